Background: an optimization exercise with open tools, aiming at small area. Do not read the settings as production practice.
At most, simulation tests tie the RTL to the original design; equivalence was not proved.
Order is by start time. A run may have started before the one above it ended, and the first run may already hold edits.
Some runs may be left out. An edit can pass the tests and still lose a function that they never use.
The RTL of runs 1 to 6 and 9 to 11 was laid out without a check of its function.
In runs 5 to 12, 14 and 15 the design's own scripts or RTL, not TritonCTS, make the clock network.
The clock input has no modelled driver; a real chip could not lean on it and would need a root buffer or a full tree.
No activity file was given, so power comes from the tool's default toggle rates.

## flow/config.mk

```make
export PLATFORM = sky130hd
export DESIGN_NAME = vg75
export DESIGN_NICKNAME = vg75
export VERILOG_FILES = /design/flow/design.v
export SDC_FILE = /design/flow/constraint.sdc
export NUM_CORES = 4
export LEC_CHECK = 0
export CAP_MARGIN = 20
export CORE_MARGIN = 2
export CORE_UTILIZATION = 40
export SLEW_MARGIN = 20
```

## flow/constraint.sdc

```tcl
create_clock -name core_clock -period 10.0 [get_ports {clock}]
set_input_delay 2.0000 -clock core_clock [delete_from_list [all_inputs] [get_ports {clock}]]
set_output_delay 2.0000 -clock core_clock [all_outputs]
set_load 0.01 [all_outputs]
```

## flow/design.v

```verilog
/*verilator lint_off WIDTH*/
/*verilator lint_off CASEINCOMPLETE*/
/*verilator lint_off CASEX*/
module vg75
(
    input               clock,           
    input               reset_n,         
    output reg          r,
    output reg          g,
    output reg          b,
    output              hs,
    output              vs,
    input      [15:0]   cpu_address,
    input      [ 7:0]   cpu_out,
    input               cpu_we,
    input               cpu_rd,
    output reg [15:0]   address,         
    output reg [10:0]   font_address,    
    input       [7:0]   in,              
    input       [7:0]   font_in          
);
localparam
    hz_visible = 640, vt_visible = 400,
    hz_front   = 16,  vt_front   = 12,
    hz_sync    = 96,  vt_sync    = 2,
    hz_back    = 48,  vt_back    = 35,
    hz_whole   = 800, vt_whole   = 449;
localparam
    LOAD_CURSOR = 1,
    DISPLAY_OFF = 2;
assign hs = x  < (hz_back + hz_visible + hz_front);  
assign vs = y >= (vt_back + vt_visible + vt_front);  
wire        xmax = (x == hz_whole - 1);
wire        ymax = (y == vt_whole - 1);
wire        vis  = (x >= hz_back && x < hz_visible + hz_back && y >= vt_back && y < vt_visible + vt_back);
reg  [10:0] x;
reg  [10:0] y;
reg  [ 2:0] cnt_xfine;   
reg  [ 3:0] cnt_yfine;   
reg  [ 6:0] cnt_x;       
reg  [ 5:0] cnt_y;       
reg         flash;       
reg  [ 5:0] frame;       
reg  [ 7:0] mask;        
reg         display;
reg  [ 2:0] cmd;
reg  [ 2:0] cmd_cnt;
reg  [ 6:0] cursor_x;
reg  [ 5:0] cursor_y;
reg  [15:0] base_address;
reg  [ 2:0] sym_height;
reg  [ 1:0] sym_gap;
wire [ 7:0] cursor_area =
    (cursor_x == cnt_x && cursor_y == cnt_y) &&
    (flash && cnt_yfine > sym_height) ?
        8'hFF : 8'h00;
always @(posedge clock)
if (reset_n == 0) begin
    base_address <= 16'hE6A0;
    sym_height   <= 7;  
    sym_gap      <= 2;  
    cursor_x     <= 0;
    cursor_y     <= 0;
    display      <= 1;
    x            <= 0;
    y            <= 0;
    cnt_xfine    <= 0;
    cnt_yfine    <= 0;
    cnt_x        <= 0;
    cnt_y        <= 0;
    flash        <= 0;
    frame        <= 0;
    mask         <= 0;
    cmd          <= 0;
    cmd_cnt      <= 0;
    {r, g, b}    <= 3'b000;
    address      <= 0;
    font_address <= 0;
end
else begin
    x <= xmax ?         0 : x + 1;
    y <= xmax ? (ymax ? 0 : y + 1) : y;
    if (xmax && ymax) begin
        frame <= (frame == 29) ? 0 : frame + 1;
        if (frame == 29) flash <= ~flash;
    end
    {r, g, b} <= display & vis & mask[5 - cnt_xfine] ? 3'b111 : 3'b000;
    if (x >= hz_back + 74 && x < hz_back + 79 + (80*6) && y >= vt_back + 50 && cnt_y < 30) begin
        cnt_xfine <= cnt_xfine + 1;
        case (cnt_xfine)
        0: begin address      <= cnt_x + (80*cnt_y) + base_address; end
        1: begin font_address <= {in, cnt_yfine[2:0]}; end
        5: begin
            mask      <= (cnt_yfine > sym_height ? cursor_area : font_in);
            cnt_xfine <= 0;
            cnt_x     <= cnt_x + 1;
        end
        endcase
    end
    else begin
        cnt_xfine <= 0;
        cnt_x     <= 0;
        mask      <= 0;
        if (xmax) begin
            if (y >= vt_back + 50 && cnt_y < 30) begin
                cnt_yfine <= (cnt_yfine == (sym_height + sym_gap) ? 0 : cnt_yfine + 1);
                if (cnt_yfine == (sym_height + sym_gap)) cnt_y <= cnt_y + 1;
            end
            if (ymax) begin cnt_y <= 0; cnt_yfine <= 0; end
        end
    end
    if (cpu_we) begin
        if (cpu_address == 16'hC001) begin
            casex (cpu_out)
            8'b001x_xxxx: begin cmd <= DISPLAY_OFF; cmd_cnt <= 0; display <= |cpu_out[4:0]; end
            8'b1000_0000: begin cmd <= LOAD_CURSOR; cmd_cnt <= 0; end
            endcase
        end
        else if (cpu_address == 16'hC000) begin
            case (cmd)
                LOAD_CURSOR: case (cmd_cnt)
                0: begin cmd_cnt <= 1; cursor_x <= cpu_out; end
                1: begin cmd_cnt <= 0; cursor_y <= cpu_out; end
                endcase
            endcase
        end
    end
end
endmodule
```

## flow/run.sh

```bash
#!/bin/bash
# synth_recipe.tcl (not shown) runs the flow's synth.tcl, then flattens the netlist and writes it again
# the make line also repeats each setting of config.mk as NAME=value (left out here)
make -C /OpenROAD-flow-scripts/flow DESIGN_CONFIG=/design/flow/config.mk WORK_HOME=/design/flow/orfs CLKGATE_MAP_FILE= SYNTH_SCRIPT=/design/flow/synth_recipe.tcl finish
```

==> results of run 1 <==
-- worst paths after layout --
| check | startpoint | endpoint | slack (ns) | depth (start not counted) |
|---|---|---|---|---|
| worst max register to register | cnt_y[1] | address[12] | 7.22 | 9 |
| worst min-delay path | address[14] | address[14] | 0.47 | 1 |
| worst min register to register | address[14] | address[14] | 0.47 | 1 |
| worst max-delay path | y[0] | vs | 5.91 | 6 |
-- power breakdown --
group          internal [mW]  total (mW)  switching (mW)
Clock                  0.247       0.404           0.157
Sequential             0.407       0.409         0.00195
Combinational         0.0179      0.0304          0.0124
Total                  0.672       0.844           0.171
-- metrics by stage --
| step | worst slack, ns | instances | util [%] | hold slack [ns] |
|---|---|---|---|---|
| floorplan | 6.516 | 616 | - | 0.4298 |
| global placement | 5.705 | 834 | 46.97 | 0.4484 |
| detailed placement | 5.617 | 834 | 46.97 | 0.4621 |
| CTS | 5.886 | 850 | 49.61 | 0.4793 |
| global route | 5.752 | 850 | 49.61 | 0.4993 |
| finish | 5.911 | 850 | 49.61 | 0.4718 |
-- layout by cell type (no fill, tap or decap), types with 17 or more instances in the layout --
cell and n:
xor2_1 17, nand3_1 42, o21ai_0 31, inv_1 18, nand2_1 27, nor2_1 72
clkdlybuf4s50_1 74, a21oi_1 44, dfxtp_1 102, xnor2_1 32, ha_1 29
-- routing by layer --
| layer | track usage [%] | routed length (um) | up-vias |
|---|---|---|---|
| met2 | 31.82 | 6189 | 74 |
| li1 | - | - | 2297 |
| met4 | 4.018 | 96 | 0 |
| met3 | 3.448 | 394 | 8 |
| met1 | 24.07 | 5964 | 2181 |
| met5 | 0 | 0 | - |
-- layout make-up --
class | instances | area (sq um)
Clock buffer | 10 | 229.0
Clock inverter | 6 | 116.4
Fill cell | 1237 | 6594
Inverter | 19 | 71.32
Multi-Input combinational cell | 458 | 3034
Sequential cell | 102 | 2042
Tap cell | 176 | 220.2
Timing Repair Buffer | 79 | 778.2
-- logic make-up (layout without fill, tap and decap cells) --
family,Yosys count,count (layout)
AOI/OAI and AO/OA,121,121
and+or+nand+nor,239,239
buffers and inverters,56,114
adders and majority gates,31,31
xor gates and xnor gates,49,49
muxes,18,18
DFF,102,102
-- synthesized netlist by cell type (3+ instances only) --
library cell	count	area (sq um)
nor4_1	10	62.56
o21a_1	4	30.03
nand3_1	42	210.2
and3_1	12	75.07
inv_1	18	67.56
a21oi_1	44	220.2
a211oi_1	14	105.1
nand2b_1	13	81.33
nor3_1	10	50.05
nand2_1	27	101.4
or3_1	8	50.05
nor2b_1	3	18.77
nor4b_1	3	26.28
xnor2_1	32	280.3
ha_1	29	362.9
a21o_1	5	37.54
buf_4	3	22.52
nand4_1	13	81.33
mux2i_1	16	160.2
xor2_1	17	148.9
o21ai_0	31	155.2
nor2_1	72	270.3
dfxtp_1	102	2042
clkbuf_1	25	93.84
nor3b_1	4	30.03
buf_2	5	25.02
or2_2	4	25.02
and4_1	3	26.28
or4_1	3	22.52
-- registers in the layout, indices dropped and copies added (netlist names), 7 cells and up --
name / flops
address: 16
font_address: 11
x: 11
y: 11
mask: 8
cnt_x: 7
cursor_x: 7
-- critical path: cells and delay by family (launching register included) --
kind | cells | cell delay (ns)
buf+inv | 1 | 0.56
flops | 1 | 0.47
fa+ha+maj | 1 | 0.32
compound gates | 2 | 0.25
simple gates | 2 | 0.16
==> impl_metrics.py, run 1 <==
metrics = {
    "status": {
        "run_status": "complete, no violations",
    },
    "clock_network": {
        "cts_made_buffers": 9,
        "cts_sinks": 102,
        "cts_setup_buffers": 0,
        "clockRootBuffer": "clkbuf_16",
        "hold_buffers": 0,
        "clkTransAtPathRegs_ns": 0.07,
        "cts_tree": "built",
        "ctsResizeCount": 0,
        "clkLatencyLatePin_ns": 0.35,
        "htreeDepth": 3,
        "clk_path_buf_depth": 2,
    },
    "placement": {
        "dpl-instance-area_sq_mm": 0.006146,
        "portBuffers": 74,
        "place.gp.congestion": 0.8527,
        "dp_hpwl_mm": 9.254,
    },
    "synthesis": {
        "synthMuxAreaShare_pct": 3.870,
        "async_flop_share_pct": 0,
        "synth_compound_gate_area_share_pct": 14.04,
        "avgSynthCellArea_sq_um": 8.608,
        "synth_edf_count": 0,
        "synth_top_family_by_area": "simple AND/OR/NAND/NOR gates",
        "synth_cells": 616,
        "synth-seq-cells": 102,
        "synth_seq_area_share_pct": 38.51,
        "synth_xor_area_share_pct": 8.093,
        "ys.flop_type": "dfxtp_1",
        "ys_warn_count": 1,
        "synth.net_count": 691,
        "synth_fa_ha_area_share_pct": 7.598,
        "ys_types": 64,
        "netlist_area_sq_mm": 0.005303,
        "synth-simple-area-share_pct": 23.43,
    },
    "detailed_routing": {
        "drt_iter0_drc": 303,
        "via_count": 4560,
        "routed_wl_mm": 12.64,
        "route.detailed.drc": 0,
        "drtPass1Iterations": 5,
        "viasPerCell": 5.365,
        "ant_nets": 0,
        "wire_per_inst_um": 14.88,
    },
    "sta": {
        "rsz0062_at_grt": "no",
        "fmax_mhz": 244.6,
        "tightest_slew_ns": 0.8487,
        "slew_viol_final": 0,
        "hold_viol_final": 0,
        "setup_viol": 0,
        "relSlewSlack_pct": 43.24,
        "setup_tns_ns": 0,
        "fin_crit_sh_pct": 40.89,
        "period_minus_slack_ns": 4.089,
        "clock_skew_ns": 0.01159,
    },
    "hold_path": {
        "hp-class": "reg -> reg",
    },
    "pwr": {
        "ir_worst_vdd_v": 0.00008831,
        "p_leak_nw": 2.381,
        "finalPower_uw": 843.5,
        "power_density_mw_per_mm2": 129.9,
    },
    "floorplan": {
        "core_sq_mm": 0.01309,
        "dieHeight_um": 119.1,
        "io_pins": 76,
        "start_util_pct": 40.52,
        "die_area_sq_mm": 0.01419,
        "num_rows": 42,
        "dieWidth_um": 119.1,
    },
    "global_route": {
        "overflow": 0,
        "antenna_found_initial": 0,
        "grt_max_degree": 44,
        "grt_pass1_vias": 4417,
        "track_usage_pct": 18.48,
        "grt_pass1_wl_mm": 21.44,
    },
    "critical_path": {
        "slowest_delay_ns": 0.56,
        "cp-start-kind": "flop",
        "required_ns": 8.00,
        "path_cells": "ha_1, a21oi_1, nor2_1, nor2_1, o21bai_1, clkdlybuf4s50_1",
        "cp-end-kind": "primary output",
        "arrival_ns": 2.09,
        "critPathKind": "reg -> out",
        "slowest_stage": "clkdlybuf4s50_1",
        "cp_max_fo": 7,
        "crit_top_cell": "nor2_1",
    },
    "cells_and_area": {
        "drive_gt1_share_pct": 5.193,
        "fin_nets": 744,
        "area_delta_synth_final_pct": 22.42,
        "post-route-cell-area_sq_mm": 0.006491,
        "diodes": 0,
    },
    "run": {
        "max-cap-violations": 0,
    },
}
==> run 2, diff against run 1 <==
==> flow/design.v (replaced) <==
module vg75
(
    input               clock,
    input               reset_n,
    output reg          r,
    output              g,
    output              b,
    output              hs,
    output              vs,
    input      [15:0]   cpu_address,
    input      [ 7:0]   cpu_out,
    input               cpu_we,
    input               cpu_rd,
    output     [15:0]   address,
    output reg [10:0]   font_address,
    input       [7:0]   in,
    input       [7:0]   font_in
);
assign g = r;
assign b = r;
reg  [ 2:0] ph;          
reg  [ 7:0] hc;          
reg  [ 3:0] ln;          
reg  [ 5:0] vr;          
reg  [ 4:0] frame;       
reg         flash;
reg  [ 5:0] mask;        
reg  [12:0] addr;        
reg         loaded;      
reg         display;
reg         ld;          
reg         ld_row;      
reg  [ 6:0] cursor_x;
reg  [ 5:0] cursor_y;
wire p0 = ~ph[2] & ~ph[0];
wire p1 = ~ph[1] &  ph[0];
wire p5 =  ph[2] & ~ph[1];
wire xmax  = ~hc[7] & hc[6] & hc[5] & hc[4] & p5;        
wire vlast =  vr[5] & ~vr[4] & vr[2];                    
wire ymax  = vlast & ln[1] & ln[0];                      
wire lnmax = ln[3] & ln[0];                              
assign hs = hc[7] | ~(hc[6] & hc[5]) | (hc[4:0] == 5'd0);   
assign vs = vlast & ln[1];                                 
wire text  = ~vr[5] & ~(vr[4] & vr[3] & vr[2] & vr[1]);   
wire hpos  = ~hc[7] & (~hc[6] | ~hc[5] & ~hc[4]);          
wire h80   = hc == 8'd80;
wire fetch = text & (hpos | h80);                          
wire match = (cursor_x == hc[6:0]) & (cursor_y == vr);
assign address = {{3{loaded}}, addr};
always @(posedge clock) begin
    ph <= reset_n == 0 || xmax ? 3'b110 : {ph[1:0], ~ph[2]};
    if (reset_n == 0 || xmax)
        hc <= 8'd235;
    else if (p5)
        hc <= hc + 1;
    if (reset_n == 0) begin
        ln <= 5;
        vr <= 6'd55;
    end else if (xmax) begin
        if (ymax) begin
            ln <= 5;
            vr <= 6'd55;
        end else if (lnmax) begin
            ln <= 0;
            vr <= vr + 1;
        end else
            ln <= ln + 1;
    end
    if (reset_n == 0) begin
        frame <= 0;
        flash <= 0;
    end else if (xmax && ymax) begin
        frame <= (frame == 29) ? 0 : frame + 1;
        if (frame == 29) flash <= ~flash;
    end
    if (reset_n == 0) begin
        addr   <= 0;
        loaded <= 0;
    end else if (fetch && p0) begin
        loaded <= 1;
        if (hc == 0) begin
            if (ln == 0) begin
                if (vr == 0) addr <= 13'h06A0;
            end else
                addr[12:4] <= addr[12:4] - 5;
        end else
            addr <= addr + 1;
    end
    if (reset_n == 0)
        font_address <= 0;
    else if (fetch && p1)
        font_address <= {in, ln[2:0]};
    if (text && hpos && p5)
        mask <= ln[3] ? {6{match & flash}} : font_in[5:0];
    else
        mask <= {mask[4:0], 1'b0};
    r <= reset_n & display & mask[5] & ~hc[7];
    if (reset_n == 0) begin
        display  <= 1;
        ld       <= 0;
        cursor_x <= 0;
        cursor_y <= 0;
    end else if (cpu_we) begin
        if (cpu_address == 16'hC001) begin
            if (cpu_out[7:5] == 3'b001) begin
                ld      <= 0;
                display <= |cpu_out[4:0];
            end
            if (cpu_out == 8'h80) begin
                ld     <= 1;
                ld_row <= 0;
            end
        end else if (cpu_address == 16'hC000 && ld) begin
            ld_row <= ~ld_row;
            if (ld_row) cursor_y <= cpu_out[5:0];
            else        cursor_x <= cpu_out[6:0];
        end
    end
end
endmodule
==> run 2 against run 1 <==
Effect of this change:
- still clean on timing, DRC and antenna
- flip-flop and latch count is 27 lower
- final area is 25% lower
- fmax is 1.2% higher
- global-route usage is 0.51 points higher
- synthesized area is 27% lower
- largest cell class unchanged
==> impl_metrics.py, run 2 <==
metrics = {
    "detailed_routing": {
        "drt_iter0_drc": 133,
        "via_count": 3442,
        "ant_nets": 0,
        "wire_per_inst_um": 14.89,
        "route.detailed.drc": 0,
        "viasPerCell": 5.403,
        "drtPass1Iterations": 5,
        "routed_wl_mm": 9.485,
    },
    "sta": {
        "fin_crit_sh_pct": 40.40,
        "hold_viol_final": 0,
        "fin_ws_ns": 5.960,
        "slew_viol_final": 0,
        "setup_viol": 0,
        "hold_ws_ns": 0.4720,
        "period_minus_slack_ns": 4.040,
        "setup_tns_ns": 0,
        "rsz0062_at_grt": "no",
        "fmax_mhz": 247.5,
        "relSlewSlack_pct": 39.05,
        "tightest_slew_ns": 0.9125,
        "clock_skew_ns": 0.01897,
    },
    "critical_path": {
        "cp-end-kind": "primary output",
        "required_ns": 8.00,
        "arrival_ns": 2.04,
        "cp-start-kind": "flop",
        "critPathKind": "reg -> out",
        "cp_max_fo": 6,
    },
    "clock_network": {
        "hold_buffers": 0,
        "cts_tree": "built",
        "clkLatencyLatePin_ns": 0.36,
        "clockRootBuffer": "clkbuf_8",
        "cts_made_buffers": 9,
        "cts_sinks": 75,
        "ctsResizeCount": 0,
        "clkTransAtPathRegs_ns": 0.10,
        "clk_path_buf_depth": 2,
        "cts_setup_buffers": 0,
        "htreeDepth": 3,
    },
    "floorplan": {
        "io_pins": 76,
        "num_rows": 35,
        "core_sq_mm": 0.009328,
        "start_util_pct": 41.50,
        "die_area_sq_mm": 0.01048,
        "dieWidth_um": 102.4,
        "dieHeight_um": 102.4,
    },
    "cells_and_area": {
        "diodes": 0,
        "area_delta_synth_final_pct": 25.11,
        "mostFrequentLayoutCell": "dfxtp_1",
        "drive_gt1_share_pct": 6.693,
        "post-route-cell-area_sq_mm": 0.004843,
        "fin_nets": 558,
        "top_register": "addr",
        "final-instance-count-excl-fill": 637,
        "layout_common_cells": "dfxtp_1 (74), clkdlybuf4s50_1 (72), nor2_1 (54), nand2_1 (38), mux2i_1 (26)",
        "largest_register_ffs": 13,
        "utilization_pct": 51.92,
        "largestRegisters": "addr: 13 flops, font_address: 11 flops, hc: 8 flops",
    },
    "pwr": {
        "ir_worst_vdd_v": 0.00009102,
        "power_density_mw_per_mm2": 120.4,
        "p_leak_nw": 1.765,
        "finalPower_uw": 583.0,
    },
    "synthesis": {
        "ys_warn_count": 1,
        "synth_edf_count": 1,
        "synth.net_count": 499,
        "async_flop_share_pct": 0,
        "synth-seq-cells": 75,
        "yosysTopAreaCell": "dfxtp_1",
        "avgSynthCellArea_sq_um": 8.719,
        "ys.flop_type": "dfxtp_1",
        "ys_types": 60,
        "synthTopCellsByArea": "dfxtp_1 (38%), mux2i_1 (6.7%), nor2_1 (5.2%)",
        "yosys-top-cells-count": "dfxtp_1 (74), nor2_1 (54), nand2_1 (38)",
        "synth_most_common_cell": "dfxtp_1",
        "synth_cells": 444,
        "synth_top_area_share_pct": 38.27,
        "synth_seq_area_share_pct": 39.04,
        "netlist_area_sq_mm": 0.003871,
    },
    "hold_path": {
        "hp-class": "reg -> reg",
    },
    "placement": {
        "portBuffers": 72,
        "dp_slack_ns": 6.011,
        "place.gp.congestion": 0.7909,
        "dp_cells": 621,
        "dp_hpwl_mm": 6.920,
        "dpl-instance-area_sq_mm": 0.004643,
    },
    "global_route": {
        "grt_max_degree": 34,
        "overflow": 0,
        "grt_pass1_wl_mm": 15.85,
        "track_usage_pct": 18.99,
        "antenna_found_initial": 0,
        "grt_pass1_vias": 3363,
    },
    "run": {
        "max-cap-violations": 0,
    },
    "status": {
        "run_status": "complete, no violations",
    },
}
==> run 2: final timing paths <==
path / start / to / slack (ns) / cells past startpoint
worst max-delay path: hc[0] / hs / 5.96 / 5
worst min-delay path: mask[3] / mask[4] / 0.47 / 2
worst max register to register: hc[0] / addr[12] / 7.60 / 7
worst min register to register: mask[3] / mask[4] / 0.47 / 2
==> run 2: report_power, final <==
| part | internal (mW) | switching, mW |
|---|---|---|
| clock | 0.117 | 0.125 |
| combinational | 0.0209 | 0.0144 |
| sequential | 0.302 | 0.00458 |
==> run 2: layout make-up <==
type	instances	area [sq um]
Fill cell	902	4484
Multi-Input combinational cell	326	2167
Sequential cell	75	1511
Timing Repair Buffer	75	743.2
Tap cell	129	161.4
Clock buffer	9	123.9
Clock inverter	7	76.32
Inverter	16	60.06
==> run 2: cells by family after synthesis <==
group,count (synthesis),synth area share (%)
xor gates and xnor gates,29,6.561
AOI/OAI and AO/OA,72,12.86
DFF,75,39.04
and+or+nand+nor,188,26.12
muxes,26,6.723
buffers and inverters,43,5.139
adders and majority gates,11,3.555
==> run 2: worst max-delay path, stage by stage, from the launching register on <==
cell and delay [ns]:
dfxtp_1 0.37, inv_1 0.08, ha_1 0.18, nor4b_4 0.35, nand2b_1 0.18, clkdlybuf4s50_1 0.54
==> run 2: per-layer routing <==
layer	vias to the layer above	wire, um	global-route usage [%]
met5	-	0	0
met4	0	116	6.051
met3	11	524	5.062
met2	122	4508	31.22
met1	1597	4337	24.34
li1	1712	-	-
==> run 3, diff against run 2 <==
--- a/flow/config.mk
+++ b/flow/config.mk
@@ -5,6 +5,7 @@
 export SDC_FILE = /design/flow/constraint.sdc
 export NUM_CORES = 4
 export LEC_CHECK = 0
+export ABC_AREA = 1
 export CAP_MARGIN = 20
 export CORE_MARGIN = 2
 export CORE_UTILIZATION = 40
==> run 3 against run 2 <==
Effect of this change:
- still clean
- global-route usage rose by 0.19 points
- clock power increased by 9.5%
- via count rose by 22%
- flip-flop and latch count stayed put
- critical path depth stayed put
- first-iteration DRC count rose by 32%
- hold slack lost 0.021 ns
- core utilization decreased by 0.91 points
- synthesized cell count increased by 48%
- critical endpoint unchanged
==> impl_metrics.py, run 3 <==
metrics = {
    "critical_path": {
        "cp-end-kind": "primary output",
        "cp-start-kind": "flop",
        "r2r_cells": 11,
        "arrival_ns": 2.06,
        "critPathKind": "reg -> out",
        "required_ns": 8.00,
        "reg2reg_to": "addr[5]",
        "reg2reg_setup_slack_ns": 7.66,
        "worstReg2RegStart": "hc[0]",
        "cp_max_fo": 4,
    },
    "synthesis": {
        "ys.flop_type": "dfxtp_1",
        "synth_cells": 657,
        "synth_edf_count": 1,
        "avgSynthCellArea_sq_um": 6.526,
        "synth_seq_area_share_pct": 35.25,
        "synth.net_count": 712,
        "yosysTopAreaCell": "dfxtp_1",
        "netlist_area_sq_mm": 0.004288,
        "synth_most_common_cell": "nand2_1",
        "synth_top_area_share_pct": 34.55,
        "yosys-top-cells-count": "nand2_1 (159), nor2_1 (95), nand3_1 (75)",
        "synthTopCellsByArea": "dfxtp_1 (35%), nand2_1 (14%), nand3_1 (8.8%)",
        "ys_warn_count": 1,
        "ys_types": 38,
        "async_flop_share_pct": 0,
        "synth-seq-cells": 75,
    },
    "clock_network": {
        "clk_path_buf_depth": 2,
        "cts_made_buffers": 9,
        "cts_setup_buffers": 0,
        "hold_buffers": 0,
        "cts_tree": "built",
        "clkTransAtPathRegs_ns": 0.08,
        "htreeDepth": 3,
        "ctsResizeCount": 0,
        "cts_sinks": 75,
        "clockRootBuffer": "clkbuf_8",
        "clkLatencyLatePin_ns": 0.34,
    },
    "pwr": {
        "power_density_mw_per_mm2": 114.8,
        "ir_worst_vdd_v": 0.00007651,
        "p_leak_nw": 2.281,
    },
    "sta": {
        "period_minus_slack_ns": 4.059,
        "slew_viol_final": 0,
        "relSlewSlack_pct": 53.75,
        "rsz0062_at_grt": "no",
        "fmax_mhz": 246.4,
        "setup_tns_ns": 0,
        "fin_crit_sh_pct": 40.59,
        "setup_viol": 0,
        "hold_viol_final": 0,
        "tightest_slew_ns": 0.6912,
        "clock_skew_ns": 0.01174,
        "fin_ws_ns": 5.941,
    },
    "floorplan": {
        "start_util_pct": 41.35,
        "io_pins": 76,
        "dieHeight_um": 107.5,
        "dieWidth_um": 107.5,
        "die_area_sq_mm": 0.01156,
        "core_sq_mm": 0.01037,
        "num_rows": 37,
    },
    "cells_and_area": {
        "fin_nets": 774,
        "largestRegisters": "addr: 13 flops, font_address: 11 flops, hc: 8 flops",
        "mostFrequentLayoutCell": "nand2_1",
        "multiInputGateArea_sq_mm": 0.002347,
        "diodes": 0,
        "layout_common_cells": "nand2_1 (159), nor2_1 (95), nand3_1 (75), dfxtp_1 (74), inv_1 (73)",
        "top_register": "addr",
        "seqCellArea_sq_mm": 0.001511,
        "largest_register_ffs": 13,
        "drive_gt1_share_pct": 4.841,
        "fill_cells": 1073,
        "area_delta_synth_final_pct": 23.37,
    },
    "global_route": {
        "grt_pass1_vias": 4082,
        "grt_max_degree": 27,
        "track_usage_pct": 19.18,
        "antenna_found_initial": 0,
        "grt_pass1_wl_mm": 18.20,
        "overflow": 0,
    },
    "detailed_routing": {
        "viasPerCell": 4.908,
        "routed_wl_mm": 10.29,
        "drt_iter0_drc": 176,
        "ant_nets": 0,
        "via_count": 4216,
        "route.detailed.drc": 0,
        "drtPass1Iterations": 4,
        "wire_per_inst_um": 11.97,
    },
    "run": {
        "max-cap-violations": 0,
    },
    "hold_path": {
        "hold_path_depth": 2,
        "whs_endpoint": "r",
        "hp-class": "reg -> reg",
        "hp-start": "display",
    },
    "placement": {
        "dp_hpwl_mm": 7.713,
        "dp_slack_ns": 6.008,
        "portBuffers": 72,
        "place.gp.congestion": 0.8665,
    },
    "status": {
        "run_status": "complete, no violations",
    },
}
run 3: cell types whose count changed after synthesis, sizes merged, moves of 6 or more:
cell	previous run	this run
or3	6	0
a21oi	20	32
a31oi	6	0
o21ai	16	25
nand2	39	160
inv	16	78
nand4	10	24
nor2	54	103
mux2i	26	0
or4	6	0
nand3	12	77
xnor2	19	7
nor4b	6	0
nor4	9	1
run 3: layer usage:
layer / track usage [%] / wire length, um / up-vias
met5: 0 / 0 / -
met4: 5.769 / 63 / 0
met3: 3.148 / 312 / 5
met2: 32.93 / 4857 / 65
met1: 24.61 / 5052 / 1912
li1: - / - / 2234
run 3: worst max path at each step:
| stage | start | endpoint | depth (start not counted) |
|---|---|---|---|
| floorplan | reset_n | ld_row | 4 |
| global placement | reset_n | ld_row | 5 |
| detailed placement | reset_n | ld_row | 5 |
| CTS | hc[1] | hs | 5 |
| global route | hc[0] | hs | 5 |
| finish | hc[0] | hs | 5 |
run 3: logic make-up after synthesis:
family	count (synthesis)	share of synthesized area, %
simple gates	386	40.12
buf+inv	103	10.01
flops	75	35.25
compound gates	69	8.754
xor+xnor	13	2.655
fa+ha+maj	11	3.210
run 3: critical path, cell delays in order, from the launching register on:
cell             delay [ns]
dfxtp_1                0.33
inv_1                  0.13
ha_1                   0.20
nand3_1                0.20
o211ai_1               0.28
clkdlybuf4s50_1        0.58
run 3: power breakdown:
part | total [mW] | internal (mW) | switching [mW]
sequential | 0.305 | 0.301 | 0.00354
clock | 0.265 | 0.154 | 0.111
combinational | 0.0380 | 0.0197 | 0.0183
total | 0.607 | 0.475 | 0.132
run 3: cell type report:
cell class	count	area share (%)
multi-input cells	479	44.37
flip-flops and latches	75	28.57
repair buffers	74	13.91
inverters	80	5.676
well taps	136	3.217
clock buffers	11	2.886
clock inverters	4	1.372
run 3: through the flow:
stage                     hold WS [ns]  instances  power [mW]  util [%]  area [sq um]
after global placement          0.4344        844      0.3490     48.84          5065
after floorplan                 0.4205        657      0.3281         -          4288
after detailed placement        0.4310        844      0.3500     48.84          5065
final                           0.4510        859      0.6074     51.01          5290
after CTS                       0.4513        859      0.6176     51.01          5290
after global routing            0.4838        859      0.6331     51.01          5290
==> run 4, diff against run 3 <==
==> flow/flow/run.sh (new file) <==
#!/bin/bash
# Standard synthesis, then the standard layout with small port buffers.
set -euo pipefail
bash standard.sh synth > synth.log 2>&1
bash standard.sh "BUFFER_PORTS_ARGS=-buffer_cell sky130_fd_sc_hd__buf_1" finish > layout.log 2>&1
==> flow/standard.sh (new file) <==
#!/bin/bash
# synth_recipe.tcl (not shown) runs the flow's synth.tcl, then flattens the netlist and writes it again
# the make line also repeats each setting of config.mk as NAME=value (left out here)
make -C /OpenROAD-flow-scripts/flow DESIGN_CONFIG=/design/flow/config.mk WORK_HOME=/design/flow/orfs CLKGATE_MAP_FILE= SYNTH_SCRIPT=/design/flow/synth_recipe.tcl "${@:-finish}"
--- a/flow/config.mk
+++ b/flow/config.mk
@@ -5,7 +5,6 @@
 export SDC_FILE = /design/flow/constraint.sdc
 export NUM_CORES = 4
 export LEC_CHECK = 0
-export ABC_AREA = 1
 export CAP_MARGIN = 20
 export CORE_MARGIN = 2
 export CORE_UTILIZATION = 40
removed: flow/run.sh
==> run 4 against run 3 <==
Effect of this change:
- hold slack gained 0.028 ns
- register-to-register slack is essentially flat
- clock skew shrank 0.0012 ns
- largest power group unchanged
- combinational power shrank 35%
- die area shrank 9.4%
- power shrank 7.9%
- count of clock-buffer cells in the layout shrank 1
- still clean
- final area shrank 17%
- synthesized cell count shrank 32%
==> impl_metrics.py, run 4 <==
metrics = {
    "status": {
        "run_status": "complete, no violations",
    },
    "detailed_routing": {
        "routed_wl_mm": 9.039,
        "drtPass1Iterations": 4,
        "drt_iter0_drc": 139,
        "wire_per_inst_um": 14.19,
        "via_count": 3380,
        "ant_nets": 0,
        "route.detailed.drc": 0,
        "viasPerCell": 5.306,
    },
    "synthesis": {
        "synth.net_count": 499,
        "synth_most_common_cell": "dfxtp_1",
        "async_flop_share_pct": 0,
        "ys_types": 60,
        "synth-seq-cells": 75,
        "synth_seq_area_share_pct": 39.04,
        "synth_cells": 444,
        "netlist_area_sq_mm": 0.003871,
        "avgSynthCellArea_sq_um": 8.719,
        "synthTopCellsByArea": "dfxtp_1 (38%), mux2i_1 (6.7%), nor2_1 (5.2%)",
        "synth_top_area_share_pct": 38.27,
        "synth_edf_count": 1,
        "ys.flop_type": "dfxtp_1",
        "ys_warn_count": 1,
        "yosys-top-cells-count": "dfxtp_1 (74), nor2_1 (54), nand2_1 (38)",
        "yosysTopAreaCell": "dfxtp_1",
    },
    "clock_network": {
        "hold_buffers": 0,
        "cts_made_buffers": 9,
        "clkTransAtPathRegs_ns": 0.09,
        "clk_path_buf_depth": 2,
        "cts_tree": "built",
        "clkLatencyLatePin_ns": 0.35,
        "ctsResizeCount": 0,
        "clockRootBuffer": "clkbuf_8",
        "htreeDepth": 3,
        "cts_setup_buffers": 0,
        "cts_sinks": 75,
    },
    "critical_path": {
        "required_ns": 8.00,
        "critPathKind": "reg -> out",
        "cp-start-kind": "flop",
        "cp-end-kind": "primary output",
        "slowest_stage": "nor4b_4",
        "arrival_ns": 1.69,
        "cp_max_fo": 6,
        "path_cells": "inv_1, ha_1, nor4b_4, nand2b_1, buf_1",
        "slowest_delay_ns": 0.38,
    },
    "floorplan": {
        "num_rows": 35,
        "dieWidth_um": 102.4,
        "core_sq_mm": 0.009328,
        "dieHeight_um": 102.4,
        "io_pins": 76,
        "start_util_pct": 41.50,
        "die_area_sq_mm": 0.01048,
    },
    "cells_and_area": {
        "post-route-cell-area_sq_mm": 0.004388,
        "drive_gt1_share_pct": 6.693,
        "top_register": "addr",
        "largest_register_ffs": 13,
        "multiInputGateArea_sq_mm": 0.002167,
        "diodes": 0,
        "fill_cells": 932,
        "seqCellArea_sq_mm": 0.001511,
        "fin_nets": 558,
        "largestRegisters": "addr: 13 flops, font_address: 11 flops, hc: 8 flops",
        "layout_common_cells": "dfxtp_1 (74), buf_1 (72), nor2_1 (54), nand2_1 (38), mux2i_1 (26)",
        "final-instance-count-excl-fill": 637,
        "mostFrequentLayoutCell": "dfxtp_1",
        "area_delta_synth_final_pct": 13.35,
    },
    "pwr": {
        "power_density_mw_per_mm2": 127.4,
        "p_leak_nw": 1.585,
        "ir_worst_vdd_v": 0.00009096,
    },
    "global_route": {
        "grt_max_degree": 33,
        "antenna_found_initial": 0,
        "track_usage_pct": 18.45,
        "grt_pass1_vias": 3208,
        "grt_pass1_wl_mm": 15.25,
        "overflow": 0,
    },
    "placement": {
        "dp_cells": 621,
        "portBuffers": 72,
        "dpl-instance-area_sq_mm": 0.004193,
        "dp_hpwl_mm": 6.543,
        "place.gp.congestion": 0.8076,
    },
    "sta": {
        "hold_viol_final": 0,
        "slew_viol_final": 0,
        "clock_skew_ns": 0.01053,
        "fmax_mhz": 271.1,
        "rsz0062_at_grt": "no",
        "tightest_slew_ns": 0.9255,
        "relSlewSlack_pct": 38.18,
        "setup_tns_ns": 0,
        "setup_viol": 0,
        "period_minus_slack_ns": 3.689,
        "fin_crit_sh_pct": 36.89,
    },
    "run": {
        "max-cap-violations": 0,
    },
    "hold_path": {
        "hp-class": "reg -> reg",
    },
}
run 4: final timing paths:
check                           startpoint       to  slack [ns]  cells after the start
worst max-delay path                 hc[0]       hs        6.31                      5
worst min register to register     mask[1]  mask[2]        0.48                      2
worst min-delay path               mask[1]  mask[2]        0.48                      2
worst max register to register       ln[0]  addr[9]        7.65                      6
run 4: power breakdown:
part / total [mW] / internal, mW / switching, mW
combinational: 0.0247 / 0.0107 / 0.0141
clock: 0.228 / 0.106 / 0.122
sequential: 0.306 / 0.301 / 0.00455
run 4: critical path: cells and delay by family, from the launching register on:
| family | cells | cell delay, ns |
|---|---|---|
| buffers and inverters | 2 | 0.23 |
| adder cells (fa/ha/maj) | 1 | 0.16 |
| AND/OR/NAND/NOR | 2 | 0.58 |
| flip-flops | 1 | 0.37 |
run 4: logic make-up (layout without fill, tap and decap cells):
group                      Yosys count  count (layout)  share of synthesized area (%)
AOI/OAI and AO/OA                   72              72                          12.86
xor gates and xnor gates            29              29                          6.561
adders and majority gates           11              11                          3.555
buffers and inverters               43             107                          5.139
DFF                                 75              75                          39.04
muxes                               26              26                          6.723
and+or+nand+nor                    188             188                          26.12
run 4: area by class of cell:
| type | count | area share [%] |
|---|---|---|
| Inverter | 16 | 1.369 |
| Sequential cell | 75 | 34.45 |
| Tap cell | 129 | 3.678 |
| Clock inverter | 6 | 1.055 |
| Timing Repair Buffer | 75 | 6.672 |
| Multi-Input combinational cell | 326 | 49.39 |
| Clock buffer | 10 | 3.393 |
run 4: through the flow:
stage	worst slack [ns]	power, mW	util [%]	hold WS (ns)
2_1_floorplan	6.621	0.3264	-	0.4386
3_3_place_gp	6.400	0.3377	44.95	0.4481
3_5_place_dp	6.354	0.3380	44.95	0.4595
4_1_cts	6.295	0.5674	47.04	0.4769
5_1_grt	6.168	0.5823	47.04	0.5164
6_report	6.311	0.5592	47.04	0.4786
run 4: layer usage:
layer	wire length [um]	vias to the layer above	global-route usage, %
met5	0	-	0
met4	88	0	5.333
met3	384	8	4.583
met2	4290	85	31.02
met1	4276	1579	23.54
li1	-	1708	-
==> run 5, diff against run 4 <==
==> flow/flow/run.sh (replaced) <==
#!/bin/bash
# Standard synthesis, then the standard layout with two changes:
#  - port buffers are buf_1 cells;
#  - the clock tree is a few clock buffers, each driving one k-means group
#    of flip-flops (flow/cts_hook.tcl), instead of TritonCTS's tree.
set -euo pipefail
export FLOW_CTS_K=${FLOW_CTS_K:-4}
export FLOW_CTS_BUF=${FLOW_CTS_BUF:-sky130_fd_sc_hd__clkbuf_8}
bash standard.sh synth > synth.log 2>&1
bash standard.sh \
  "BUFFER_PORTS_ARGS=-buffer_cell sky130_fd_sc_hd__buf_1" \
  "PRE_CTS_TCL=$PWD/flow/cts_hook.tcl" \
  finish > layout.log 2>&1
==> flow/flow/cts_hook.tcl (new file) <==
# Clock tree: the clock port drives a few clock buffers, each placed at the
# centre of a group of flip-flops (k-means on their placed positions), and
# each buffer drives its group's clock pins. This replaces TritonCTS.
proc my_kmeans_cts { k bufcell } {
  set block [ord::get_db_block]
  set dbu [$block getDefUnits]
  set pins {}
  set xs {}
  set ys {}
  foreach pin [get_pins -of_objects [get_nets clock]] {
    if { [get_property $pin direction] != "input" } { continue }
    set it [sta::sta_to_db_pin $pin]
    set loc [[$it getInst] getLocation]
    lappend pins $pin
    lappend xs [expr [lindex $loc 0] / double($dbu)]
    lappend ys [expr [lindex $loc 1] / double($dbu)]
  }
  set n [llength $pins]
  # initial centres: spread along x
  set order [lsort -real -indices $xs]
  set cx {}
  set cy {}
  for { set j 0 } { $j < $k } { incr j } {
    set i [lindex $order [expr int(($j + 0.5) * $n / $k)]]
    lappend cx [lindex $xs $i]
    lappend cy [lindex $ys $i]
  }
  for { set iter 0 } { $iter < 50 } { incr iter } {
    set asg {}
    for { set i 0 } { $i < $n } { incr i } {
      set best 0
      set bd 1e30
      for { set j 0 } { $j < $k } { incr j } {
        set d [expr abs([lindex $xs $i] - [lindex $cx $j]) + abs([lindex $ys $i] - [lindex $cy $j])]
        if { $d < $bd } { set bd $d; set best $j }
      }
      lappend asg $best
    }
    set ncx {}
    set ncy {}
    for { set j 0 } { $j < $k } { incr j } {
      set sx 0.0; set sy 0.0; set c 0
      for { set i 0 } { $i < $n } { incr i } {
        if { [lindex $asg $i] == $j } {
          set sx [expr $sx + [lindex $xs $i]]
          set sy [expr $sy + [lindex $ys $i]]
          incr c
        }
      }
      if { $c > 0 } {
        lappend ncx [expr $sx / $c]
        lappend ncy [expr $sy / $c]
      } else {
        lappend ncx [lindex $cx $j]
        lappend ncy [lindex $cy $j]
      }
    }
    set cx $ncx
    set cy $ncy
  }
  for { set j 0 } { $j < $k } { incr j } {
    set group {}
    for { set i 0 } { $i < $n } { incr i } {
      if { [lindex $asg $i] == $j } { lappend group [lindex $pins $i] }
    }
    if { [llength $group] == 0 } { continue }
    puts "clock group $j: [llength $group] sinks at [lindex $cx $j] [lindex $cy $j]"
    insert_buffer -buffer_cell $bufcell -net clock -load_pins $group \
      -location [list [lindex $cx $j] [lindex $cy $j]] \
      -buffer_name clkbuf_leaf_$j -net_name clknet_leaf_$j
  }
}

my_kmeans_cts $::env(FLOW_CTS_K) $::env(FLOW_CTS_BUF)
rename clock_tree_synthesis my_unused_cts
proc clock_tree_synthesis { args } {
  set_propagated_clock [all_clocks]
}
--- a/flow/config.mk
+++ b/flow/config.mk
@@ -7,5 +7,6 @@
 export LEC_CHECK = 0
 export CAP_MARGIN = 20
 export CORE_MARGIN = 2
-export CORE_UTILIZATION = 40
+export CORE_UTILIZATION = 70
+export PLACE_DENSITY = 0.8
 export SLEW_MARGIN = 20
==> run 5 against run 4 <==
Effect of this change:
- still clean on timing, DRC and antenna
- synthesized cell count did not move
- synthesized area unchanged
- setup slack better by 0.20 ns
- sequential share of layout area grew 1.7 points
- power down 20%
- largest cell class unchanged
==> impl_metrics.py, run 5 <==
metrics = {
    "status": {
        "run_status": "complete, no violations",
    },
    "global_route": {
        "overflow": 0,
        "grt_max_degree": 39,
        "antenna_found_initial": 0,
        "grt_pass1_wl_mm": 14.88,
        "grt_pass1_vias": 3273,
        "track_usage_pct": 28.92,
    },
    "detailed_routing": {
        "wire_per_inst_um": 15.34,
        "routed_wl_mm": 8.714,
        "via_count": 3436,
        "drtPass1Iterations": 4,
        "drt_iter0_drc": 160,
        "route.detailed.drc": 0,
        "viasPerCell": 6.049,
        "ant_nets": 0,
    },
    "cells_and_area": {
        "post-route-cell-area_sq_mm": 0.004177,
        "diodes": 0,
        "top_register": "addr",
        "drive_gt1_share_pct": 4.435,
        "largest_register_ffs": 13,
        "layout_common_cells": "dfxtp_1 (74), buf_1 (72), nor2_1 (54), nand2_1 (38), mux2i_1 (26)",
        "mostFrequentLayoutCell": "dfxtp_1",
        "fin_nets": 553,
        "largestRegisters": "addr: 13 flops, font_address: 11 flops, hc: 8 flops",
        "area_delta_synth_final_pct": 7.886,
    },
    "synthesis": {
        "synth_top_area_share_pct": 38.27,
        "synth_most_common_cell": "dfxtp_1",
        "avgSynthCellArea_sq_um": 8.719,
        "ys.flop_type": "dfxtp_1",
        "ys_types": 60,
        "yosys-top-cells-count": "dfxtp_1 (74), nor2_1 (54), nand2_1 (38)",
        "ys_warn_count": 1,
        "synth_cells": 444,
        "synth_seq_area_share_pct": 39.04,
        "synth.net_count": 499,
        "synthTopCellsByArea": "dfxtp_1 (38%), mux2i_1 (6.7%), nor2_1 (5.2%)",
        "async_flop_share_pct": 0,
        "synth_edf_count": 1,
        "netlist_area_sq_mm": 0.003871,
        "synth-seq-cells": 75,
        "yosysTopAreaCell": "dfxtp_1",
    },
    "sta": {
        "setup_viol": 0,
        "slew_viol_final": 0,
        "clock_skew_ns": 0.01993,
        "period_minus_slack_ns": 3.494,
        "hold_viol_final": 0,
        "fin_crit_sh_pct": 34.94,
        "rsz0062_at_grt": "no",
        "setup_tns_ns": 0,
        "fmax_mhz": 286.2,
        "tightest_slew_ns": 0.9347,
        "relSlewSlack_pct": 37.52,
    },
    "hold_path": {
        "hold_path_depth": 2,
        "hp-class": "reg -> reg",
    },
    "critical_path": {
        "arrival_ns": 3.53,
        "cp-end-kind": "flop",
        "r2r_cells": 8,
        "required_ns": 10.04,
        "cp-start-kind": "input port",
        "critPathKind": "in -> reg",
        "cp_max_fo": 7,
    },
    "pwr": {
        "power_density_mw_per_mm2": 106.8,
        "ir_worst_vdd_v": 0.0001324,
        "p_leak_nw": 1.520,
    },
    "placement": {
        "portBuffers": 72,
        "dpl-instance-area_sq_mm": 0.004121,
        "dp_hpwl_mm": 6.291,
        "place.gp.congestion": 0.8453,
    },
    "floorplan": {
        "core_sq_mm": 0.005439,
        "dieWidth_um": 78.37,
        "io_pins": 76,
        "dieHeight_um": 78.37,
        "die_area_sq_mm": 0.006141,
        "num_rows": 27,
        "start_util_pct": 71.18,
    },
    "run": {
        "max-cap-violations": 0,
    },
    "clock_network": {
        "hold_buffers": 0,
        "clkTransAtPathRegs_ns": 0.12,
        "cts_setup_buffers": 0,
        "ctsResizeCount": 0,
        "clkLatencyLatePin_ns": 0.17,
    },
}
run 5: cell counts after synthesis:
Identical to the previous run, type by type.
run 5: cell families after synthesis:
logic type	Yosys count	share of synthesized area [%]
mux	26	6.723
xor+xnor	29	6.561
simple gates	188	26.12
buf+inv	43	5.139
fa+ha+maj	11	3.555
compound gates	72	12.86
flops	75	39.04
run 5: final timing paths:
| check | slack [ns] | end | start |
|---|---|---|---|
| max | 6.51 | cursor_x[1] | cpu_address[12] |
| min | 0.48 | mask[3] | mask[2] |
| max reg2reg | 7.52 | font_address[6] | hc[0] |
| min reg2reg | 0.48 | mask[3] | mask[2] |
run 5: through the flow:
stage	utilization [%]	cells	setup slack [ns]	total power, mW	hold slack [ns]
3_3_place_gp	75.78	564	6.410	0.3367	0.4464
2_1_floorplan	-	444	6.621	0.3264	0.4386
3_5_place_dp	75.78	564	6.333	0.3382	0.4683
5_1_grt	76.79	568	6.322	0.4612	0.5040
6_report	76.79	568	6.506	0.4460	0.4798
4_1_cts	76.79	568	6.495	0.4447	0.4853
run 5: final cells by class, without the clock buffers:
type	count	area, sq um
flip-flops and latches	75	1511
inverters	16	60.06
fillers	433	1262
well taps	72	90.09
repair buffers	75	292.8
multi-input cells	326	2167
run 5: worst max-delay path, cell delays in order:
cell       delay, ns
buf_1           0.08
nand4bb_1       0.25
nor3b_1         0.37
nand3b_1        0.43
mux2i_1         0.33
nor2_1          0.07
run 5: where the power goes:
group	total (mW)	internal (mW)	switching (mW)
clock network	0.114	0.0375	0.0767
registers	0.306	0.302	0.00462
logic	0.0255	0.0107	0.0147
total	0.446	0.350	0.0960
run 5: layer usage:
metal  global-route usage (%)  vias up  wire (um)
met1                    36.36     1623       3669
li1                         -     1695          -
met2                    54.14      106       4501
met3                    2.184       12        412
met4                    6.140        0        131
met5                        0        -          0
==> run 6, diff against run 5 <==
--- a/flow/flow/run.sh
+++ b/flow/flow/run.sh
@@ -5,7 +5,7 @@
 #    of flip-flops (flow/cts_hook.tcl), instead of TritonCTS's tree.
 set -euo pipefail
 export FLOW_CTS_K=${FLOW_CTS_K:-4}
-export FLOW_CTS_BUF=${FLOW_CTS_BUF:-sky130_fd_sc_hd__clkbuf_8}
+export FLOW_CTS_BUF=${FLOW_CTS_BUF:-sky130_fd_sc_hd__clkbuf_16}
 bash standard.sh synth > synth.log 2>&1
 bash standard.sh \
   "BUFFER_PORTS_ARGS=-buffer_cell sky130_fd_sc_hd__buf_1" \
--- a/flow/config.mk
+++ b/flow/config.mk
@@ -7,6 +7,5 @@
 export LEC_CHECK = 0
 export CAP_MARGIN = 20
 export CORE_MARGIN = 2
-export CORE_UTILIZATION = 70
-export PLACE_DENSITY = 0.8
+export CORE_UTILIZATION = 40
 export SLEW_MARGIN = 20
==> run 6 against run 5 <==
Effect of this change:
- core utilization decreased by 31 points
- still clean
- clock skew decreased by 0.0050 ns
- flip-flop and latch count did not move
- sequential share of layout area is 0.98 points lower
- hold slack about the same
- power is 7.9% higher
- fmax grew 0.49%
- register-to-register slack better by 0.12 ns
- largest power group unchanged
- routed wire length up 1.8%
- clock power is 32% higher
- via count fell by 2.6%
==> impl_metrics.py, run 6 <==
metrics = {
    "status": {
        "run_status": "complete, no violations",
    },
    "hold_path": {
        "hp-class": "reg -> reg",
        "hold_path_depth": 2,
        "whs_endpoint": "mask[2]",
        "hp-start": "mask[1]",
    },
    "synthesis": {
        "ys_warn_count": 1,
        "synth-seq-cells": 75,
        "synth_fa_ha_area_share_pct": 3.555,
        "synth_seq_area_share_pct": 39.04,
        "synth_top_area_share_pct": 38.27,
        "ys.flop_type": "dfxtp_1",
        "synth_most_common_cell": "dfxtp_1",
        "yosys-top-cells-count": "dfxtp_1 (74), nor2_1 (54), nand2_1 (38)",
        "netlist_area_sq_mm": 0.003871,
        "synth.net_count": 499,
        "async_flop_share_pct": 0,
        "synthMuxAreaShare_pct": 6.723,
        "synth_cells": 444,
        "synth_xor_area_share_pct": 6.561,
        "synth_top_family_by_area": "simple AND/OR/NAND/NOR gates",
        "yosysTopAreaCell": "dfxtp_1",
        "synthTopCellsByArea": "dfxtp_1 (38%), mux2i_1 (6.7%), nor2_1 (5.2%)",
        "synth_compound_gate_area_share_pct": 12.86,
        "ys_types": 60,
        "avgSynthCellArea_sq_um": 8.719,
        "synth-simple-area-share_pct": 26.12,
        "synth_edf_count": 1,
    },
    "detailed_routing": {
        "wire_per_inst_um": 14.20,
        "routed_wl_mm": 8.874,
        "route.detailed.drc": 0,
        "viasPerCell": 5.354,
        "via_count": 3346,
        "drt_iter0_drc": 138,
        "ant_nets": 0,
        "drtPass1Iterations": 4,
    },
    "global_route": {
        "antenna_found_initial": 0,
        "track_usage_pct": 17.15,
        "grt_pass1_vias": 3133,
        "grt_max_degree": 33,
        "grt_pass1_wl_mm": 15.01,
        "overflow": 0,
    },
    "floorplan": {
        "die_area_sq_mm": 0.01048,
        "num_rows": 35,
        "io_pins": 76,
        "dieWidth_um": 102.4,
        "start_util_pct": 41.50,
        "core_sq_mm": 0.009328,
        "dieHeight_um": 102.4,
    },
    "placement": {
        "place.gp.congestion": 0.8076,
        "dp_cells": 621,
        "portBuffers": 72,
        "dpl-instance-area_sq_mm": 0.004193,
        "dp_hpwl_mm": 6.543,
    },
    "clock_network": {
        "clkLatencyLatePin_ns": 0.15,
        "ctsResizeCount": 0,
        "hold_buffers": 0,
        "cts_setup_buffers": 0,
        "clkTransAtPathRegs_ns": 0.09,
    },
    "cells_and_area": {
        "layout_common_cells": "dfxtp_1 (74), buf_1 (72), nor2_1 (54), nand2_1 (38), mux2i_1 (26)",
        "fin_nets": 553,
        "largest_register_ffs": 13,
        "mostFrequentLayoutCell": "dfxtp_1",
        "drive_gt1_share_pct": 4.435,
        "largestRegisters": "addr: 13 flops, font_address: 11 flops, hc: 8 flops",
        "post-route-cell-area_sq_mm": 0.004293,
        "top_register": "addr",
        "area_delta_synth_final_pct": 10.89,
        "utilization_pct": 46.02,
        "diodes": 0,
        "final-instance-count-excl-fill": 625,
    },
    "sta": {
        "setup_viol": 0,
        "tightest_slew_ns": 0.9438,
        "relSlewSlack_pct": 36.96,
        "fin_crit_sh_pct": 34.77,
        "rsz0062_at_grt": "no",
        "setup_tns_ns": 0,
        "fmax_mhz": 287.6,
        "hold_viol_final": 0,
        "period_minus_slack_ns": 3.477,
        "clock_skew_ns": 0.01491,
        "slew_viol_final": 0,
    },
    "pwr": {
        "power_density_mw_per_mm2": 112.1,
        "ir_worst_vdd_v": 0.0001529,
        "finalPower_uw": 481.2,
        "p_leak_nw": 1.541,
    },
    "run": {
        "max-cap-violations": 0,
    },
    "critical_path": {
        "cp-start-kind": "input port",
        "cp-end-kind": "flop",
        "reg2reg_to": "addr[5]",
        "arrival_ns": 3.51,
        "cp_max_fo": 7,
        "worstReg2RegStart": "ln[0]",
        "critPathKind": "in -> reg",
        "r2r_cells": 6,
        "reg2reg_setup_slack_ns": 7.64,
        "required_ns": 10.03,
    },
}
==> run 6: cell count changes in the layout (fill, tap and decap cells not counted) <==
cell / previous run / this run
clkbuf_8: 4 / 0
clkbuf_16: 0 / 4
==> run 6: cell type report, without the clock buffers <==
cell class / count / area (sq um)
timing repair buffer: 75 / 292.8
inverter: 16 / 60.06
sequential: 75 / 1511
tap: 129 / 161.4
multi-input combinational: 326 / 2167
fill: 941 / 5035
==> run 6: per-stage QoR <==
stage                     hold WS (ns)  setup slack [ns]
final                           0.4798             6.523
after global routing            0.5197             6.383
after CTS                       0.4785             6.515
after detailed placement        0.4595             6.354
after global placement          0.4481             6.400
after floorplan                 0.4386             6.621
==> run 6: power breakdown <==
part           switching (mW)  internal (mW)  leakage (nW)
clock                  0.0778         0.0726        0.0493
sequential            0.00452          0.302         0.610
combinational          0.0142         0.0107         0.882
total                  0.0964          0.385          1.54
==> run 6: how the worst max path moves through the flow <==
stage / startpoint / to / cells past startpoint
global placement: cpu_out[1] / ld_row / 5
global route: cpu_out[1] / ld_row / 5
floorplan: cpu_out[1] / ld_row / 4
CTS: cpu_address[9] / cursor_x[3] / 6
finish: cpu_address[9] / cursor_x[3] / 6
detailed placement: cpu_address[9] / cursor_x[3] / 6
==> run 6: layer usage <==
metal | global-route usage, % | wire (um)
met1 | 23.56 | 4271
met3 | 0.9576 | 347
met2 | 30.67 | 4176
met4 | 2.051 | 78
met5 | 0 | 0
==> run 6: cells by family after synthesis <==
kind of cell | after synthesis
and+or+nand+nor | 188
DFF | 75
adders and majority gates | 11
AOI/OAI and AO/OA | 72
xor gates and xnor gates | 29
muxes | 26
buffers and inverters | 43
==> run 6: critical path, cell delays in order <==
cell and delay (ns):
buf_1 0.07, nor4_1 0.45, and3_1 0.26, nand3b_1 0.36, mux2i_1 0.30, nor2_1 0.06
==> run 7, diff against run 6 <==
--- a/flow/design.v
+++ b/flow/design.v
@@ -25,7 +25,6 @@
 reg  [ 4:0] frame;       
 reg         flash;
 reg  [ 5:0] mask;        
-reg  [12:0] addr;        
 reg         loaded;      
 reg         display;
 reg         ld;          
@@ -39,19 +38,26 @@
 wire vlast =  vr[5] & ~vr[4] & vr[2];                    
 wire ymax  = vlast & ln[1] & ln[0];                      
 wire lnmax = ln[3] & ln[0];                              
-assign hs = hc[7] | ~(hc[6] & hc[5]) | (hc[4:0] == 5'd0);   
-assign vs = vlast & ln[1];                                 
+assign hs = hc[7] | ~(hc[6] & hc[5]) | (hc[4:0] == 5'd0 & ~p0);   
+assign vs = vlast & ln[1];                                         
 wire text  = ~vr[5] & ~(vr[4] & vr[3] & vr[2] & vr[1]);   
 wire hpos  = ~hc[7] & (~hc[6] | ~hc[5] & ~hc[4]);          
 wire h80   = hc == 8'd80;
-wire fetch = text & (hpos | h80);                          
+wire hin   = hpos | h80;                                   
+wire hm1   = hc[7] & (hc[4:0] == 5'b11111);                
+wire ln0   = ln == 4'd0;
 wire match = (cursor_x == hc[6:0]) & (cursor_y == vr);
-assign address = {{3{loaded}}, addr};
+wire       first = hc[7] & ln0;                            
+wire [4:0] row   = text & ~(first & vr == 0) ? vr[4:0] : 5'd30;
+wire [2:0] colh  = ~text ? 3'd0 : hin ? hc[6:4] : first ? 3'd0 : 3'd5;
+wire [3:0] coll  = text & hin ? hc[3:0] : 4'd0;
+wire [8:0] ahi   = 9'h06A + row * 5 + colh;
+assign address = loaded ? {3'b111, ahi, coll} : 16'h0000;
 always @(posedge clock) begin
     ph <= reset_n == 0 || xmax ? 3'b110 : {ph[1:0], ~ph[2]};
     if (reset_n == 0 || xmax)
         hc <= 8'd235;
-    else if (p5)
+    else if (p0)
         hc <= hc + 1;
     if (reset_n == 0) begin
         ln <= 5;
@@ -73,22 +79,13 @@
         frame <= (frame == 29) ? 0 : frame + 1;
         if (frame == 29) flash <= ~flash;
     end
-    if (reset_n == 0) begin
-        addr   <= 0;
+    if (reset_n == 0)
         loaded <= 0;
-    end else if (fetch && p0) begin
+    else if (text && hm1 && p0)
         loaded <= 1;
-        if (hc == 0) begin
-            if (ln == 0) begin
-                if (vr == 0) addr <= 13'h06A0;
-            end else
-                addr[12:4] <= addr[12:4] - 5;
-        end else
-            addr <= addr + 1;
-    end
     if (reset_n == 0)
         font_address <= 0;
-    else if (fetch && p1)
+    else if (text && hin && p1)
         font_address <= {in, ln[2:0]};
     if (text && hpos && p5)
         mask <= ln[3] ? {6{match & flash}} : font_in[5:0];
==> flow/flow/run.sh (replaced) <==
#!/bin/bash
# Layout flow:
#  1. the standard synthesis (standard.sh synth);
#  2. its combinational logic re-mapped for area by Yosys/ABC (flow/reopt.tcl),
#     flip-flops untouched, and the result proven equivalent to the standard
#     netlist (flow/eqv.tcl); if anything fails the standard netlist is kept;
#  3. the standard layout, with buf_1 port buffers and a clock tree of a few
#     clock buffers, each driving a k-means group of flip-flops (flow/cts_hook.tcl).
set -euo pipefail
W=$PWD
RES=$W/orfs/results/$FLOW_PLATFORM/vg75/base
export FLOW_CTS_K=${FLOW_CTS_K:-4}
export FLOW_CTS_BUF=${FLOW_CTS_BUF:-sky130_fd_sc_hd__clkbuf_16}
export REOPT_LIB=$FLOW_HOME/platforms/sky130hd/lib/sky130_fd_sc_hd__tt_025C_1v80.lib
export REOPT_DONT_USE="sky130_fd_sc_hd__probe_p_8 sky130_fd_sc_hd__probec_p_8 sky130_fd_sc_hd__lpflow_bleeder_1 sky130_fd_sc_hd__lpflow_clkbufkapwr_1 sky130_fd_sc_hd__lpflow_clkbufkapwr_16 sky130_fd_sc_hd__lpflow_clkbufkapwr_2 sky130_fd_sc_hd__lpflow_clkbufkapwr_4 sky130_fd_sc_hd__lpflow_clkbufkapwr_8 sky130_fd_sc_hd__lpflow_clkinvkapwr_1 sky130_fd_sc_hd__lpflow_clkinvkapwr_16 sky130_fd_sc_hd__lpflow_clkinvkapwr_2 sky130_fd_sc_hd__lpflow_clkinvkapwr_4 sky130_fd_sc_hd__lpflow_clkinvkapwr_8 sky130_fd_sc_hd__lpflow_decapkapwr_12 sky130_fd_sc_hd__lpflow_decapkapwr_3 sky130_fd_sc_hd__lpflow_decapkapwr_4 sky130_fd_sc_hd__lpflow_decapkapwr_6 sky130_fd_sc_hd__lpflow_decapkapwr_8 sky130_fd_sc_hd__lpflow_inputiso0n_1 sky130_fd_sc_hd__lpflow_inputiso0p_1 sky130_fd_sc_hd__lpflow_inputiso1n_1 sky130_fd_sc_hd__lpflow_inputiso1p_1 sky130_fd_sc_hd__lpflow_inputisolatch_1 sky130_fd_sc_hd__lpflow_isobufsrc_1 sky130_fd_sc_hd__lpflow_isobufsrc_16 sky130_fd_sc_hd__lpflow_isobufsrc_2 sky130_fd_sc_hd__lpflow_isobufsrc_4 sky130_fd_sc_hd__lpflow_isobufsrc_8 sky130_fd_sc_hd__lpflow_isobufsrckapwr_16 sky130_fd_sc_hd__lpflow_lsbuf_lh_hl_isowell_tap_1 sky130_fd_sc_hd__lpflow_lsbuf_lh_hl_isowell_tap_2 sky130_fd_sc_hd__lpflow_lsbuf_lh_hl_isowell_tap_4 sky130_fd_sc_hd__lpflow_lsbuf_lh_isowell_4 sky130_fd_sc_hd__lpflow_lsbuf_lh_isowell_tap_1 sky130_fd_sc_hd__lpflow_lsbuf_lh_isowell_tap_2 sky130_fd_sc_hd__lpflow_lsbuf_lh_isowell_tap_4"

bash standard.sh synth > synth.log 2>&1

mkdir -p reopt
cp $RES/1_2_yosys.v reopt/standard.v
if REOPT_IN=$W/reopt/standard.v REOPT_OUT=$W/reopt/remapped.v REOPT_STAT=$W/reopt/stat.txt \
     REOPT_ABC=$W/flow/abc_area.script yosys -c flow/reopt.tcl > reopt.log 2>&1 \
   && python3 flow/cut.py reopt/standard.v reopt/standard_cut.v \
   && python3 flow/cut.py reopt/remapped.v reopt/remapped_cut.v \
   && EQV_GOLD=$W/reopt/standard_cut.v EQV_GATE=$W/reopt/remapped_cut.v \
        yosys -c flow/eqv.tcl > eqv.log 2>&1; then
  echo "using the re-mapped netlist" > reopt/choice.txt
  cp reopt/remapped.v $RES/1_2_yosys.v
  rm -f $RES/1_synth.odb $RES/1_synth.sdc
else
  echo "re-mapping failed; using the standard netlist" > reopt/choice.txt
fi

bash standard.sh \
  "BUFFER_PORTS_ARGS=-buffer_cell sky130_fd_sc_hd__buf_1" \
  "PRE_CTS_TCL=$W/flow/cts_hook.tcl" \
  finish > layout.log 2>&1
==> flow/flow/abc_area.script (new file) <==
strash
&get -n
&st
&deepsyn -T 60
&put
dch -f
amap
==> flow/flow/cut.py (new file) <==
# cut.py in.v out.v: replace every flip-flop instance by ports (Q -> input, D/DE -> outputs)
import re, sys
s = open(sys.argv[1]).read()
m = re.search(r'module\s+(\S+)\s*\((.*?)\);', s, re.S)
ports = m.group(2)
newports, decls = [], []
def repl(mm):
    cell, name, body = mm.group(1), mm.group(2), mm.group(3)
    if not re.search(r'__(e?dfxtp|dfxbp|dfrtp|dfstp|sdfxtp)_\d', cell):
        return mm.group(0)
    pins = dict(re.findall(r'\.(\w+)\s*\(\s*(.*?)\s*\)\s*(?:,|$)', body, re.S))
    key = re.sub(r'[^A-Za-z0-9_]', '_', name.strip('\\ '))
    out = []
    for p, net in pins.items():
        if p in ('CLK',):
            continue
        if p in ('Q', 'Q_N'):
            pn = f'q_{key}_{p}'
            newports.append(pn); decls.append(f'input {pn};')
            out.append(f'assign {net} = {pn};')
        else:
            pn = f'd_{key}_{p}'
            newports.append(pn); decls.append(f'output {pn};')
            out.append(f'assign {pn} = {net};')
    return '\n'.join(out) + '\n'
s = re.sub(r'(sky130_fd_sc_hd__\w+)\s+(\\?\S+)\s*\((.*?)\);', repl, s, flags=re.S)
s = s.replace(m.group(0), 'module %s (%s, %s);\n%s' % (m.group(1), ports, ', '.join(newports), '\n'.join(decls)), 1)
open(sys.argv[2], 'w').write(s)
==> flow/flow/eqv.tcl (new file) <==
# Prove the re-mapped netlist equivalent to the standard one: both have their
# flip-flops cut into ports (flow/cut.py), then a SAT miter over the logic.
yosys -import
read_liberty -ignore_miss_func $::env(REOPT_LIB)
read_verilog $::env(EQV_GOLD)
rename $::env(FLOW_TOP) gold
read_verilog $::env(EQV_GATE)
rename $::env(FLOW_TOP) gate
hierarchy -check
flatten
opt_clean
miter -equiv -flatten -make_assert gold gate miter
hierarchy -top miter
sat -verify -prove-asserts miter
==> flow/flow/reopt.tcl (new file) <==
# Re-map the combinational logic of the standard synthesis for area.
# Flip-flops are kept as they are (same instances, names and cell types):
# they are black boxes here, so only the logic between them is rebuilt.
yosys -import
set lib $::env(REOPT_LIB)
read_liberty -ignore_miss_func $lib
read_verilog $::env(REOPT_IN)
hierarchy -top $::env(FLOW_TOP)
foreach m [list sky130_fd_sc_hd__dfxtp_1 sky130_fd_sc_hd__dfxtp_2 sky130_fd_sc_hd__dfxtp_4 \
             sky130_fd_sc_hd__edfxtp_1 sky130_fd_sc_hd__dfrtp_1 sky130_fd_sc_hd__dfstp_1 \
             sky130_fd_sc_hd__dfxbp_1 sky130_fd_sc_hd__sdfxtp_1] {
  blackbox $m
}
flatten
opt_clean
set dont_use {}
foreach c $::env(REOPT_DONT_USE) { lappend dont_use -dont_use $c }
abc -script $::env(REOPT_ABC) -liberty $lib {*}$dont_use
opt_clean -purge
hilomap -singleton -hicell sky130_fd_sc_hd__conb_1 HI -locell sky130_fd_sc_hd__conb_1 LO
insbuf -buf sky130_fd_sc_hd__buf_1 A X
splitnets
opt_clean -purge
tee -o $::env(REOPT_STAT) stat -liberty $lib $::env(FLOW_TOP)
select $::env(FLOW_TOP)
write_verilog -noattr -noexpr -nohex -nodec -selected $::env(REOPT_OUT)
==> run 7 against run 6 <==
Effect of this change:
- core utilization fell by 0.38 points
- routed wire length shrank 16%
- critical endpoint is now address[10]
- highest routed layer unchanged
- final cell count shrank 4.3%
- fmax fell by 45%
- die area shrank 7.9%
==> impl_metrics.py, run 7 <==
metrics = {
    "status": {
        "run_status": "complete, no violations",
    },
    "placement": {
        "place.gp.congestion": 0.7963,
        "dp_hpwl_mm": 5.740,
        "portBuffers": 72,
    },
    "run": {
        "max-cap-violations": 0,
    },
    "synthesis": {
        "yosysTopAreaCell": "dfxtp_1",
        "ys_warn_count": 1,
        "yosys-top-cells-count": "dfxtp_1 (61), nand2_1 (59), nor2_1 (36)",
        "ys.flop_type": "dfxtp_1",
        "synth_cells": 436,
        "avgSynthCellArea_sq_um": 8.150,
        "synth_edf_count": 1,
        "synth-seq-cells": 62,
        "synth_seq_area_share_pct": 35.21,
        "async_flop_share_pct": 0,
        "synth_most_common_cell": "dfxtp_1",
        "synthTopCellsByArea": "dfxtp_1 (34%), ha_1 (8.8%), nand2_1 (6.2%)",
        "synth.net_count": 506,
        "netlist_area_sq_mm": 0.003553,
        "synth_top_area_share_pct": 34.37,
        "ys_types": 55,
    },
    "critical_path": {
        "required_ns": 8.00,
        "arrival_ns": 4.29,
        "critPathKind": "reg -> out",
        "cp-start-kind": "flop",
        "slowest_stage": "nor4bb_1",
        "worstReg2RegStart": "hc[1]",
        "cp.depth": 14,
        "crit_buf_inv": 2,
        "cp_max_fo": 6,
        "critical_path.top_delay_family": "simple AND/OR/NAND/NOR gates",
        "cp-end-kind": "primary output",
        "critical_path.startpoint": "ln[0]",
        "r2r_cells": 6,
        "crit_top_cell": "ha_1",
        "slowest_delay_ns": 0.47,
        "path_cells": "inv_1, ha_1, nor4bb_1, nand3_1, o21ai_0, or2_2, ha_1, ha_1, ha_1, nor2b_1, o31a_1, or3_1, a221oi_1, buf_1",
    },
    "pwr": {
        "pwr-share-seq_pct": 61.3,
        "p_clk_share_pct": 33.1,
        "power_density_mw_per_mm2": 103.8,
        "finalPower_uw": 411.2,
        "p_int_uw": 330.8,
        "p_sw_share_pct": 19.54,
        "p_leak_nw": 1.473,
        "ir_worst_vdd_v": 0.00008066,
        "p_comb_share_pct": 5.6,
        "p_sw_uw": 80.32,
    },
    "detailed_routing": {
        "drtPass1Iterations": 4,
        "routed_wl_mm": 7.469,
        "route.detailed.drc": 0,
        "via_count": 3098,
        "viasPerCell": 5.181,
        "drt_iter0_drc": 81,
        "wire_per_inst_um": 12.49,
        "ant_nets": 0,
    },
    "hold_path": {
        "hold_path_depth": 1,
        "hp-class": "reg -> reg",
        "hp-start": "ph[2]",
    },
    "cells_and_area": {
        "diodes": 0,
        "largestRegisters": "font_address: 11 flops, hc: 8 flops, cursor_x: 7 flops",
        "fin_nets": 562,
        "mostFrequentLayoutCell": "buf_1",
        "layout_common_cells": "buf_1 (71), dfxtp_1 (61), nand2_1 (59), nor2_1 (36), o21ai_0 (31)",
        "largest_register_ffs": 11,
        "area_delta_synth_final_pct": 11.48,
        "drive_gt1_share_pct": 4.082,
        "top_register": "font_address",
    },
    "sta": {
        "rsz0062_at_grt": "no",
        "fin_crit_sh_pct": 62.90,
        "fmax_mhz": 159.0,
        "period_minus_slack_ns": 6.290,
        "tightest_slew_ns": 0.8257,
        "setup_viol": 0,
        "slew_viol_final": 0,
        "setup_tns_ns": 0,
        "clock_skew_ns": 0.02524,
        "relSlewSlack_pct": 44.66,
        "hold_viol_final": 0,
    },
    "global_route": {
        "antenna_found_initial": 0,
        "overflow": 0,
        "grt_pass1_vias": 2800,
        "grt_max_degree": 58,
        "grt_pass1_wl_mm": 12.75,
        "track_usage_pct": 15.09,
    },
    "clock_network": {
        "clkLatencyLatePin_ns": 0.15,
        "clkTransAtPathRegs_ns": 0.08,
        "ctsResizeCount": 0,
        "cts_setup_buffers": 0,
        "hold_buffers": 0,
    },
    "floorplan": {
        "core_sq_mm": 0.008678,
        "die_area_sq_mm": 0.009653,
        "dieWidth_um": 98.25,
        "io_pins": 76,
        "num_rows": 34,
        "start_util_pct": 40.95,
        "dieHeight_um": 98.25,
    },
}
-- run 7: cell count changes in the layout (fill, tap and decap cells not counted), sizes merged, moves of 6 or more --
cell   change
mux2i     -20
nand2     +20
nand3     +18
nor2      -18
o21ai     +15
ha        +14
dfxtp     -13
a21oi     -11
nor3       -9
nor4       -6
-- run 7: final cells by class, without the clock buffers --
type                       instances  area [sq um]
fill                             907          4717
sequential                        62          1251
inverter                          20         75.07
multi-input combinational        330          2113
timing repair buffer              74         286.5
tap                              108         135.1
-- run 7: metal layers --
metal,global-route usage [%],up-vias,part of all wire (%)
met5,0,-,0
met4,1.054,0,0.87
met3,1.002,6,3.8
met2,26.77,50,46
met1,21.17,1413,49
li1,-,1629,-
-- run 7: power by group through the flow --
stage | combinational [mW] | clock (mW) | sequential, mW
finish | 0.0232 | 0.136 | 0.252
global route | 0.0267 | 0.147 | 0.252
CTS | 0.0235 | 0.139 | 0.252
detailed placement | 0.0233 | 0 | 0.258
global placement | 0.0230 | 0 | 0.258
floorplan | 0.0139 | 0 | 0.257
-- run 7: worst paths after layout --
path                            slack (ns)               to
worst max-delay path                  3.71      address[10]
worst min-delay path                  0.47            ph[0]
worst max register to register        7.43  font_address[1]
worst min register to register        0.47            ph[0]
-- run 7: kinds of logic (layout without fill, tap and decap cells) --
kind of cell	after synthesis	count (layout)	share of synthesized area, %
XOR/XNOR	28	28	6.901
adder cells (fa/ha/maj)	26	26	9.366
flip-flops	62	62	35.21
AND/OR/NAND/NOR	192	192	27.15
AO/OA/AOI/OAI	78	78	14.23
buffers and inverters	44	98	5.458
multiplexers	6	6	1.690
-- run 7: stage by stage --
stage	hold WS, ns	utilization, %	setup slack [ns]	cells	area (sq um)
global placement	0.4478	44.43	3.939	594	3856
floorplan	0.4233	-	4.411	436	3553
CTS	0.4645	45.59	3.681	598	3956
global route	0.4952	45.65	3.310	598	3961
finish	0.4695	45.65	3.710	598	3961
detailed placement	0.4641	44.43	3.863	594	3856
==> run 8, diff against run 7 <==
--- a/flow/flow/eqv.tcl
+++ b/flow/flow/eqv.tcl
@@ -3,9 +3,9 @@
 yosys -import
 read_liberty -ignore_miss_func $::env(REOPT_LIB)
 read_verilog $::env(EQV_GOLD)
-rename $::env(FLOW_TOP) gold
+yosys rename $::env(FLOW_TOP) gold
 read_verilog $::env(EQV_GATE)
-rename $::env(FLOW_TOP) gate
+yosys rename $::env(FLOW_TOP) gate
 hierarchy -check
 flatten
 opt_clean
==> run 8 against run 7 <==
Effect of this change:
- still clean
- first-iteration DRC count rose by 35%
- synthesized area fell by 22%
- register-to-register slack worse by 0.31 ns
- setup slack gained 1.0 ns
- clock skew is 0.0081 ns lower
==> impl_metrics.py, run 8 <==
metrics = {
    "status": {
        "run_status": "complete, no violations",
    },
    "sta": {
        "rsz0062_at_grt": "no",
        "fin_crit_sh_pct": 52.67,
        "hold_viol_final": 0,
        "relSlewSlack_pct": 48.82,
        "setup_viol": 0,
        "setup_tns_ns": 0,
        "fmax_mhz": 189.9,
        "clock_skew_ns": 0.01716,
        "slew_viol_final": 0,
        "tightest_slew_ns": 0.7483,
        "hold_ws_ns": 0.4296,
        "period_minus_slack_ns": 5.267,
    },
    "detailed_routing": {
        "m1WireLength_mm": 3.394,
        "wire_per_inst_um": 13.12,
        "dr_wl_met2_mm": 2.895,
        "ant_nets": 0,
        "drt_iter0_drc": 109,
        "viasPerCell": 5.283,
        "met3_length_um": 282,
        "top_layer": "met4",
        "via_count": 2673,
        "routed_wl_mm": 6.640,
        "drtPass1Iterations": 4,
        "route.detailed.drc": 0,
    },
    "cells_and_area": {
        "top_register": "font_address",
        "fin_nets": 472,
        "multiInputGateArea_sq_mm": 0.001259,
        "layout_common_cells": "buf_1 (72), dfxtp_1 (61), clkinv_1 (57), nor2_1 (57), nand2_1 (26)",
        "diodes": 0,
        "area_delta_synth_final_pct": 15.28,
        "fill_cells": 701,
        "utilization_pct": 47.50,
        "mostFrequentLayoutCell": "buf_1",
        "final-instance-count-excl-fill": 506,
        "largest_register_ffs": 11,
        "seqCellArea_sq_mm": 0.001251,
        "largestRegisters": "font_address: 11 flops, hc: 8 flops, cursor_x: 7 flops",
        "drive_gt1_share_pct": 1.408,
    },
    "global_route": {
        "track_usage_pct": 16.89,
        "grt_max_degree": 27,
        "antenna_found_initial": 0,
        "overflow": 0,
        "grt_pass1_wl_mm": 10.72,
        "grt_pass1_vias": 2282,
    },
    "pwr": {
        "ir_worst_vdd_v": 0.00008649,
        "power_density_mw_per_mm2": 125.7,
        "p_leak_nw": 1.066,
    },
    "critical_path": {
        "required_ns": 8.00,
        "cp-end-kind": "primary output",
        "arrival_ns": 3.27,
        "reg2reg_to": "vr[3]",
        "r2r_cells": 12,
        "critPathKind": "reg -> out",
        "worstReg2RegStart": "hc[5]",
        "cp_max_fo": 5,
        "reg2reg_setup_slack_ns": 7.12,
        "cp-start-kind": "flop",
    },
    "floorplan": {
        "start_util_pct": 41.20,
        "dieHeight_um": 87.43,
        "dieWidth_um": 87.43,
        "core_sq_mm": 0.006756,
        "io_pins": 76,
        "die_area_sq_mm": 0.007643,
        "num_rows": 30,
    },
    "placement": {
        "portBuffers": 72,
        "place.gp.congestion": 0.8633,
        "dp_hpwl_mm": 5.221,
        "dp_cells": 502,
    },
    "clock_network": {
        "ctsResizeCount": 0,
        "clkTransAtPathRegs_ns": 0.08,
        "cts_setup_buffers": 0,
        "hold_buffers": 0,
        "clkLatencyLatePin_ns": 0.14,
    },
    "hold_path": {
        "hp-class": "reg -> reg",
        "whs_endpoint": "r",
        "hp-start": "mask[5]",
        "hold_path_depth": 2,
    },
    "synthesis": {
        "synth.net_count": 408,
        "ys_warn_count": 1,
        "avgSynthCellArea_sq_um": 7.648,
        "synth_cells": 364,
        "netlist_area_sq_mm": 0.002784,
    },
    "run": {
        "max-cap-violations": 0,
    },
}
## run 8: cell types whose count changed in the layout (fill, tap and decap cells not counted), moves of 11 or more
cell      before  now
clkinv_1       1   57
nor2_1        36   57
nand4_1       12    1
xnor2_1       22    0
nand2_1       59   26
ha_1          25    0
inv_1         19    0
nand3_1       30    9
o22ai_1        2   13
## run 8: power by group
group	internal, mW	switching [mW]	total (mW)	leakage [nW]
Combinational	0.00675	0.0109	0.0176	0.512
Clock	0.0719	0.0631	0.135	0.0493
Sequential	0.249	0.00164	0.251	0.505
## run 8: layout make-up, without the clock buffers
cell class              count  share of cell area (%)
multi-input cells         229                   39.22
well taps                  80                   3.119
flip-flops and latches     62                   38.99
inverters                  57                   6.667
repair buffers             74                   8.889
## run 8: critical path, cell delays in order, from the launching register on
cell and delay (ns):
dfxtp_1 0.34, clkinv_1 0.11, nor2_1 0.08, nor3_1 0.35, nor3_1 0.15, nor2_1 0.17, clkinv_1 0.09, nand2_1 0.11
o21ai_0 0.14, o211ai_1 0.31, or3_1 0.17, o21ai_0 0.08, a31oi_1 0.19, nand2_1 0.12, o21a_1 0.22, a221oi_1 0.28
nor2_1 0.06, buf_1 0.14
## run 8: per-stage QoR
stage	power (mW)	cell area, sq um	setup WS, ns
3_5_place_dp	0.2740	3109	4.946
5_1_grt	0.4167	3209	4.309
4_1_cts	0.4058	3209	4.753
6_report	0.4034	3209	4.733
2_1_floorplan	0.2636	2784	5.426
3_3_place_gp	0.2738	3109	5.003
## run 8: how the worst max path moves through the flow
stage	from	to	slack [ns]	depth (start not counted)
2_1_floorplan	hc[5]	address[9]	5.43	16
3_3_place_gp	hc[5]	address[9]	5.00	17
3_5_place_dp	hc[5]	address[9]	4.95	17
4_1_cts	hc[5]	address[9]	4.75	17
5_1_grt	hc[5]	address[10]	4.31	19
6_report	hc[5]	address[9]	4.73	17
## run 8: metal layers
| layer | GRT usage (%) | vias up |
|---|---|---|
| met5 | 0 | - |
| met4 | 2.378 | 0 |
| met3 | 1.422 | 5 |
| met2 | 27.62 | 63 |
| met1 | 24.81 | 1211 |
| li1 | - | 1394 |
==> run 9, diff against run 8 <==
--- a/flow/design.v
+++ b/flow/design.v
@@ -30,7 +30,7 @@
 reg         ld;          
 reg         ld_row;      
 reg  [ 6:0] cursor_x;
-reg  [ 5:0] cursor_y;
+reg  [ 4:0] cursor_y;    
 wire p0 = ~ph[2] & ~ph[0];
 wire p1 = ~ph[1] &  ph[0];
 wire p5 =  ph[2] & ~ph[1];
@@ -46,7 +46,7 @@
 wire hin   = hpos | h80;                                   
 wire hm1   = hc[7] & (hc[4:0] == 5'b11111);                
 wire ln0   = ln == 4'd0;
-wire match = (cursor_x == hc[6:0]) & (cursor_y == vr);
+wire match = (cursor_x == hc[6:0]) & (cursor_y == vr[4:0]);
 wire       first = hc[7] & ln0;                            
 wire [4:0] row   = text & ~(first & vr == 0) ? vr[4:0] : 5'd30;
 wire [2:0] colh  = ~text ? 3'd0 : hin ? hc[6:4] : first ? 3'd0 : 3'd5;
@@ -73,11 +73,11 @@
             ln <= ln + 1;
     end
     if (reset_n == 0) begin
-        frame <= 0;
+        frame <= 5'b00010;
         flash <= 0;
     end else if (xmax && ymax) begin
-        frame <= (frame == 29) ? 0 : frame + 1;
-        if (frame == 29) flash <= ~flash;
+        frame <= (frame == 5'b10000) ? 5'b00010 : {frame[3:0], frame[4] ^ frame[2]};
+        if (frame == 5'b10000) flash <= ~flash;
     end
     if (reset_n == 0)
         loaded <= 0;
@@ -109,7 +109,7 @@
             end
         end else if (cpu_address == 16'hC000 && ld) begin
             ld_row <= ~ld_row;
-            if (ld_row) cursor_y <= cpu_out[5:0];
+            if (ld_row) cursor_y <= cpu_out[4:0] | {5{cpu_out[5]}};
             else        cursor_x <= cpu_out[6:0];
         end
     end
--- a/flow/flow/run.sh
+++ b/flow/flow/run.sh
@@ -18,14 +18,26 @@
 
 mkdir -p reopt
 cp $RES/1_2_yosys.v reopt/standard.v
-if REOPT_IN=$W/reopt/standard.v REOPT_OUT=$W/reopt/remapped.v REOPT_STAT=$W/reopt/stat.txt \
-     REOPT_ABC=$W/flow/abc_area.script yosys -c flow/reopt.tcl > reopt.log 2>&1 \
-   && python3 flow/cut.py reopt/standard.v reopt/standard_cut.v \
-   && python3 flow/cut.py reopt/remapped.v reopt/remapped_cut.v \
-   && EQV_GOLD=$W/reopt/standard_cut.v EQV_GATE=$W/reopt/remapped_cut.v \
-        yosys -c flow/eqv.tcl > eqv.log 2>&1; then
-  echo "using the re-mapped netlist" > reopt/choice.txt
-  cp reopt/remapped.v $RES/1_2_yosys.v
+python3 flow/cut.py reopt/standard.v reopt/standard_cut.v
+# Several ABC runs with different random seeds, in parallel; the smallest
+# netlist that is proven equivalent to the standard one is used.
+remap() {
+  local s=$1
+  sed "s/SEED/$s/" flow/abc_area.script.in > reopt/abc_$s.script
+  REOPT_IN=$W/reopt/standard.v REOPT_OUT=$W/reopt/remapped_$s.v REOPT_STAT=$W/reopt/stat_$s.txt \
+    REOPT_ABC=$W/reopt/abc_$s.script yosys -c flow/reopt.tcl > reopt_$s.log 2>&1 \
+  && python3 flow/cut.py reopt/remapped_$s.v reopt/remapped_${s}_cut.v \
+  && EQV_GOLD=$W/reopt/standard_cut.v EQV_GATE=$W/reopt/remapped_${s}_cut.v \
+       yosys -c flow/eqv.tcl > eqv_$s.log 2>&1 \
+  && echo "$(awk '/Chip area/ {print $NF}' reopt/stat_$s.txt) $s" >> reopt/proven.txt
+}
+: > reopt/proven.txt
+for s in 0 1 2 3; do remap $s & done
+wait
+if [[ -s reopt/proven.txt ]]; then
+  best=$(sort -g reopt/proven.txt | head -1 | awk '{print $2}')
+  echo "using the re-mapped netlist of seed $best" > reopt/choice.txt
+  cp reopt/remapped_$best.v $RES/1_2_yosys.v
   rm -f $RES/1_synth.odb $RES/1_synth.sdc
 else
   echo "re-mapping failed; using the standard netlist" > reopt/choice.txt
==> flow/flow/abc_area.script.in (new file) <==
strash
&get -n
&st
&deepsyn -T 60 -S SEED
&put
dch -f
amap
--- a/flow/flow/cts_hook.tcl
+++ b/flow/flow/cts_hook.tcl
@@ -72,6 +72,21 @@
 }
 
 my_kmeans_cts $::env(FLOW_CTS_K) $::env(FLOW_CTS_BUF)
+# Optional root driver between the clock port and the leaf drivers (needed
+# when the leaves are inverters, or when there are more than 4 of them).
+if { [info exists ::env(FLOW_CTS_ROOT)] && $::env(FLOW_CTS_ROOT) != "" } {
+  set leaves [get_pins -of_objects [get_nets clock] -filter "direction == input"]
+  set sx 0.0; set sy 0.0; set c 0
+  set dbu [[ord::get_db_block] getDefUnits]
+  foreach pin $leaves {
+    set loc [[[sta::sta_to_db_pin $pin] getInst] getLocation]
+    set sx [expr $sx + [lindex $loc 0] / double($dbu)]
+    set sy [expr $sy + [lindex $loc 1] / double($dbu)]
+    incr c
+  }
+  insert_buffer -buffer_cell $::env(FLOW_CTS_ROOT) -net clock -load_pins $leaves \
+    -location [list [expr $sx / $c] [expr $sy / $c]] -buffer_name clkbuf_root -net_name clknet_root
+}
 rename clock_tree_synthesis my_unused_cts
 proc clock_tree_synthesis { args } {
   set_propagated_clock [all_clocks]
--- a/flow/config.mk
+++ b/flow/config.mk
@@ -7,5 +7,5 @@
 export LEC_CHECK = 0
 export CAP_MARGIN = 20
 export CORE_MARGIN = 2
-export CORE_UTILIZATION = 40
+export CORE_UTILIZATION = 65
 export SLEW_MARGIN = 20
removed: flow/flow/abc_area.script
==> run 9 against run 8 <==
Effect of this change:
- still clean
- sequential share of layout area fell by 0.11 points
- synthesized cell count shrank 0.55%
- fmax increased by 1.8%
- hold slack improved by 0.0020 ns
- sequential power decreased by 2%
- critical path depth decreased by 5
- critical path type unchanged
==> impl_metrics.py, run 9 <==
metrics = {
    "floorplan": {
        "start_util_pct": 68.67,
        "core_sq_mm": 0.004058,
        "num_rows": 23,
        "dieHeight_um": 69.48,
        "io_pins": 76,
        "die_area_sq_mm": 0.004827,
        "dieWidth_um": 69.48,
    },
    "detailed_routing": {
        "drt_iter0_drc": 173,
        "viasPerCell": 5.901,
        "ant_nets": 0,
        "route.detailed.drc": 0,
        "routed_wl_mm": 6.442,
        "drtPass1Iterations": 4,
        "via_count": 2791,
        "wire_per_inst_um": 13.62,
    },
    "cells_and_area": {
        "fill_cells": 338,
        "diodes": 0,
        "mostFrequentLayoutCell": "buf_1",
        "area_delta_synth_final_pct": 13.65,
        "final-instance-count-excl-fill": 473,
        "largestRegisters": "font_address: 11 flops, hc: 8 flops, cursor_x: 7 flops",
        "layout_common_cells": "buf_1 (72), dfxtp_1 (60), nor2_1 (58), clkinv_1 (56), o21ai_0 (27)",
        "fin_nets": 469,
        "utilization_pct": 78.05,
        "drive_gt1_share_pct": 1.182,
        "largest_register_ffs": 11,
        "top_register": "font_address",
    },
    "critical_path": {
        "required_ns": 8.00,
        "cp_max_fo": 8,
        "cp-start-kind": "flop",
        "critPathKind": "reg -> out",
        "arrival_ns": 3.17,
        "r2r_cells": 13,
        "cp-end-kind": "primary output",
    },
    "clock_network": {
        "hold_buffers": 0,
        "ctsResizeCount": 0,
        "cts_setup_buffers": 0,
        "clkTransAtPathRegs_ns": 0.07,
        "clkLatencyLatePin_ns": 0.14,
    },
    "synthesis": {
        "synth_cells": 362,
        "avgSynthCellArea_sq_um": 7.697,
        "ys_warn_count": 1,
        "netlist_area_sq_mm": 0.002786,
        "synth.net_count": 406,
    },
    "global_route": {
        "grt_pass1_vias": 2491,
        "grt_pass1_wl_mm": 11.20,
        "antenna_found_initial": 0,
        "overflow": 0,
        "track_usage_pct": 26.66,
        "grt_max_degree": 28,
    },
    "pwr": {
        "power_density_mw_per_mm2": 124.6,
        "ir_worst_vdd_v": 0.0001667,
        "p_leak_nw": 1.064,
    },
    "sta": {
        "hold_viol_final": 0,
        "relSlewSlack_pct": 37.94,
        "fin_crit_sh_pct": 51.74,
        "rsz0062_at_grt": "no",
        "slew_viol_final": 0,
        "tightest_slew_ns": 0.9238,
        "setup_tns_ns": 0,
        "period_minus_slack_ns": 5.174,
        "clock_skew_ns": 0.01500,
        "setup_viol": 0,
        "fmax_mhz": 193.3,
    },
    "run": {
        "max-cap-violations": 0,
    },
    "placement": {
        "dp_cells": 469,
        "dp_hpwl_mm": 5.006,
        "portBuffers": 72,
        "place.gp.congestion": 0.9364,
    },
    "hold_path": {
        "hp-class": "reg -> reg",
        "hold_path_depth": 2,
    },
    "status": {
        "run_status": "complete, no violations",
    },
}
-- run 9: cell count changes in the layout (fill, tap and decap cells not counted), moves of 3 or more --
| cell | before | now |
|---|---|---|
| a21oi_1 | 13 | 17 |
| o22ai_1 | 13 | 5 |
| a32o_1 | 10 | 13 |
| nand2_1 | 26 | 21 |
-- run 9: final cells by class, without the clock buffers --
class                           count  area [sq um]  area share, %
Timing Repair Buffer               73         277.8          8.771
Multi-Input combinational cell    229          1285          40.58
Tap cell                           50         62.56          1.976
Sequential cell                    61          1231          38.88
Inverter                           56         210.2          6.638
-- run 9: per-layer routing --
layer | share of wire (%) | global-route usage (%)
met4 | 1.4 | 5.011
met5 | 0 | 0
met1 | 45 | 36.05
met2 | 48 | 47.44
met3 | 5.5 | 1.599
-- run 9: stage by stage --
stage / hold WS, ns / setup WS [ns] / area, sq um / power, mW
floorplan: 0.3938 / 5.661 / 2786 / 0.2590
global placement: 0.4148 / 5.089 / 3067 / 0.2689
detailed placement: 0.4164 / 4.998 / 3067 / 0.2692
CTS: 0.4329 / 4.828 / 3167 / 0.3943
global route: 0.4557 / 4.533 / 3167 / 0.4068
finish: 0.4317 / 4.826 / 3167 / 0.3947
-- run 9: worst max-delay path: stages (launching register included) --
cell and delay [ns]:
dfxtp_1 0.50, clkinv_1 0.22, nor2_1 0.29, nand2_1 0.12
o21ai_0 0.45, a31oi_1 0.14, o211ai_1 0.17, o21ai_0 0.21
nand2_1 0.14, clkinv_1 0.11, or3_1 0.35, a31oi_1 0.16
buf_1 0.16
-- run 9: where the power goes --
part / switching, mW / total (mW) / internal [mW]
logic: 0.0103 / 0.0172 / 0.00685
registers: 0.00167 / 0.247 / 0.245
clock network: 0.0589 / 0.131 / 0.0718
total: 0.0709 / 0.395 / 0.324
-- run 9: final timing paths --
kind | from | slack [ns] | endpoint
setup reg to reg | hc[5] | 6.65 | vr[4]
hold reg to reg | mask[5] | 0.43 | r
hold / removal | mask[5] | 0.43 | r
setup / recovery | vr[2] | 4.83 | address[9]
==> run 10, diff against run 9 <==
--- a/flow/config.mk
+++ b/flow/config.mk
@@ -7,5 +7,5 @@
 export LEC_CHECK = 0
 export CAP_MARGIN = 20
 export CORE_MARGIN = 2
-export CORE_UTILIZATION = 65
+export CORE_UTILIZATION = 40
 export SLEW_MARGIN = 20
==> run 10 against run 9 <==
Effect of this change:
- still clean on timing, DRC and antenna
- power increased by 0.16%
- synthesized cell count unchanged
- routed wire length increased by 3.6%
- first-iteration DRC count decreased by 24%
- sequential power about the same
- fmax increased by 1.0%
- critical path depth unchanged
- critical path type unchanged
- critical endpoint unchanged
- largest cell class unchanged
==> impl_metrics.py, run 10 <==
metrics = {
    "clock_network": {
        "cts_setup_buffers": 0,
        "hold_buffers": 0,
        "clkTransAtPathRegs_ns": 0.08,
        "clkLatencyLatePin_ns": 0.14,
        "ctsResizeCount": 0,
    },
    "detailed_routing": {
        "viasPerCell": 5.260,
        "drtPass1Iterations": 4,
        "ant_nets": 0,
        "drt_iter0_drc": 132,
        "via_count": 2651,
        "routed_wl_mm": 6.676,
        "wire_per_inst_um": 13.25,
        "route.detailed.drc": 0,
    },
    "floorplan": {
        "dieWidth_um": 87.46,
        "io_pins": 76,
        "num_rows": 30,
        "die_area_sq_mm": 0.007649,
        "core_sq_mm": 0.006756,
        "dieHeight_um": 87.46,
        "start_util_pct": 41.24,
    },
    "critical_path": {
        "cp_max_fo": 8,
        "critPathKind": "reg -> out",
        "cp-end-kind": "primary output",
        "required_ns": 8.00,
        "cp-start-kind": "flop",
        "arrival_ns": 3.12,
    },
    "synthesis": {
        "ys_warn_count": 1,
        "synth.net_count": 406,
        "netlist_area_sq_mm": 0.002786,
        "synth_cells": 362,
        "avgSynthCellArea_sq_um": 7.697,
    },
    "cells_and_area": {
        "fin_nets": 470,
        "largest_register_ffs": 11,
        "drive_gt1_share_pct": 1.415,
        "final-instance-count-excl-fill": 504,
        "layout_common_cells": "buf_1 (72), dfxtp_1 (60), nor2_1 (58), clkinv_1 (56), o21ai_0 (27)",
        "largestRegisters": "font_address: 11 flops, hc: 8 flops, cursor_x: 7 flops",
        "mostFrequentLayoutCell": "buf_1",
        "top_register": "font_address",
        "area_delta_synth_final_pct": 15.27,
        "diodes": 0,
    },
    "sta": {
        "fmax_mhz": 195.3,
        "tightest_slew_ns": 0.8718,
        "fin_crit_sh_pct": 51.20,
        "rsz0062_at_grt": "no",
        "relSlewSlack_pct": 41.43,
        "hold_viol_final": 0,
        "clock_skew_ns": 0.02714,
        "setup_tns_ns": 0,
        "setup_viol": 0,
        "period_minus_slack_ns": 5.120,
        "slew_viol_final": 0,
    },
    "placement": {
        "dp_hpwl_mm": 5.218,
        "place.gp.congestion": 0.8399,
        "portBuffers": 72,
        "dp_cells": 500,
    },
    "global_route": {
        "antenna_found_initial": 0,
        "grt_pass1_wl_mm": 11.56,
        "overflow": 0,
        "track_usage_pct": 18.11,
        "grt_max_degree": 28,
        "grt_pass1_vias": 2497,
    },
    "pwr": {
        "ir_worst_vdd_v": 0.0001423,
        "power_density_mw_per_mm2": 123.1,
        "finalPower_uw": 395.3,
        "p_leak_nw": 1.069,
    },
    "run": {
        "max-cap-violations": 0,
    },
    "status": {
        "run_status": "complete, no violations",
    },
    "hold_path": {
        "hp-class": "reg -> reg",
    },
}
-- run 10: cell type report, without the clock buffers --
class                      count  area [sq um]
inverter                      56         210.2
fill                         700          3545
tap                           80         100.1
timing repair buffer          74         285.3
multi-input combinational    229          1285
sequential                    61          1231
-- run 10: path summary, 6_finish.rpt --
kind | from | end | slack [ns] | depth (start not counted)
worst min-delay path | mask[5] | r | 0.43 | 2
worst max-delay path | vr[2] | address[9] | 4.88 | 12
worst max register to register | hc[5] | vr[4] | 6.72 | 13
worst min register to register | mask[5] | r | 0.43 | 2
-- run 10: per-layer routing --
layer / track usage, % / part of all wire [%] / vias up
met5: 0 / 0 / -
met4: 1.818 / 0.90 / 0
met3: 1.896 / 4.3 / 5
met2: 29.55 / 44 / 50
met1: 26.76 / 50 / 1193
li1: - / - / 1403
-- run 10: power by group --
part           switching [mW]  total, mW  internal (mW)
clock                  0.0593      0.131         0.0718
combinational          0.0105     0.0173        0.00684
sequential            0.00169      0.247          0.245
total                  0.0715      0.395          0.324
-- run 10: critical path: stages, from the launching register on --
cell and delay [ns]:
dfxtp_1 0.51, clkinv_1 0.22, nor2_1 0.25, nand2_1 0.10
o21ai_0 0.43, a31oi_1 0.14, o211ai_1 0.17, o21ai_0 0.20
nand2_1 0.14, clkinv_1 0.12, or3_1 0.35, a31oi_1 0.16
buf_1 0.17
-- run 10: through the flow --
stage	cell area (sq um)	utilization (%)	setup WS, ns	hold WS [ns]
3_3_place_gp	3112	46.06	5.026	0.4194
5_1_grt	3212	47.54	4.537	0.4478
6_report	3212	47.54	4.880	0.4304
4_1_cts	3212	47.54	4.896	0.4340
3_5_place_dp	3112	46.06	5.089	0.4183
2_1_floorplan	2786	-	5.661	0.3938
==> run 11, diff against run 10 <==
--- a/flow/flow/run.sh
+++ b/flow/flow/run.sh
@@ -5,12 +5,11 @@
 #     flip-flops untouched, and the result proven equivalent to the standard
 #     netlist (flow/eqv.tcl); if anything fails the standard netlist is kept;
 #  3. the standard layout, with buf_1 port buffers and a clock tree of a few
-#     clock buffers, each driving a k-means group of flip-flops (flow/cts_hook.tcl).
+#     buffers, each driving a k-means group of flip-flops (flow/cts_hook.tcl),
+#     sized by trying a few on the placed design (flow/cts_pick.tcl).
 set -euo pipefail
 W=$PWD
 RES=$W/orfs/results/$FLOW_PLATFORM/vg75/base
-export FLOW_CTS_K=${FLOW_CTS_K:-4}
-export FLOW_CTS_BUF=${FLOW_CTS_BUF:-sky130_fd_sc_hd__clkbuf_16}
 export REOPT_LIB=$FLOW_HOME/platforms/sky130hd/lib/sky130_fd_sc_hd__tt_025C_1v80.lib
 export REOPT_DONT_USE="sky130_fd_sc_hd__probe_p_8 sky130_fd_sc_hd__probec_p_8 sky130_fd_sc_hd__lpflow_bleeder_1 sky130_fd_sc_hd__lpflow_clkbufkapwr_1 sky130_fd_sc_hd__lpflow_clkbufkapwr_16 sky130_fd_sc_hd__lpflow_clkbufkapwr_2 sky130_fd_sc_hd__lpflow_clkbufkapwr_4 sky130_fd_sc_hd__lpflow_clkbufkapwr_8 sky130_fd_sc_hd__lpflow_clkinvkapwr_1 sky130_fd_sc_hd__lpflow_clkinvkapwr_16 sky130_fd_sc_hd__lpflow_clkinvkapwr_2 sky130_fd_sc_hd__lpflow_clkinvkapwr_4 sky130_fd_sc_hd__lpflow_clkinvkapwr_8 sky130_fd_sc_hd__lpflow_decapkapwr_12 sky130_fd_sc_hd__lpflow_decapkapwr_3 sky130_fd_sc_hd__lpflow_decapkapwr_4 sky130_fd_sc_hd__lpflow_decapkapwr_6 sky130_fd_sc_hd__lpflow_decapkapwr_8 sky130_fd_sc_hd__lpflow_inputiso0n_1 sky130_fd_sc_hd__lpflow_inputiso0p_1 sky130_fd_sc_hd__lpflow_inputiso1n_1 sky130_fd_sc_hd__lpflow_inputiso1p_1 sky130_fd_sc_hd__lpflow_inputisolatch_1 sky130_fd_sc_hd__lpflow_isobufsrc_1 sky130_fd_sc_hd__lpflow_isobufsrc_16 sky130_fd_sc_hd__lpflow_isobufsrc_2 sky130_fd_sc_hd__lpflow_isobufsrc_4 sky130_fd_sc_hd__lpflow_isobufsrc_8 sky130_fd_sc_hd__lpflow_isobufsrckapwr_16 sky130_fd_sc_hd__lpflow_lsbuf_lh_hl_isowell_tap_1 sky130_fd_sc_hd__lpflow_lsbuf_lh_hl_isowell_tap_2 sky130_fd_sc_hd__lpflow_lsbuf_lh_hl_isowell_tap_4 sky130_fd_sc_hd__lpflow_lsbuf_lh_isowell_4 sky130_fd_sc_hd__lpflow_lsbuf_lh_isowell_tap_1 sky130_fd_sc_hd__lpflow_lsbuf_lh_isowell_tap_2 sky130_fd_sc_hd__lpflow_lsbuf_lh_isowell_tap_4"
 
@@ -43,7 +42,27 @@
   echo "re-mapping failed; using the standard netlist" > reopt/choice.txt
 fi
 
-bash standard.sh \
-  "BUFFER_PORTS_ARGS=-buffer_cell sky130_fd_sc_hd__buf_1" \
-  "PRE_CTS_TCL=$W/flow/cts_hook.tcl" \
-  finish > layout.log 2>&1
+MAKEARGS=("BUFFER_PORTS_ARGS=-buffer_cell sky130_fd_sc_hd__buf_1" "PRE_CTS_TCL=$W/flow/cts_hook.tcl")
+bash standard.sh "${MAKEARGS[@]}" place > place.log 2>&1
+
+# Clock tree: the smallest of these (leaf count, leaf buffer, root buffer)
+# whose estimated clock-pin slew after placement is under 100 ps.
+: > cts_pick.log
+picked=""
+for cfg in "4 buf_8 -" "4 buf_12 -" "4 clkbuf_16 -" "6 buf_12 buf_4" "8 clkbuf_16 buf_8"; do
+  set -- $cfg
+  root=""; [[ $3 != - ]] && root=sky130_fd_sc_hd__$3
+  slew=$(FLOW_CTS_K=$1 FLOW_CTS_BUF=sky130_fd_sc_hd__$2 FLOW_CTS_ROOT=$root PICK_RES=$RES PICK_FLOW=$W/flow \
+         openroad -no_init -exit flow/cts_pick.tcl 2>&1 | tee -a cts_pick.log | awk '/^PICK_SLEW/ {print $2}' || true)
+  echo "config $cfg: slew $slew" >> cts_pick.log
+  if [[ -n $slew ]] && awk -v s=$slew 'BEGIN {exit !(s < 0.100)}'; then
+    picked=$cfg; break
+  fi
+done
+[[ -z $picked ]] && picked="8 clkbuf_16 buf_8"
+echo "picked $picked" >> cts_pick.log
+set -- $picked
+export FLOW_CTS_K=$1 FLOW_CTS_BUF=sky130_fd_sc_hd__$2
+export FLOW_CTS_ROOT=""; [[ $3 != - ]] && FLOW_CTS_ROOT=sky130_fd_sc_hd__$3
+
+bash standard.sh "${MAKEARGS[@]}" finish > layout.log 2>&1
==> flow/flow/abc_area.script.in (replaced) <==
strash
&get -n
&st
&deepsyn -J 1000 -T 240 -S SEED
&put
dch -f
amap
==> flow/flow/cts_pick.tcl (new file) <==
# Try one clock tree (flow/cts_hook.tcl with the FLOW_CTS_* settings) on the
# placed design and print the largest flip-flop clock-pin slew it gives.
set p $::env(FLOW_HOME)/platforms/sky130hd
read_lef $p/lef/sky130_fd_sc_hd.tlef
read_lef $p/lef/sky130_fd_sc_hd_merged.lef
read_liberty $p/lib/sky130_fd_sc_hd__tt_025C_1v80.lib
read_db $::env(PICK_RES)/3_place.odb
read_sdc $::env(PICK_RES)/3_place.sdc
source $p/setRC.tcl
source $::env(PICK_FLOW)/cts_hook.tcl
clock_tree_synthesis
detailed_placement
estimate_parasitics -placement
set mx 0
foreach pin [get_pins -hierarchical */CLK] {
  foreach k {slew_max_rise slew_max_fall} {
    set v [get_property $pin $k]
    if { $v > $mx } { set mx $v }
  }
}
puts "PICK_SLEW $mx"
--- a/flow/config.mk
+++ b/flow/config.mk
@@ -7,5 +7,5 @@
 export LEC_CHECK = 0
 export CAP_MARGIN = 20
 export CORE_MARGIN = 2
-export CORE_UTILIZATION = 40
+export CORE_UTILIZATION = 70
 export SLEW_MARGIN = 20
==> run 11 against run 10 <==
Effect of this change:
- critical path depth rose by 8
- final area is 2.3% lower
- setup slack got worse by 0.87 ns
==> impl_metrics.py, run 11 <==
metrics = {
    "critical_path": {
        "cp_max_fo": 5,
        "slowest_delay_ns": 0.43,
        "crit_buf_inv": 3,
        "cp-start-kind": "flop",
        "critPathKind": "reg -> out",
        "worstReg2RegStart": "hc[6]",
        "crit_top_cell": "o21ai_0",
        "cp-end-kind": "primary output",
        "slowest_stage": "dfxtp_1",
        "arrival_ns": 3.99,
        "critical_path.top_delay_family": "simple AND/OR/NAND/NOR gates",
        "critical_path.startpoint": "hc[5]",
        "path_cells": "clkinv_1, o21ai_0, o21ai_0, nor2_1, clkinv_1, nor2_1, a21oi_1, and2_0, o21ai_0, o31ai_1, nor3_1, nand3b_1, o21ai_0, and2_0, o21a_1, or2_0, nand2_1, o21ai_0, nor3_1, buf_1",
        "required_ns": 8.00,
    },
    "sta": {
        "tightest_slew_ns": 0.7181,
        "hold_ws_ns": 0.4454,
        "fmax_mhz": 166.9,
        "clock_skew_ns": 0.03620,
        "slew_viol_final": 0,
        "relSlewSlack_pct": 51.76,
        "setup_viol": 0,
        "rsz0062_at_grt": "no",
        "hold_viol_final": 0,
        "period_minus_slack_ns": 5.990,
        "fin_crit_sh_pct": 59.90,
        "setup_tns_ns": 0,
        "fin_ws_ns": 4.010,
    },
    "detailed_routing": {
        "wire_per_inst_um": 14.50,
        "via_count": 2832,
        "drt_iter0_drc": 273,
        "drtPass1Iterations": 5,
        "ant_nets": 0,
        "routed_wl_mm": 6.916,
        "route.detailed.drc": 0,
        "viasPerCell": 5.937,
    },
    "synthesis": {
        "avgSynthCellArea_sq_um": 7.551,
        "synth.net_count": 412,
        "netlist_area_sq_mm": 0.002779,
        "ys_warn_count": 1,
        "synth_cells": 368,
    },
    "hold_path": {
        "hp-start": "display",
        "hp-class": "reg -> reg",
    },
    "placement": {
        "dp_hpwl_mm": 5.461,
        "dpl-instance-area_sq_mm": 0.003057,
        "dp_cells": 473,
        "portBuffers": 72,
        "dp_slack_ns": 4.240,
        "place.gp.congestion": 0.8877,
    },
    "global_route": {
        "overflow": 0,
        "grt_pass1_wl_mm": 11.43,
        "antenna_found_initial": 0,
        "track_usage_pct": 31.96,
        "grt_pass1_vias": 2674,
        "grt_max_degree": 23,
    },
    "clock_network": {
        "hold_buffers": 0,
        "ctsResizeCount": 0,
        "clkTransAtPathRegs_ns": 0.09,
        "clkLatencyLatePin_ns": 0.13,
        "cts_setup_buffers": 0,
    },
    "floorplan": {
        "num_rows": 22,
        "io_pins": 76,
        "die_area_sq_mm": 0.004490,
        "start_util_pct": 74.23,
        "dieHeight_um": 67.01,
        "core_sq_mm": 0.003744,
        "dieWidth_um": 67.01,
    },
    "cells_and_area": {
        "post-route-cell-area_sq_mm": 0.003137,
        "area_delta_synth_final_pct": 12.88,
        "diodes": 0,
        "largest_register_ffs": 11,
        "drive_gt1_share_pct": 1.166,
        "mostFrequentLayoutCell": "buf_1",
        "final-instance-count-excl-fill": 477,
        "largestRegisters": "font_address: 11 flops, hc: 8 flops, cursor_x: 7 flops",
        "top_register": "font_address",
        "layout_common_cells": "buf_1 (72), nor2_1 (63), dfxtp_1 (60), clkinv_1 (58), nand2_1 (31)",
        "fin_nets": 475,
        "utilization_pct": 83.79,
    },
    "pwr": {
        "p_leak_nw": 1.041,
        "finalPower_uw": 389.4,
        "ir_worst_vdd_v": 0.0001393,
        "power_density_mw_per_mm2": 124.1,
    },
    "status": {
        "run_status": "complete, no violations",
    },
    "run": {
        "max-cap-violations": 0,
    },
}
[run 11: area by class of cell, without the clock buffers]
type,count,area [sq um]
inverters,58,217.7
repair buffers,73,277.8
flip-flops and latches,61,1231
multi-input cells,233,1270
fillers,253,606.8
well taps,48,60.06
[run 11: path summary, 6_finish.rpt]
| kind | endpoint | slack, ns | depth (start not counted) |
|---|---|---|---|
| min reg2reg | r | 0.45 | 2 |
| max | address[9] | 4.01 | 20 |
| min | r | 0.45 | 2 |
| max reg2reg | vr[5] | 6.73 | 13 |
[run 11: per-layer routing]
| metal | track usage (%) | vias to the layer above | share of wire [%] |
|---|---|---|---|
| met4 | 6.888 | 0 | 2.0 |
| li1 | - | 1399 | - |
| met3 | 2.365 | 15 | 7.0 |
| met2 | 60.89 | 131 | 51 |
| met1 | 38.68 | 1287 | 40 |
| met5 | 0 | - | 0 |
[run 11: worst reg2reg max path: stages, from the launching register on]
cell and delay, ns:
dfxtp_1 0.44, nand3_1 0.17, nor3_1 0.62, clkinv_1 0.34
nor2_1 0.22, clkinv_1 0.15, nor2_1 0.27, nand2_1 0.12
nor2_1 0.21, nand2_1 0.13, nor2_1 0.20, nand2_1 0.11
clkinv_1 0.06, o221ai_1 0.10
[run 11: where the power goes]
group          internal, mW  leakage (nW)  total [mW]  switching (mW)
Combinational       0.00707         0.506      0.0193          0.0123
Sequential            0.246         0.497       0.247         0.00129
Clock                0.0639        0.0376       0.123          0.0593
==> run 12, diff against run 11 <==
--- a/flow/design.v
+++ b/flow/design.v
@@ -12,7 +12,7 @@
     input               cpu_we,
     input               cpu_rd,
     output     [15:0]   address,
-    output reg [10:0]   font_address,
+    output     [10:0]   font_address,
     input       [7:0]   in,
     input       [7:0]   font_in
 );
@@ -25,6 +25,7 @@
 reg  [ 4:0] frame;       
 reg         flash;
 reg  [ 5:0] mask;        
+reg  [ 7:0] glyph;       
 reg         loaded;      
 reg         display;
 reg         ld;          
@@ -52,7 +53,14 @@
 wire [2:0] colh  = ~text ? 3'd0 : hin ? hc[6:4] : first ? 3'd0 : 3'd5;
 wire [3:0] coll  = text & hin ? hc[3:0] : 4'd0;
 wire [8:0] ahi   = 9'h06A + row * 5 + colh;
-assign address = loaded ? {3'b111, ahi, coll} : 16'h0000;
+wire h0    = hc == 8'd0;
+wire fetch1 = text & h0 & p1;                              
+wire vr0   = vr == 6'd0;
+assign address = loaded | fetch1 & vr0 & ln0 ? {3'b111, ahi, coll} : 16'h0000;
+wire       fetched = ~hc[7] & ~(h0 & p1);                  
+wire [2:0] lnm1    = ln[2:0] - 1;
+wire [2:0] fline   = ~loaded ? 3'd0 : text & fetched ? ln[2:0] : text & ~ln0 ? lnm1 : 3'd1;
+assign font_address = {glyph, fline};
 always @(posedge clock) begin
     ph <= reset_n == 0 || xmax ? 3'b110 : {ph[1:0], ~ph[2]};
     if (reset_n == 0 || xmax)
@@ -81,12 +89,12 @@
     end
     if (reset_n == 0)
         loaded <= 0;
-    else if (text && hm1 && p0)
+    else if (fetch1)
         loaded <= 1;
     if (reset_n == 0)
-        font_address <= 0;
+        glyph <= 0;
     else if (text && hin && p1)
-        font_address <= {in, ln[2:0]};
+        glyph <= in;
     if (text && hpos && p5)
         mask <= ln[3] ? {6{match & flash}} : font_in[5:0];
     else
--- a/flow/flow/run.sh
+++ b/flow/flow/run.sh
@@ -18,24 +18,32 @@
 mkdir -p reopt
 cp $RES/1_2_yosys.v reopt/standard.v
 python3 flow/cut.py reopt/standard.v reopt/standard_cut.v
-# Several ABC runs with different random seeds, in parallel; the smallest
-# netlist that is proven equivalent to the standard one is used.
+# Rounds of ABC runs with different random seeds, in parallel; each round
+# starts from the best netlist so far. Only netlists proven equivalent to the
+# standard one are kept.
 remap() {
-  local s=$1
-  sed "s/SEED/$s/" flow/abc_area.script.in > reopt/abc_$s.script
-  REOPT_IN=$W/reopt/standard.v REOPT_OUT=$W/reopt/remapped_$s.v REOPT_STAT=$W/reopt/stat_$s.txt \
-    REOPT_ABC=$W/reopt/abc_$s.script yosys -c flow/reopt.tcl > reopt_$s.log 2>&1 \
-  && python3 flow/cut.py reopt/remapped_$s.v reopt/remapped_${s}_cut.v \
-  && EQV_GOLD=$W/reopt/standard_cut.v EQV_GATE=$W/reopt/remapped_${s}_cut.v \
-       yosys -c flow/eqv.tcl > eqv_$s.log 2>&1 \
-  && echo "$(awk '/Chip area/ {print $NF}' reopt/stat_$s.txt) $s" >> reopt/proven.txt
+  local r=$1 s=$2 in=$3
+  local n=r${r}_s$s
+  sed "s/SEED/$((s + 4 * r))/" flow/abc_area.script.in > reopt/abc_$n.script
+  REOPT_IN=$in REOPT_OUT=$W/reopt/remapped_$n.v REOPT_STAT=$W/reopt/stat_$n.txt \
+    REOPT_ABC=$W/reopt/abc_$n.script yosys -c flow/reopt.tcl > reopt_$n.log 2>&1 \
+  && python3 flow/cut.py reopt/remapped_$n.v reopt/remapped_${n}_cut.v \
+  && EQV_GOLD=$W/reopt/standard_cut.v EQV_GATE=$W/reopt/remapped_${n}_cut.v \
+       yosys -c flow/eqv.tcl > eqv_$n.log 2>&1 \
+  && echo "$(awk '/Chip area/ {print $NF}' reopt/stat_$n.txt) $n" >> reopt/proven.txt
 }
 : > reopt/proven.txt
-for s in 0 1 2 3; do remap $s & done
-wait
+best_in=$W/reopt/standard.v
+for r in 0 1 2; do
+  for s in 0 1 2 3; do remap $r $s $best_in & done
+  wait
+  if [[ -s reopt/proven.txt ]]; then
+    best=$(sort -g reopt/proven.txt | head -1 | awk '{print $2}')
+    best_in=$W/reopt/remapped_$best.v
+  fi
+done
 if [[ -s reopt/proven.txt ]]; then
-  best=$(sort -g reopt/proven.txt | head -1 | awk '{print $2}')
-  echo "using the re-mapped netlist of seed $best" > reopt/choice.txt
+  echo "using the re-mapped netlist $best" > reopt/choice.txt
   cp reopt/remapped_$best.v $RES/1_2_yosys.v
   rm -f $RES/1_synth.odb $RES/1_synth.sdc
 else
==> flow/flow/abc_area.script.in (replaced) <==
strash
&get -n
&st
&deepsyn -T 60 -S SEED
&put
dch -f
amap
==> run 12 against run 11 <==
Effect of this change:
- still clean
- global-route usage fell by 0.43 points
- sequential share of layout area down 1.2 points
- die area is 2.2% lower
- critical path depth rose by 1
- fmax rose by 0.68%
- first-iteration DRC count decreased by 8.8%
- hold slack worse by 0.0034 ns
- highest routed layer unchanged
==> impl_metrics.py, run 12 <==
metrics = {
    "status": {
        "run_status": "complete, no violations",
    },
    "sta": {
        "tightest_slew_ns": 0.7528,
        "fin_ws_ns": 4.050,
        "slew_viol_final": 0,
        "clock_skew_ns": 0.009381,
        "hold_viol_final": 0,
        "fin_crit_sh_pct": 59.50,
        "relSlewSlack_pct": 49.43,
        "rsz0062_at_grt": "no",
        "setup_tns_ns": 0,
        "setup_viol": 0,
        "period_minus_slack_ns": 5.950,
        "fmax_mhz": 168.1,
    },
    "floorplan": {
        "dieHeight_um": 66.28,
        "start_util_pct": 73.61,
        "dieWidth_um": 66.28,
        "io_pins": 76,
        "core_sq_mm": 0.003689,
        "num_rows": 22,
        "die_area_sq_mm": 0.004393,
    },
    "cells_and_area": {
        "fin_nets": 469,
        "largestRegisters": "glyph: 8 flops, hc: 8 flops, cursor_x: 7 flops",
        "seqCellArea_sq_mm": 0.001171,
        "area_delta_synth_final_pct": 13.27,
        "drive_gt1_share_pct": 1.418,
        "fill_cells": 242,
        "multiInputGateArea_sq_mm": 0.001308,
        "utilization_pct": 83.38,
        "layout_common_cells": "nor2_1 (73), buf_1 (72), dfxtp_1 (57), clkinv_1 (51), nand2_1 (23)",
        "mostFrequentLayoutCell": "nor2_1",
        "diodes": 0,
    },
    "placement": {
        "dp_hpwl_mm": 5.278,
        "dp_slack_ns": 4.265,
        "portBuffers": 72,
        "place.gp.congestion": 0.9004,
    },
    "detailed_routing": {
        "ant_nets": 0,
        "wire_per_inst_um": 14.19,
        "via_count": 2834,
        "routed_wl_mm": 6.685,
        "route.detailed.drc": 0,
        "drtPass1Iterations": 8,
        "viasPerCell": 6.017,
        "drt_iter0_drc": 249,
    },
    "clock_network": {
        "clkLatencyLatePin_ns": 0.12,
        "clkTransAtPathRegs_ns": 0.08,
        "hold_buffers": 0,
        "ctsResizeCount": 0,
        "cts_setup_buffers": 0,
    },
    "hold_path": {
        "hold_path_depth": 1,
        "whs_endpoint": "ph[0]",
        "hp-start": "ph[2]",
        "hp-class": "reg -> reg",
    },
    "critical_path": {
        "crit_top_cell": "nor2_1",
        "slowest_delay_ns": 0.41,
        "slowest_stage": "nor3_1",
        "cp-start-kind": "flop",
        "cp-end-kind": "primary output",
        "arrival_ns": 3.95,
        "worstReg2RegStart": "hc[6]",
        "cp_max_fo": 7,
        "reg2reg_setup_slack_ns": 6.80,
        "r2r_cells": 11,
        "path_cells": "clkinv_1, nor3_1, clkinv_1, nand2_1, nor2_1, nor2_1, a21oi_1, nor2_1, clkinv_1, nand2_1, o21ai_0, and2_0, o32ai_1, o21a_1, o21ai_0, o21ai_0, nor2_1, a21oi_1, clkinv_1, nor2_1, buf_1",
        "reg2reg_to": "frame[0]",
        "critPathKind": "reg -> out",
        "required_ns": 8.00,
    },
    "synthesis": {
        "netlist_area_sq_mm": 0.002715,
        "synth_cells": 357,
        "synth.net_count": 401,
        "ys_warn_count": 1,
        "avgSynthCellArea_sq_um": 7.605,
    },
    "global_route": {
        "grt_pass1_vias": 2515,
        "grt_pass1_wl_mm": 11.09,
        "grt_max_degree": 28,
        "antenna_found_initial": 0,
        "overflow": 0,
        "track_usage_pct": 31.54,
    },
    "pwr": {
        "ir_worst_vdd_v": 0.0001127,
        "p_leak_nw": 1.052,
        "power_density_mw_per_mm2": 116.5,
    },
    "run": {
        "max-cap-violations": 0,
    },
}
==> run 12: cell count changes in the layout (fill, tap and decap cells not counted), sizes merged, moves of 4 or more <==
cell    before  now
o21a         2    6
nand2       31   23
clkinv      58   51
nand3        7    3
o221a        1    5
or4          4    0
nor2        63   73
==> run 12: how the worst max path moves through the flow <==
stage	endpoint	from	slack, ns
global placement	address[10]	hc[6]	4.40
global route	address[10]	hc[6]	3.34
detailed placement	address[10]	hc[6]	4.27
CTS	address[10]	hc[6]	4.12
finish	address[10]	hc[6]	4.05
floorplan	address[10]	hc[6]	4.90
==> run 12: worst max-delay path: cells and delay by family (launching register included) <==
kind	cells	cell delay (ns)
simple gates	9	1.41
flops	1	0.38
compound gates	7	1.29
buf+inv	5	0.75
==> run 12: power by group <==
group          switching, mW  internal [mW]
Sequential           0.00168          0.233
Clock                 0.0582         0.0455
Combinational         0.0115        0.00783
==> run 12: final cells by class, without the clock buffers <==
type,count,area share (%)
inverter,51,6.225
multi-input combinational,236,42.51
sequential,58,38.08
tap,48,1.953
timing repair buffer,74,9.276
==> run 12: routing by layer <==
metal / part of all wire, % / GRT usage [%] / up-vias
met3: 8.7 / 4.089 / 15
met4: 1.9 / 6.888 / 0
met2: 48 / 55.38 / 144
met1: 41 / 41.18 / 1284
met5: 0 / 0 / -
li1: - / - / 1391
==> run 12: through the flow <==
step	instance area (sq um)	total power [mW]	std cells	hold WS, ns
after global placement	3015	0.2581	467	0.4173
after CTS	3075	0.3559	471	0.4422
final	3075	0.3581	471	0.4421
after floorplan	2715	0.2480	357	0.3986
after global routing	3075	0.3701	471	0.4661
after detailed placement	3015	0.2590	467	0.4283
==> run 13, diff against run 12 <==
--- a/flow/design.v
+++ b/flow/design.v
@@ -43,9 +43,8 @@
 assign vs = vlast & ln[1];                                         
 wire text  = ~vr[5] & ~(vr[4] & vr[3] & vr[2] & vr[1]);   
 wire hpos  = ~hc[7] & (~hc[6] | ~hc[5] & ~hc[4]);          
-wire h80   = hc == 8'd80;
+wire h80   = hc[6] & ~hc[5] & hc[4] & (hc[3:0] == 4'd0);     
 wire hin   = hpos | h80;                                   
-wire hm1   = hc[7] & (hc[4:0] == 5'b11111);                
 wire ln0   = ln == 4'd0;
 wire match = (cursor_x == hc[6:0]) & (cursor_y == vr[4:0]);
 wire       first = hc[7] & ln0;                            
@@ -53,7 +52,7 @@
 wire [2:0] colh  = ~text ? 3'd0 : hin ? hc[6:4] : first ? 3'd0 : 3'd5;
 wire [3:0] coll  = text & hin ? hc[3:0] : 4'd0;
 wire [8:0] ahi   = 9'h06A + row * 5 + colh;
-wire h0    = hc == 8'd0;
+wire h0    = hc[6:0] == 7'd0;                             
 wire fetch1 = text & h0 & p1;                              
 wire vr0   = vr == 6'd0;
 assign address = loaded | fetch1 & vr0 & ln0 ? {3'b111, ahi, coll} : 16'h0000;
--- a/flow/flow/run.sh
+++ b/flow/flow/run.sh
@@ -34,7 +34,7 @@
 }
 : > reopt/proven.txt
 best_in=$W/reopt/standard.v
-for r in 0 1 2; do
+for r in 0 1 2 3 4; do
   for s in 0 1 2 3; do remap $r $s $best_in & done
   wait
   if [[ -s reopt/proven.txt ]]; then
@@ -57,7 +57,7 @@
 # whose estimated clock-pin slew after placement is under 100 ps.
 : > cts_pick.log
 picked=""
-for cfg in "4 buf_8 -" "4 buf_12 -" "4 clkbuf_16 -" "6 buf_12 buf_4" "8 clkbuf_16 buf_8"; do
+for cfg in "4 buf_6 -" "4 clkbuf_8 -" "4 buf_8 -" "6 buf_6 buf_2" "4 buf_12 -" "4 clkbuf_16 -" "6 buf_12 buf_4" "8 clkbuf_16 buf_8"; do
   set -- $cfg
   root=""; [[ $3 != - ]] && root=sky130_fd_sc_hd__$3
   slew=$(FLOW_CTS_K=$1 FLOW_CTS_BUF=sky130_fd_sc_hd__$2 FLOW_CTS_ROOT=$root PICK_RES=$RES PICK_FLOW=$W/flow \
--- a/flow/config.mk
+++ b/flow/config.mk
@@ -7,5 +7,5 @@
 export LEC_CHECK = 0
 export CAP_MARGIN = 20
 export CORE_MARGIN = 2
-export CORE_UTILIZATION = 70
+export CORE_UTILIZATION = 80
 export SLEW_MARGIN = 20
==> run 13 against run 12 <==
Effect of this change:
- the run now fails in 3_3_place_gp
- synthesized cell count fell by 1.1%
- synthesized area fell by 0.18%
==> impl_metrics.py, run 13 <==
metrics = {
    "status": {
        "run_status": "stopped before the end",
        "lastStage": "3_3_place_gp",
        "toolErrorMsg": "[ERROR GPL-0301] Utilization 102.469 % exceeds 100%.",
    },
    "floorplan": {
        "start_util_pct": 82.51,
        "num_rows": 21,
        "dieWidth_um": 62.21,
        "io_pins": 76,
        "dieHeight_um": 62.21,
    },
    "synthesis": {
        "ys_warn_count": 1,
        "avgSynthCellArea_sq_um": 7.677,
        "synth.net_count": 397,
        "synth_cells": 353,
        "netlist_area_sq_mm": 0.002710,
    },
    "placement": {
        "portBuffers": 72,
    },
}
==> run 14, diff against run 13 <==
--- a/flow/config.mk
+++ b/flow/config.mk
@@ -7,5 +7,5 @@
 export LEC_CHECK = 0
 export CAP_MARGIN = 20
 export CORE_MARGIN = 2
-export CORE_UTILIZATION = 80
+export CORE_UTILIZATION = 70
 export SLEW_MARGIN = 20
==> run 14 against run 13 <==
Effect of this change:
- the run now finishes clean
- synthesized cell count is the same
- synthesized area is the same
==> impl_metrics.py, run 14 <==
metrics = {
    "clock_network": {
        "cts_setup_buffers": 0,
        "hold_buffers": 0,
        "ctsResizeCount": 0,
        "clkTransAtPathRegs_ns": 0.08,
        "clkLatencyLatePin_ns": 0.41,
    },
    "detailed_routing": {
        "drt_iter0_drc": 156,
        "drtPass1Iterations": 5,
        "route.detailed.drc": 0,
        "routed_wl_mm": 6.206,
        "ant_nets": 0,
        "viasPerCell": 5.938,
        "wire_per_inst_um": 13.23,
        "via_count": 2785,
    },
    "synthesis": {
        "avgSynthCellArea_sq_um": 7.677,
        "synth_cells": 353,
        "netlist_area_sq_mm": 0.002710,
        "synth.net_count": 397,
        "ys_warn_count": 1,
    },
    "critical_path": {
        "cp-end-kind": "primary output",
        "cp-start-kind": "flop",
        "reg2reg_to": "vr[4]",
        "r2r_cells": 11,
        "critPathKind": "reg -> out",
        "cp_max_fo": 11,
        "arrival_ns": 4.02,
        "required_ns": 8.00,
        "worstReg2RegStart": "hc[5]",
        "reg2reg_setup_slack_ns": 6.97,
    },
    "floorplan": {
        "dieHeight_um": 66.22,
        "core_sq_mm": 0.003689,
        "die_area_sq_mm": 0.004385,
        "num_rows": 22,
        "io_pins": 76,
        "dieWidth_um": 66.22,
        "start_util_pct": 73.47,
    },
    "placement": {
        "place.gp.congestion": 0.8357,
        "dp_hpwl_mm": 4.804,
        "portBuffers": 72,
        "dpl-instance-area_sq_mm": 0.003003,
    },
    "sta": {
        "hold_viol_final": 0,
        "setup_viol": 0,
        "clock_skew_ns": 0.03835,
        "period_minus_slack_ns": 6.022,
        "fmax_mhz": 166.1,
        "relSlewSlack_pct": 31.95,
        "rsz0062_at_grt": "no",
        "setup_tns_ns": 0,
        "tightest_slew_ns": 1.013,
        "fin_crit_sh_pct": 60.22,
        "slew_viol_final": 0,
    },
    "hold_path": {
        "hp-class": "reg -> reg",
        "whs_endpoint": "r",
        "hold_path_depth": 2,
        "hp-start": "mask[5]",
    },
    "cells_and_area": {
        "mostFrequentLayoutCell": "buf_1",
        "post-route-cell-area_sq_mm": 0.003075,
        "area_delta_synth_final_pct": 13.48,
        "largestRegisters": "glyph: 8 flops, hc: 8 flops, cursor_x: 7 flops",
        "diodes": 0,
        "layout_common_cells": "buf_1 (72), nor2_1 (61), dfxtp_1 (57), clkinv_1 (49)",
        "fin_nets": 467,
        "utilization_pct": 83.38,
        "fill_cells": 249,
        "drive_gt1_share_pct": 1.900,
    },
    "pwr": {
        "p_leak_nw": 1.025,
        "power_density_mw_per_mm2": 120.0,
        "ir_worst_vdd_v": 0.0001160,
    },
    "global_route": {
        "track_usage_pct": 29.03,
        "grt_pass1_vias": 2430,
        "grt_max_degree": 25,
        "grt_pass1_wl_mm": 10.32,
        "overflow": 0,
        "antenna_found_initial": 0,
    },
    "status": {
        "run_status": "complete, no violations",
    },
    "run": {
        "max-cap-violations": 0,
    },
}
==> run 14: routing by layer <==
metal  vias up  global-route usage (%)  routed length, um
met2       123                   52.38               3003
met5         -                       0                  0
met3        19                   3.237                468
li1       1396                       -                  -
met1      1247                   36.23               2579
met4         0                   8.418                154
==> run 14: power by group <==
part / switching (mW) / total, mW / internal, mW / leakage, nW
Sequential: 0.00120 / 0.235 / 0.234 / 0.473
Combinational: 0.0111 / 0.0182 / 0.00714 / 0.512
Clock: 0.0680 / 0.116 / 0.0479 / 0.0402
==> run 14: how the worst max path moves through the flow <==
stage / from / to / slack [ns] / cells after the start
finish: ln[3] / address[10] / 3.98 / 20
global route: ln[3] / address[10] / 3.61 / 20
CTS: ln[3] / address[10] / 4.03 / 20
detailed placement: ln[3] / address[10] / 4.47 / 20
global placement: ln[3] / address[10] / 4.57 / 20
floorplan: ln[3] / address[10] / 4.96 / 19
==> run 14: stage by stage <==
step	hold slack, ns	cells	power, mW	setup slack (ns)
global placement	0.4058	462	0.2569	4.572
finish	0.4311	469	0.3691	3.978
detailed placement	0.4145	462	0.2576	4.475
floorplan	0.3982	353	0.2475	4.960
global route	0.4473	469	0.3828	3.608
CTS	0.4316	469	0.3709	4.025
==> run 14: worst max-delay path, stage by stage, from the launching register on <==
cell	delay, ns
dfxtp_1	0.43
nor4_1	0.43
nor2_1	0.08
nor3_1	0.28
clkinv_1	0.13
nand2_1	0.08
o21ai_0	0.10
nand2_1	0.12
nand2_1	0.09
nand2_1	0.13
o21ai_0	0.12
and2_0	0.18
o21a_1	0.18
nor3_1	0.23
nor2_1	0.11
o21ai_0	0.11
o211ai_1	0.11
o21ai_0	0.13
nor2_1	0.11
a311oi_1	0.28
buf_1	0.18
==> run 14: area by class of cell, without the clock buffers <==
class,instances,area (sq um),area share [%]
tap,48,60.06,1.953
multi-input combinational,234,1310,42.60
timing repair buffer,73,277.8,9.032
sequential,58,1171,38.08
inverter,49,183.9,5.980
==> run 15, diff against run 14 <==
--- a/flow/flow/run.sh
+++ b/flow/flow/run.sh
@@ -57,7 +57,7 @@
 # whose estimated clock-pin slew after placement is under 100 ps.
 : > cts_pick.log
 picked=""
-for cfg in "4 buf_6 -" "4 clkbuf_8 -" "4 buf_8 -" "6 buf_6 buf_2" "4 buf_12 -" "4 clkbuf_16 -" "6 buf_12 buf_4" "8 clkbuf_16 buf_8"; do
+for cfg in "4 buf_6 -" "4 clkbuf_8 -" "4 buf_8 -" "5 buf_6 buf_2" "5 buf_6 buf_4" "8 buf_4 buf_2" "6 buf_6 buf_2" "4 buf_12 -" "4 clkbuf_16 -" "6 buf_12 buf_4" "8 clkbuf_16 buf_8"; do
   set -- $cfg
   root=""; [[ $3 != - ]] && root=sky130_fd_sc_hd__$3
   slew=$(FLOW_CTS_K=$1 FLOW_CTS_BUF=sky130_fd_sc_hd__$2 FLOW_CTS_ROOT=$root PICK_RES=$RES PICK_FLOW=$W/flow \
==> run 15 against run 14 <==
Effect of this change:
- first-iteration DRC count increased by 18%
- global-route usage decreased by 0.072 points
- sequential power about the same
- flip-flop and latch count unchanged
- register-to-register slack got worse by 0.03 ns
- routed wire length increased by 0.58%
- largest cell class unchanged
- largest power group unchanged
==> impl_metrics.py, run 15 <==
metrics = {
    "sta": {
        "fin_crit_sh_pct": 60.00,
        "period_minus_slack_ns": 6.000,
        "setup_tns_ns": 0,
        "relSlewSlack_pct": 29.13,
        "rsz0062_at_grt": "no",
        "hold_ws_ns": 0.4314,
        "tightest_slew_ns": 1.055,
        "setup_viol": 0,
        "slew_viol_final": 0,
        "hold_viol_final": 0,
        "fmax_mhz": 166.7,
        "clock_skew_ns": 0.02203,
    },
    "floorplan": {
        "dieWidth_um": 66.22,
        "io_pins": 76,
        "core_sq_mm": 0.003689,
        "num_rows": 22,
        "start_util_pct": 73.47,
        "dieHeight_um": 66.22,
        "die_area_sq_mm": 0.004385,
    },
    "run": {
        "max-cap-violations": 0,
    },
    "global_route": {
        "grt_pass1_vias": 2421,
        "antenna_found_initial": 0,
        "grt_pass1_wl_mm": 10.28,
        "grt_max_degree": 25,
        "overflow": 0,
        "track_usage_pct": 28.96,
    },
    "detailed_routing": {
        "drt_iter0_drc": 184,
        "drtPass1Iterations": 5,
        "ant_nets": 0,
        "routed_wl_mm": 6.242,
        "viasPerCell": 5.904,
        "via_count": 2763,
        "route.detailed.drc": 0,
        "wire_per_inst_um": 13.34,
    },
    "cells_and_area": {
        "diodes": 0,
        "drive_gt1_share_pct": 1.667,
        "layout_common_cells": "buf_1 (72), nor2_1 (61), dfxtp_1 (57), clkinv_1 (49)",
        "area_delta_synth_final_pct": 13.07,
        "fill_cells": 249,
        "seqCellArea_sq_mm": 0.001171,
        "largestRegisters": "glyph: 8 flops, hc: 8 flops, cursor_x: 7 flops",
        "mostFrequentLayoutCell": "buf_1",
        "fin_nets": 466,
        "multiInputGateArea_sq_mm": 0.001310,
        "utilization_pct": 83.07,
    },
    "placement": {
        "place.gp.congestion": 0.8357,
        "dp_hpwl_mm": 4.804,
        "portBuffers": 72,
    },
    "critical_path": {
        "required_ns": 8.00,
        "arrival_ns": 4.00,
        "crit_buf_inv": 2,
        "cp.depth": 20,
        "slowest_stage": "dfxtp_1",
        "cp-end-kind": "primary output",
        "slowest_delay_ns": 0.43,
        "cp_max_fo": 11,
        "cp-start-kind": "flop",
        "path_cells": "nor4_1, nor2_1, nor3_1, clkinv_1, nand2_1, o21ai_0, nand2_1, nand2_1, nand2_1, o21ai_0, and2_0, o21a_1, nor3_1, nor2_1, o21ai_0, o211ai_1, o21ai_0, nor2_1, a311oi_1, buf_1",
        "critPathKind": "reg -> out",
        "critical_path.top_delay_family": "simple AND/OR/NAND/NOR gates",
        "r2r_cells": 11,
    },
    "clock_network": {
        "clkTransAtPathRegs_ns": 0.09,
        "cts_setup_buffers": 0,
        "clkLatencyLatePin_ns": 0.40,
        "ctsResizeCount": 0,
        "hold_buffers": 0,
    },
    "pwr": {
        "p_leak_nw": 1.019,
        "finalPower_uw": 364.3,
        "ir_worst_vdd_v": 0.0001051,
        "power_density_mw_per_mm2": 118.9,
    },
    "status": {
        "run_status": "complete, no violations",
    },
    "synthesis": {
        "synth_cells": 353,
        "avgSynthCellArea_sq_um": 7.677,
        "synth.net_count": 397,
        "ys_warn_count": 1,
        "netlist_area_sq_mm": 0.002710,
    },
    "hold_path": {
        "hp-class": "reg -> reg",
        "hold_path_depth": 2,
    },
}
run 15: worst paths after layout:
path	start	end	slack, ns
worst min-delay path	display	r	0.43
worst max register to register	hc[5]	vr[4]	6.94
worst min register to register	display	r	0.43
worst max-delay path	ln[3]	address[10]	4.00
run 15: area by class of cell, without the clock buffers:
cell class              instances  area share (%)
repair buffers                 73           9.065
inverters                      49           6.002
flip-flops and latches         58           38.22
well taps                      48           1.960
multi-input cells             234           42.75
run 15: routing by layer:
layer	global-route usage, %	wire [um]	vias up
li1	-	-	1394
met1	36.98	2716	1229
met2	52.13	2970	125
met3	2.555	440	15
met4	7.653	114	0
met5	0	0	-
run 15: tightest hold or removal path, delay by kind of cell (launching register included):
kind	cells	cell delay, ns
flops	1	0.32
simple gates	2	0.09
run 15: report_power, final:
group	internal, mW	switching, mW
registers	0.234	0.00123
clock network	0.0408	0.0705
logic	0.00714	0.0111
run 15: stage by stage:
stage	instance area, sq um	setup slack, ns	instances
3_5_place_dp	3003	4.475	462
5_1_grt	3064	3.636	468
4_1_cts	3064	4.041	468
2_1_floorplan	2710	4.960	353
3_3_place_gp	3003	4.572	462
6_report	3064	4.000	468

==> afterwards: timing with drivers on the ports <==
No port has a modelled driver above. Below, the same layouts with a new extraction and two added sets of constraints. Step 1: set_driving_cell puts a clkbuf_16 on clock and a buf_2 on each other input, an assumption about the parent block. Step 2 moves the port delays by t, midway between the first and last clock arrival at a register: inputs arrive t later, outputs are due t later. That takes back most of the time a late clock gives input paths. a / b / c = ideal / step 1 / step 2; a / b = the first two.
run | t, ns | slack for setup (ns) | worst hold slack (ns) | worst setup path at the end | latest minus earliest clock arrival (ns)
run 1 | 0.381 | 5.911 / 5.871 / 5.644 | 0.472 / 0.472 / 0.472 | input to register | 0.011 / 0.012
run 2 | 0.384 | 5.960 / 5.927 / 5.996 | 0.472 / 0.472 / 0.472 | input to register | 0.019 / 0.019
run 3 | 0.371 | 5.941 / 5.907 / 6.034 | 0.451 / 0.451 / 0.451 | input to register | 0.012 / 0.012
run 4 | 0.378 | 6.311 / 6.280 / 6.361 | 0.479 / 0.479 / 0.479 | input to register | 0.011 / 0.011
run 5 | 0.221 | 6.506 / 6.460 / 6.323 | 0.480 / 0.480 / 0.480 | input to register | 0.020 / 0.020
run 6 | 0.220 | 6.523 / 6.467 / 6.361 | 0.480 / 0.480 / 0.480 | input to register | 0.015 / 0.015
run 7 | 0.210 | 3.710 / 3.636 / 3.845 | 0.469 / 0.469 / 0.469 | register to output | 0.026 / 0.025
run 8 | 0.211 | 4.733 / 4.658 / 4.869 | 0.430 / 0.430 / 0.430 | register to output | 0.017 / 0.017
run 9 | 0.199 | 4.826 / 4.758 / 4.956 | 0.432 / 0.432 / 0.432 | register to output | 0.015 / 0.015
run 10 | 0.205 | 4.880 / 4.806 / 5.011 | 0.430 / 0.430 / 0.430 | register to output | 0.028 / 0.028
run 11 | 0.185 | 4.010 / 3.933 / 4.118 | 0.445 / 0.446 / 0.446 | register to output | 0.036 / 0.036
run 12 | 0.181 | 4.050 / 3.982 / 4.164 | 0.442 / 0.442 / 0.442 | register to output | 0.009 / 0.009
run 14 | 0.417 | 3.978 / 3.953 / 4.371 | 0.431 / 0.431 / 0.431 | register to output | 0.038 / 0.039
run 15 | 0.416 | 4.000 / 3.977 / 4.393 | 0.431 / 0.431 / 0.431 | register to output | 0.022 / 0.022
After both steps setup and hold are still met in every run listed. For run 1, which loses most, drivers alone change the setup slack by -0.040 ns; drivers and shift together by -0.267 ns.
